What follows belongs to an exercise in optimizing a design on an open flow for small area; a production flow would make more cautious choices. At most, simulation tests tie the RTL to the original design; equivalence was not proved. The runs stand in the order in which they began. Some may have run side by side, so a run need not build on the results above it, and the first need not be the original design. Not every run is shown, and edits may drop behaviour that the tests do not exercise. For runs 2 to 5, only the layout was checked, not whether the RTL still works. Power figures rest on the tool's default switching activity, not on a simulated workload.

## flow/config.mk

```make
export PLATFORM = sky130hd
export DESIGN_NAME = sound
export DESIGN_NICKNAME = sound
export VERILOG_FILES = /design/flow/design.v
export SDC_FILE = /design/flow/constraint.sdc
export NUM_CORES = 4
export LEC_CHECK = 0
export CAP_MARGIN = 20
export CORE_MARGIN = 2
export CORE_UTILIZATION = 40
export SLEW_MARGIN = 20
```

## flow/constraint.sdc

```tcl
create_clock -name core_clock -period 10.0 [get_ports {sys_CLK}]
set_input_delay 2.0000 -clock core_clock [delete_from_list [all_inputs] [get_ports {sys_CLK}]]
set_output_delay 2.0000 -clock core_clock [all_outputs]
set_load 0.01 [all_outputs]
```

## flow/design.v

```verilog
`timescale 1ns / 1ps
module sound(sys_CLK, rst, button, replay, key, high, low, audio, light);
  input         sys_CLK;
  input         rst;
  input  [2:0]  button;
  input         replay;
  input  [6:0]  key;
  input         high, low;
  output        audio;
  output [10:0] light;
  assign light = {replay, button, key};
  reg  [13:0] m;         
  reg  [13:0] count;     
  reg         audiof;
  reg  [4:0]  j;         
  reg  [4:0]  jd;        
  reg  [6:0]  len;       
  reg  [5:0]  track_c;   
  reg  [4:0]  last;      
  reg  [254:0] ring;     
  reg  [5:0]  p;         
  reg         clr;       
  reg         pend;      
  reg  [4:0]  rd;        
  assign audio = (|button || |key) ? audiof : 1'b1;
  wire tick4 = (m == 14'd8191);
  wire tick6 = ~m[0];
  function [4:0] song1;
    input [6:0] l;
    begin
      case (l)
        7'd0: song1 = 5'd10;
        7'd1: song1 = 5'd9;
        7'd2: song1 = 5'd10;
        7'd3: song1 = 5'd11;
        7'd4: song1 = 5'd11;
        7'd5: song1 = 5'd11;
        7'd6: song1 = 5'd0;
        7'd7: song1 = 5'd10;
        7'd8: song1 = 5'd10;
        7'd9: song1 = 5'd10;
        7'd10: song1 = 5'd11;
        7'd11: song1 = 5'd13;
        7'd12: song1 = 5'd13;
        7'd13: song1 = 5'd0;
        7'd14: song1 = 5'd11;
        7'd15: song1 = 5'd10;
        7'd16: song1 = 5'd9;
        7'd17: song1 = 5'd10;
        7'd18: song1 = 5'd11;
        7'd19: song1 = 5'd11;
        7'd20: song1 = 5'd11;
        7'd21: song1 = 5'd9;
        7'd22: song1 = 5'd0;
        7'd23: song1 = 5'd10;
        7'd24: song1 = 5'd10;
        7'd25: song1 = 5'd11;
        7'd26: song1 = 5'd10;
        7'd27: song1 = 5'd9;
        7'd28: song1 = 5'd0;
        7'd29: song1 = 5'd11;
        7'd30: song1 = 5'd11;
        7'd31: song1 = 5'd11;
        7'd32: song1 = 5'd11;
        7'd33: song1 = 5'd11;
        7'd34: song1 = 5'd11;
        7'd35: song1 = 5'd11;
        7'd36: song1 = 5'd11;
        7'd37: song1 = 5'd11;
        7'd38: song1 = 5'd11;
        7'd39: song1 = 5'd11;
        7'd40: song1 = 5'd11;
        7'd41: song1 = 5'd11;
        7'd42: song1 = 5'd11;
        7'd43: song1 = 5'd11;
        7'd44: song1 = 5'd11;
        7'd45: song1 = 5'd11;
        7'd46: song1 = 5'd11;
        7'd47: song1 = 5'd11;
        7'd48: song1 = 5'd11;
        7'd49: song1 = 5'd11;
        7'd50: song1 = 5'd11;
        7'd51: song1 = 5'd11;
        7'd52: song1 = 5'd11;
        7'd53: song1 = 5'd11;
        7'd54: song1 = 5'd11;
        7'd55: song1 = 5'd11;
        7'd56: song1 = 5'd11;
        7'd57: song1 = 5'd11;
        7'd58: song1 = 5'd11;
        7'd59: song1 = 5'd11;
        7'd60: song1 = 5'd11;
        7'd61: song1 = 5'd11;
        7'd62: song1 = 5'd11;
        7'd63: song1 = 5'd11;
        7'd64: song1 = 5'd11;
        7'd65: song1 = 5'd11;
        7'd66: song1 = 5'd11;
        7'd67: song1 = 5'd11;
        7'd68: song1 = 5'd11;
        7'd69: song1 = 5'd11;
        7'd70: song1 = 5'd11;
        7'd71: song1 = 5'd11;
        7'd72: song1 = 5'd11;
        7'd73: song1 = 5'd11;
        7'd74: song1 = 5'd11;
        7'd75: song1 = 5'd11;
        7'd76: song1 = 5'd11;
        7'd77: song1 = 5'd11;
        7'd78: song1 = 5'd11;
        7'd79: song1 = 5'd11;
        7'd80: song1 = 5'd11;
        7'd81: song1 = 5'd11;
        7'd82: song1 = 5'd11;
        7'd83: song1 = 5'd11;
        7'd84: song1 = 5'd11;
        7'd85: song1 = 5'd11;
        7'd86: song1 = 5'd11;
        7'd87: song1 = 5'd11;
        7'd88: song1 = 5'd11;
        7'd89: song1 = 5'd11;
        7'd90: song1 = 5'd11;
        7'd91: song1 = 5'd11;
        7'd92: song1 = 5'd11;
        7'd93: song1 = 5'd11;
        7'd94: song1 = 5'd11;
        7'd95: song1 = 5'd11;
        7'd96: song1 = 5'd11;
        7'd97: song1 = 5'd11;
        7'd98: song1 = 5'd11;
        7'd99: song1 = 5'd11;
        7'd100: song1 = 5'd11;
        7'd101: song1 = 5'd11;
        7'd102: song1 = 5'd11;
        7'd103: song1 = 5'd11;
        7'd104: song1 = 5'd11;
        7'd105: song1 = 5'd11;
        7'd106: song1 = 5'd11;
        7'd107: song1 = 5'd11;
        7'd108: song1 = 5'd11;
        7'd109: song1 = 5'd11;
        7'd110: song1 = 5'd11;
        7'd111: song1 = 5'd11;
        7'd112: song1 = 5'd11;
        7'd113: song1 = 5'd11;
        7'd114: song1 = 5'd11;
        7'd115: song1 = 5'd11;
        7'd116: song1 = 5'd11;
        7'd117: song1 = 5'd11;
        7'd118: song1 = 5'd11;
        7'd119: song1 = 5'd11;
        7'd120: song1 = 5'd11;
        7'd121: song1 = 5'd11;
        7'd122: song1 = 5'd11;
        7'd123: song1 = 5'd11;
        7'd124: song1 = 5'd11;
        7'd125: song1 = 5'd11;
        7'd126: song1 = 5'd11;
        7'd127: song1 = 5'd11;
        default: song1 = 5'd0;
      endcase
    end
  endfunction
  function [4:0] song2;
    input [6:0] l;
    begin
      case (l)
        7'd0: song2 = 5'd3;
        7'd1: song2 = 5'd3;
        7'd2: song2 = 5'd3;
        7'd3: song2 = 5'd5;
        7'd4: song2 = 5'd5;
        7'd5: song2 = 5'd5;
        7'd6: song2 = 5'd6;
        7'd7: song2 = 5'd9;
        7'd8: song2 = 5'd9;
        7'd9: song2 = 5'd9;
        7'd10: song2 = 5'd6;
        7'd11: song2 = 5'd6;
        7'd12: song2 = 5'd6;
        7'd13: song2 = 5'd6;
        7'd14: song2 = 5'd13;
        7'd15: song2 = 5'd13;
        7'd16: song2 = 5'd13;
        7'd17: song2 = 5'd17;
        7'd18: song2 = 5'd17;
        7'd19: song2 = 5'd17;
        7'd20: song2 = 5'd17;
        7'd21: song2 = 5'd17;
        7'd22: song2 = 5'd10;
        7'd23: song2 = 5'd10;
        7'd24: song2 = 5'd10;
        7'd25: song2 = 5'd10;
        7'd26: song2 = 5'd10;
        7'd27: song2 = 5'd10;
        7'd28: song2 = 5'd10;
        7'd29: song2 = 5'd10;
        7'd30: song2 = 5'd10;
        7'd31: song2 = 5'd10;
        7'd32: song2 = 5'd10;
        7'd33: song2 = 5'd11;
        7'd34: song2 = 5'd7;
        7'd35: song2 = 5'd7;
        7'd36: song2 = 5'd6;
        7'd37: song2 = 5'd6;
        7'd38: song2 = 5'd5;
        7'd39: song2 = 5'd5;
        7'd40: song2 = 5'd5;
        7'd41: song2 = 5'd6;
        7'd42: song2 = 5'd9;
        7'd43: song2 = 5'd9;
        7'd44: song2 = 5'd10;
        7'd45: song2 = 5'd10;
        7'd46: song2 = 5'd3;
        7'd47: song2 = 5'd3;
        7'd48: song2 = 5'd9;
        7'd49: song2 = 5'd9;
        7'd50: song2 = 5'd9;
        7'd51: song2 = 5'd5;
        7'd52: song2 = 5'd5;
        7'd53: song2 = 5'd9;
        7'd54: song2 = 5'd5;
        7'd55: song2 = 5'd5;
        7'd56: song2 = 5'd5;
        7'd57: song2 = 5'd5;
        7'd58: song2 = 5'd5;
        7'd59: song2 = 5'd5;
        7'd60: song2 = 5'd5;
        7'd61: song2 = 5'd5;
        7'd62: song2 = 5'd5;
        7'd63: song2 = 5'd3;
        7'd64: song2 = 5'd3;
        7'd65: song2 = 5'd3;
        7'd66: song2 = 5'd3;
        7'd67: song2 = 5'd3;
        7'd68: song2 = 5'd3;
        7'd69: song2 = 5'd3;
        7'd70: song2 = 5'd3;
        7'd71: song2 = 5'd3;
        7'd72: song2 = 5'd3;
        7'd73: song2 = 5'd3;
        7'd74: song2 = 5'd3;
        7'd75: song2 = 5'd3;
        7'd76: song2 = 5'd3;
        7'd77: song2 = 5'd3;
        7'd78: song2 = 5'd3;
        7'd79: song2 = 5'd3;
        7'd80: song2 = 5'd3;
        7'd81: song2 = 5'd3;
        7'd82: song2 = 5'd3;
        7'd83: song2 = 5'd3;
        7'd84: song2 = 5'd3;
        7'd85: song2 = 5'd3;
        7'd86: song2 = 5'd3;
        7'd87: song2 = 5'd3;
        7'd88: song2 = 5'd3;
        7'd89: song2 = 5'd3;
        7'd90: song2 = 5'd3;
        7'd91: song2 = 5'd3;
        7'd92: song2 = 5'd3;
        7'd93: song2 = 5'd3;
        7'd94: song2 = 5'd3;
        7'd95: song2 = 5'd3;
        7'd96: song2 = 5'd3;
        7'd97: song2 = 5'd3;
        7'd98: song2 = 5'd3;
        7'd99: song2 = 5'd3;
        7'd100: song2 = 5'd3;
        7'd101: song2 = 5'd3;
        7'd102: song2 = 5'd3;
        7'd103: song2 = 5'd3;
        7'd104: song2 = 5'd3;
        7'd105: song2 = 5'd3;
        7'd106: song2 = 5'd3;
        7'd107: song2 = 5'd3;
        7'd108: song2 = 5'd3;
        7'd109: song2 = 5'd3;
        7'd110: song2 = 5'd3;
        7'd111: song2 = 5'd3;
        7'd112: song2 = 5'd3;
        7'd113: song2 = 5'd3;
        7'd114: song2 = 5'd3;
        7'd115: song2 = 5'd3;
        7'd116: song2 = 5'd3;
        7'd117: song2 = 5'd3;
        7'd118: song2 = 5'd3;
        7'd119: song2 = 5'd3;
        7'd120: song2 = 5'd3;
        7'd121: song2 = 5'd3;
        7'd122: song2 = 5'd3;
        7'd123: song2 = 5'd3;
        7'd124: song2 = 5'd3;
        7'd125: song2 = 5'd3;
        7'd126: song2 = 5'd3;
        7'd127: song2 = 5'd3;
        default: song2 = 5'd0;
      endcase
    end
  endfunction
  function [4:0] song3;
    input [6:0] l;
    begin
      case (l)
        7'd0: song3 = 5'd9;
        7'd1: song3 = 5'd9;
        7'd2: song3 = 5'd7;
        7'd3: song3 = 5'd7;
        7'd4: song3 = 5'd7;
        7'd5: song3 = 5'd7;
        7'd6: song3 = 5'd5;
        7'd7: song3 = 5'd5;
        7'd8: song3 = 5'd3;
        7'd9: song3 = 5'd3;
        7'd10: song3 = 5'd3;
        7'd11: song3 = 5'd3;
        7'd12: song3 = 5'd3;
        7'd13: song3 = 5'd3;
        7'd14: song3 = 5'd7;
        7'd15: song3 = 5'd7;
        7'd16: song3 = 5'd7;
        7'd17: song3 = 5'd7;
        7'd18: song3 = 5'd6;
        7'd19: song3 = 5'd6;
        7'd20: song3 = 5'd6;
        7'd21: song3 = 5'd6;
        7'd22: song3 = 5'd9;
        7'd23: song3 = 5'd9;
        7'd24: song3 = 5'd9;
        7'd25: song3 = 5'd7;
        7'd26: song3 = 5'd7;
        7'd27: song3 = 5'd9;
        7'd28: song3 = 5'd9;
        7'd29: song3 = 5'd7;
        7'd30: song3 = 5'd7;
        7'd31: song3 = 5'd10;
        7'd32: song3 = 5'd10;
        7'd33: song3 = 5'd11;
        7'd34: song3 = 5'd11;
        7'd35: song3 = 5'd11;
        7'd36: song3 = 5'd11;
        7'd37: song3 = 5'd11;
        7'd38: song3 = 5'd11;
        7'd39: song3 = 5'd11;
        7'd40: song3 = 5'd11;
        7'd41: song3 = 5'd11;
        7'd42: song3 = 5'd11;
        7'd43: song3 = 5'd0;
        7'd44: song3 = 5'd6;
        7'd45: song3 = 5'd9;
        7'd46: song3 = 5'd6;
        7'd47: song3 = 5'd9;
        7'd48: song3 = 5'd9;
        7'd49: song3 = 5'd9;
        7'd50: song3 = 5'd9;
        7'd51: song3 = 5'd9;
        7'd52: song3 = 5'd11;
        7'd53: song3 = 5'd10;
        7'd54: song3 = 5'd10;
        7'd55: song3 = 5'd10;
        7'd56: song3 = 5'd10;
        7'd57: song3 = 5'd0;
        7'd58: song3 = 5'd5;
        7'd59: song3 = 5'd7;
        7'd60: song3 = 5'd5;
        7'd61: song3 = 5'd7;
        7'd62: song3 = 5'd7;
        7'd63: song3 = 5'd7;
        7'd64: song3 = 5'd7;
        7'd65: song3 = 5'd10;
        7'd66: song3 = 5'd10;
        7'd67: song3 = 5'd9;
        7'd68: song3 = 5'd9;
        7'd69: song3 = 5'd9;
        7'd70: song3 = 5'd9;
        7'd71: song3 = 5'd9;
        7'd72: song3 = 5'd9;
        7'd73: song3 = 5'd0;
        7'd74: song3 = 5'd11;
        7'd75: song3 = 5'd11;
        7'd76: song3 = 5'd10;
        7'd77: song3 = 5'd9;
        7'd78: song3 = 5'd9;
        7'd79: song3 = 5'd9;
        7'd80: song3 = 5'd9;
        7'd81: song3 = 5'd10;
        7'd82: song3 = 5'd10;
        7'd83: song3 = 5'd9;
        7'd84: song3 = 5'd9;
        7'd85: song3 = 5'd9;
        7'd86: song3 = 5'd6;
        7'd87: song3 = 5'd6;
        7'd88: song3 = 5'd5;
        7'd89: song3 = 5'd5;
        7'd90: song3 = 5'd5;
        7'd91: song3 = 5'd5;
        7'd92: song3 = 5'd5;
        7'd93: song3 = 5'd9;
        7'd94: song3 = 5'd7;
        7'd95: song3 = 5'd6;
        7'd96: song3 = 5'd5;
        7'd97: song3 = 5'd5;
        7'd98: song3 = 5'd5;
        7'd99: song3 = 5'd5;
        7'd100: song3 = 5'd9;
        7'd101: song3 = 5'd9;
        7'd102: song3 = 5'd9;
        7'd103: song3 = 5'd9;
        7'd104: song3 = 5'd9;
        7'd105: song3 = 5'd9;
        7'd106: song3 = 5'd9;
        7'd107: song3 = 5'd9;
        7'd108: song3 = 5'd9;
        7'd109: song3 = 5'd9;
        7'd110: song3 = 5'd9;
        7'd111: song3 = 5'd9;
        7'd112: song3 = 5'd9;
        7'd113: song3 = 5'd9;
        7'd114: song3 = 5'd9;
        7'd115: song3 = 5'd9;
        7'd116: song3 = 5'd9;
        7'd117: song3 = 5'd9;
        7'd118: song3 = 5'd9;
        7'd119: song3 = 5'd9;
        7'd120: song3 = 5'd9;
        7'd121: song3 = 5'd9;
        7'd122: song3 = 5'd9;
        7'd123: song3 = 5'd9;
        7'd124: song3 = 5'd9;
        7'd125: song3 = 5'd9;
        7'd126: song3 = 5'd9;
        7'd127: song3 = 5'd9;
        default: song3 = 5'd0;
      endcase
    end
  endfunction
  function [13:0] tone;
    input [4:0] c;
    begin
      case (c)
        5'd1: tone = 14'd4916;
        5'd2: tone = 14'd6168;
        5'd3: tone = 14'd7281;
        5'd4: tone = 14'd7791;
        5'd5: tone = 14'd8730;
        5'd6: tone = 14'd9565;
        5'd7: tone = 14'd10310;
        5'd9: tone = 14'd10647;
        5'd10: tone = 14'd11272;
        5'd11: tone = 14'd11831;
        5'd12: tone = 14'd12087;
        5'd13: tone = 14'd12556;
        5'd14: tone = 14'd12974;
        5'd15: tone = 14'd13346;
        5'd17: tone = 14'd13516;
        5'd18: tone = 14'd13829;
        5'd19: tone = 14'd14108;
        5'd20: tone = 14'd11535;
        5'd21: tone = 14'd14470;
        5'd22: tone = 14'd14678;
        5'd23: tone = 14'd14864;
        default: tone = 14'd0;
      endcase
    end
  endfunction
  reg [2:0] kk;
  always @* begin
    case (key)
      7'b0000001: kk = 3'd1;
      7'b0000010: kk = 3'd2;
      7'b0000100: kk = 3'd3;
      7'b0001000: kk = 3'd4;
      7'b0010000: kk = 3'd5;
      7'b0100000: kk = 3'd6;
      7'b1000000: kk = 3'd7;
      default:    kk = 3'd0;
    endcase
  end
  wire [4:0] kbd = (kk == 3'd0) ? 5'd0 : {high, ~high & ~low, kk};
  wire [6:0] len1 = len + 7'd1;
  wire       s1 = (button == 3'b001);
  wire       s2 = (button == 3'b010);
  wire       s3 = (button == 3'b100);
  wire       kb = ~s1 & ~s2 & ~s3 & ~replay;
  wire       rwrap = (len > 7'd50);
  wire [4:0] rnote = (len == 7'd50) ? 5'd0 : rd;
  reg [6:0] len_n;
  reg [4:0] j_n;
  always @* begin
    if (s1) begin
      len_n = (len > 7'd28) ? 7'd0 : len1;
      j_n = song1(len);
    end else if (s2) begin
      len_n = (len > 7'd62) ? 7'd0 : len1;
      j_n = song2(len);
    end else if (s3) begin
      len_n = (len > 7'd99) ? 7'd0 : len1;
      j_n = song3(len);
    end else if (replay) begin
      len_n = rwrap ? 7'd0 : len1;
      j_n = rnote;
    end else begin
      len_n = len;
      j_n = kbd;
    end
  end
  wire full = (track_c > 6'd50);
  wire wr = kb & ~full & ((track_c == 6'd0) | (last != j_n));
  always @(posedge sys_CLK) begin
    if (rst) begin
      m <= 14'd0;
      count <= 14'd0;
      audiof <= 1'b0;
      j <= 5'd0;
      jd <= 5'd0;
      len <= 7'd0;
      track_c <= 6'd0;
      pend <= 1'b0;
    end else begin
      m <= m + 14'd1;
      if (tick6) begin
        if (count == 14'd16383 && jd != 5'd0) begin
          count <= tone(jd);
          audiof <= ~audiof;
        end else
          count <= count + 14'd1;
      end
      if (tick4) begin
        j <= j_n;
        jd <= j;
        len <= len_n;
        if (kb & full)
          track_c <= 6'd0;
        else if (wr)
          track_c <= track_c + 6'd1;
      end
      if (tick4 & wr)
        pend <= 1'b1;
      else if (p == track_c)
        pend <= 1'b0;
    end
  end
  always @(posedge sys_CLK)
    if (tick4 & wr)
      last <= j_n;
  wire [5:0] pn = (p == 6'd51) ? 6'd1 : p + 6'd1;
  wire [4:0] rin = clr ? 5'd0 : (pend && p == track_c) ? j : ring[254:250];
  always @(posedge sys_CLK) begin
    ring <= {ring[249:0], rin};
    if (rst) begin
      p <= 6'd1;
      clr <= 1'b1;
    end else begin
      p <= pn;
      if (p == 6'd51)
        clr <= 1'b0;
    end
    if (rwrap ? (p == 6'd51) : (p == len1[5:0]))
      rd <= ring[249:245];
  end
endmodule
```

## flow/run.sh

```bash
#!/bin/bash
# synth_recipe.tcl (not shown) runs the flow's synth.tcl, then flattens the netlist and writes it again
# the make line also repeats each setting of config.mk as NAME=value (left out here)
make -C /OpenROAD-flow-scripts/flow DESIGN_CONFIG=/design/flow/config.mk WORK_HOME=/design/flow/orfs CLKGATE_MAP_FILE= SYNTH_SCRIPT=/design/flow/synth_recipe.tcl finish
```

==> impl_summary.txt, run 1 <==
----------------------------------------------------
[Floorplanning]
  Total Die Area ... 30000 um^2
  Num ports ... 27
  Die outline width ... between 150 and 200 um
  Std-Cell Core Area ... around 28000 um^2
  Initial Utilization ... 0.409
  Total number of placement rows ... around 60
  Overall die height ... 173 um

[Worst setup path]
  Data required time of the critical path ... ~10000 ps
  Start of the worst register-to-register path ... m[0]
  Worst Setup Start Kind ... primary input
  Kind of critical path ... primary input to flip-flop
  Number of cell instances on the worst register-to-register path ... 11
  Buffering stage count on the worst path with inverters included ... 2
  Crit path capture type ... flip-flop
  Data arrival time of the critical path ... approximately 6400 ps
  Largest stage delay, worst path ... 810 ps
  Largest fanout of any net on the critical path ... 18
  CP Cell Sequence ... clkdlybuf4s50_1 -> or3b_2 -> o211ai_1 -> nand2_1 -> nand2_1 -> a2bb2oi_2 -> ha_1 -> inv_1 -> nor2_1 -> a21oi_1 -> a211o_1 -> a311o_1
  Crit-path most repeated cell ... sky130_fd_sc_hd__nand2_1
  Top Family by Delay on Critical Path ... compound AO/OA/AOI/OAI gates
  Number of logic stages on the critical path including buffering ... 12
  Worst path slowest cell ... sky130_fd_sc_hd__clkdlybuf4s50_1
  Worst setup path start ... button[0]

[GRT]
  Wire length of the first global-routing pass ... around 36000 um
  Overflow left after global routing ... 0
  Number of global-route vias before repair ... 7128
  Pin count of the biggest net entering global routing ... 39
  Overall fraction of global-route tracks in use ... 0.146
  Number of antenna violations at the first check in global routing ... 0

[Min path]
  Hold Crit Depth ... 0
  Min-delay worst type ... flip-flop to flip-flop
  Startpoint of the most critical hold path ... ring[169]

[Power and ir drop]
  PwrDens ... roughly 220 nW/um^2
  Pleak ... roughly 0.0051 uW
  Worst vdd rail ir drop ... around 0.11 mV

[Layout]
  Commonest cells after routing, fill and taps aside ... 342 x sky130_fd_sc_hd__dfxtp_1, 89 x sky130_fd_sc_hd__nor2_1, 63 x sky130_fd_sc_hd__nand2_1
  Post-route cell area ... about 13000 um^2
  Most common cell after layout, fill and taps aside ... sky130_fd_sc_hd__dfxtp_1
  Fraction of final layout cells with drive strength greater than 1 ... 0.0804
  # diodes ... 0
  Nets@finish ... between 1k and 1.5k
  Area added between synthesis and finish ... 15.3%
  End-of-flow core utilization ... 0.471

[STA]
  Endpoints failing setup ... 0
  Minimum period implied by the final worst setup slack ... between 6000 and 7000 ps
  Number of hold violations in the final report ... 0
  Max Transition Viols Final ... 0
  Max Clock Skew ... about 11 ps
  Setup tns final ... 0 ps
  WHS ... roughly 320 ps
  Max-Slew Margin vs Limit ... 0.278
  Unrepaired setup endpoints after global routing ... false
  Achievable clock frequency ... around 170 MHz
  Measured slew at the worst slew-check pin ... between 1000 and 1500 ps
  Post-route fraction of the period consumed by the critical path ... 0.601

[Status]
  Status ... finished clean

[Clocking]
  Setup fix buffers added after clock tree synthesis ... 0
  Clock-pin slew on the worst setup and hold paths ... around 60 ps
  Hold_buf cts ... 0
  Number of buffers added by the clock tree synthesis step ... 35
  Skew-Pair Late Insertion Delay ... ~520 ps
  # clock sinks ... 352
  Number of H-tree levels ... 2
  Gates resized, CTS repair ... 0
  Library cell used as clock root buffer ... sky130_fd_sc_hd__clkbuf_16
  Bufs on Longest Clock Path ... 3
  CTS tree ... done

[Place]
  Final weighted congestion of routability-driven global placement ... around 0.9
  Quantity of I/O buffers inserted on ports ... 26
  Half-perimeter wire length after detailed placement ... roughly 14000 um
  Placed standard-cell area ... approximately 12000 um^2

[Logic synthesis]
  Number of enable-type register cells in the synthesized netlist ... 10
  Seq/Total Area, Yosys ... 0.624
  Flop and latch count out of synthesis ... ~350
  Number of different library cells in the post-synthesis netlist ... between 70 and 80
  Synth Net Count ... about 1.1k
  Gate count after technology mapping ... 1060
  Share of synthesized registers carrying an async set or reset ... 0
  Leading register cell type out of synthesis ... sky130_fd_sc_hd__dfxtp_1
  Synthesized area ... approximately 11000 um^2
  Synthesis warning total ... 1
  Post-synthesis average cell area ... roughly 11 um^2

[Route]
  DRC Markers ... 0
  Via-to-Cell Ratio ... between 5 and 6
  Overall via count from detail_route ... around 7.7k
  Detailed router's first-iteration violation count ... ~820
  Average wire per cell in the routed design ... 15.1 um
  Iteration count of the initial detailed-routing pass ... 5
  Routed Antenna Nets ... 0
  Final wirelength ... ~22000 um

[Job]
  Reported max-cap violation count ... 0

----------------------------------------------------
per-stage QoR:
stage	total power (uW)	instances	setup WS (ps)
after global placement	1520	1410	3720
after global routing	2950	1473	3720
after detailed placement	1520	1410	3600
final	2840	1473	3990
after floorplan	1500	1060	4810
after CTS	2880	1473	4120
cells by family after synthesis:
| logic type | share of synthesized area |
|---|---|
| AO/OA/AOI/OAI | 0.139 |
| XOR/XNOR | 0.0291 |
| adder cells (fa/ha/maj) | 0.0262 |
| buffers and inverters | 0.0349 |
| flip-flops | 0.624 |
| multiplexers | 0.0185 |
| AND/OR/NAND/NOR | 0.128 |
state kept, by name, summed over array words and instances (netlist names), named ones only:
register and cells:
len 7, pend 1, rd 5, m 14, ring 255, clr 1
p 6, count 14, jd 5, j 5, track_c 6, last 5
audiof 1
area by class of cell:
cell class / count / area (um^2)
Clock buffer: 44 / 961
Sequential cell: 352 / 7150
Clock inverter: 19 / 265
Tap cell: 378 / 473
Multi-Input combinational cell: 614 / 3930
Inverter: 35 / 131
Fill cell: 2571 / 14800
Timing Repair Buffer: 31 / 298
synth_stat cells, types with 8 or more instances:
cell type	instances	area (um^2)
sky130_fd_sc_hd__and3_1	11	68.8
sky130_fd_sc_hd__dfxtp_1	342	6850
sky130_fd_sc_hd__buf_4	11	82.6
sky130_fd_sc_hd__nor2_1	89	334
sky130_fd_sc_hd__o22ai_1	8	50.1
sky130_fd_sc_hd__edfxtp_1	10	300
sky130_fd_sc_hd__nand3_1	35	175
sky130_fd_sc_hd__a21oi_1	51	255
sky130_fd_sc_hd__nand2_1	63	236
sky130_fd_sc_hd__o211ai_1	15	113
sky130_fd_sc_hd__a31oi_1	9	56.3
sky130_fd_sc_hd__a211oi_1	12	90.1
sky130_fd_sc_hd__mux2i_1	20	200
sky130_fd_sc_hd__clkbuf_1	39	146
sky130_fd_sc_hd__inv_1	32	120
sky130_fd_sc_hd__xnor2_1	14	123
sky130_fd_sc_hd__nor3_1	14	70.1
sky130_fd_sc_hd__o21ai_0	52	260
sky130_fd_sc_hd__and2_1	8	50.1
sky130_fd_sc_hd__nand4_1	9	56.3
sky130_fd_sc_hd__nand2b_1	8	50.1
sky130_fd_sc_hd__ha_1	24	300
sky130_fd_sc_hd__nor4_1	10	62.6
sky130_fd_sc_hd__xor2_1	24	210
sky130_fd_sc_hd__or2_2	11	68.8
routing by layer:
layer	wire, um	share of wire	GRT usage
met1	10800	0.49	0.203
met2	9570	0.43	0.220
met3	1330	0.060	0.0352
met4	516	0.023	0.0537
met5	0	0	0
final timing paths:
kind | to | slack [ps]
setup / recovery | flip-flop | 3990
hold / removal | ring[174] | 320
setup reg to reg | flip-flop | 5320
hold reg to reg | ring[174] | 320
power breakdown:
group	internal, uW	total (uW)	switching [uW]
registers	1420	1420	8.36
clock network	803	1350	544
logic	29.8	69.3	39.5
worst reg2reg max path: stages (launching register included):
cell and delay [ps]:
sky130_fd_sc_hd__dfxtp_1 780, sky130_fd_sc_hd__ha_1 350, sky130_fd_sc_hd__nand3_1 140, sky130_fd_sc_hd__or4_1 780, sky130_fd_sc_hd__nor3_1 380, sky130_fd_sc_hd__nor4_1 120, sky130_fd_sc_hd__o21ai_2 350, sky130_fd_sc_hd__clkinv_1 690
sky130_fd_sc_hd__nor2_1 270, sky130_fd_sc_hd__a21oi_1 90, sky130_fd_sc_hd__a211o_1 310, sky130_fd_sc_hd__a311o_1 310
==> run 2: changes to the inputs <==
==> flow/design.v (replaced) <==
`timescale 1ns / 1ps
module sound(sys_CLK, rst, button, replay, key, high, low, audio, light);
  input         sys_CLK;
  input         rst;
  input  [2:0]  button;
  input         replay;
  input  [6:0]  key;
  input         high, low;
  output        audio;
  output [10:0] light;
  assign light = {replay, button, key};
  reg         t;         
  reg  [13:0] m;         
  reg  [13:0] count;     
  reg         audiof;
  reg  [4:0]  j;         
  reg  [4:0]  jd;        
  reg         f;         
  reg  [6:0]  len;       
  reg  [5:0]  track_c;   
  reg  [4:0]  last;      
  reg  [254:0] ring;     
  reg  [5:0]  p;         
  reg         clr;       
  assign audio = (|button || |key) ? audiof : 1'b1;
  wire tick4 = (m == 14'd4032);
  wire tick6 = ~t;
  wire [13:0] m_n = {m[12:0], m[13] ^ m[0] ^ m[1] ^ m[11] ^ (m[12:0] == 13'd0)};
  wire [13:0] count_n = {count[12:0], count[13] ^ count[0] ^ count[1] ^ count[11] ^ (count[12:0] == 13'd0)};
  localparam [639:0] SONG1_T = 640'h5ad6b5ad6b5ad6b5ad6b5ad6b5ad6b5ad6b5ad6b5ad6b5ad6b5ad6b5ad6b5ad6b5ad6b5ad6b5ad6b5ad6b5ad6b5ad6b5ad6b5ad6b5ad6b5ad6b5ad6b5ad604a96a5012b5ad4952c0d6ad4a5016b5a92a;
  function [4:0] song1;
    input [6:0] a;
    song1 = SONG1_T[a * 5 +: 5];
  endfunction
  localparam [639:0] SONG2_T = 640'h18c6318c6318c6318c6318c6318c6318c6318c6318c6318c6318c6318c6318c6318c6318c6318c63194a5294a5295252a52918d4a4a4c5294c639d6a5294a5294a52a318c62d6b4c631929498a528c63;
  function [4:0] song2;
    input [6:0] a;
    song2 = SONG2_T[a * 5 +: 5];
  endfunction
  localparam [639:0] SONG3_T = 640'h4a5294a5294a5294a5294a5294a5294a529294a531d25294a5319294a9494a52a5ac094a5294a94739ce53940a5294b4a5294992602d6b5ad6b5ad6a51ce949ce94a4c6318e739c6318c63294e739d29;
  function [4:0] song3;
    input [6:0] a;
    song3 = SONG3_T[a * 5 +: 5];
  endfunction
  localparam [447:0] TONE_T = 448'h939d8bf16ecb7ac0739afbdf4000a5e9ebfdf9ef788b5bd9e1d50000fa24d7fe1a9d6ab1eba7bd948000;
  function [13:0] tone;
    input [4:0] a;
    tone = TONE_T[a * 14 +: 14];
  endfunction
  reg [2:0] kk;
  always @* begin
    case (key)
      7'b0000001: kk = 3'd1;
      7'b0000010: kk = 3'd2;
      7'b0000100: kk = 3'd3;
      7'b0001000: kk = 3'd4;
      7'b0010000: kk = 3'd5;
      7'b0100000: kk = 3'd6;
      7'b1000000: kk = 3'd7;
      default:    kk = 3'd0;
    endcase
  end
  wire [4:0] kbd = (kk == 3'd0) ? 5'd0 : {high, ~high & ~low, kk};
  wire [6:0] len1 = len + 7'd1;
  wire       s1 = (button == 3'b001);
  wire       s2 = (button == 3'b010);
  wire       s3 = (button == 3'b100);
  wire       rp = ~s1 & ~s2 & ~s3 & replay;
  wire       kb = ~s1 & ~s2 & ~s3 & ~replay;
  reg [6:0] len_n;
  reg [4:0] j_n;
  always @* begin
    if (s1) begin
      len_n = (len > 7'd28) ? 7'd0 : len1;
      j_n = song1(len);
    end else if (s2) begin
      len_n = (len > 7'd62) ? 7'd0 : len1;
      j_n = song2(len);
    end else if (s3) begin
      len_n = (len > 7'd99) ? 7'd0 : len1;
      j_n = song3(len);
    end else if (replay) begin
      len_n = (len > 7'd50) ? 7'd0 : len1;
      j_n = 5'd0;
    end else begin
      len_n = len;
      j_n = kbd;
    end
  end
  wire full = (track_c > 6'd50);
  wire wr = kb & ~full & ((track_c == 6'd0) | (last != j_n));
  wire [4:0] ring_out = ring[254:250];
  wire fetch = f & (p == len1[5:0]);
  always @(posedge sys_CLK) begin
    if (rst) begin
      t <= 1'b0;
      m <= 14'd0;
      count <= 14'd0;
      audiof <= 1'b0;
      j <= 5'd0;
      jd <= 5'd0;
      f <= 1'b0;
      len <= 7'd0;
      track_c <= 6'd0;
    end else begin
      t <= ~t;
      m <= m_n;
      if (tick6) begin
        if (count == 14'd8192 && jd != 5'd0) begin
          count <= tone(jd);
          audiof <= ~audiof;
        end else
          count <= count_n;
      end
      if (tick4) begin
        j <= j_n;
        jd <= j;
        f <= rp & (len_n != 7'd51);
        len <= len_n;
        if (kb & full)
          track_c <= 6'd0;
        else if (wr)
          track_c <= track_c + 6'd1;
      end else if (fetch) begin
        j <= ring_out;
        f <= 1'b0;
      end
    end
  end
  always @(posedge sys_CLK)
    if (tick4 & wr)
      last <= j_n;
  wire [5:0] pn = (p == 6'd51) ? 6'd1 : p + 6'd1;
  wire [4:0] rin = clr ? 5'd0 : (p == track_c) ? last : ring_out;
  always @(posedge sys_CLK) begin
    ring <= {ring[249:0], rin};
    if (rst) begin
      p <= 6'd1;
      clr <= 1'b1;
    end else begin
      p <= pn;
      if (p == 6'd51)
        clr <= 1'b0;
    end
  end
endmodule
--- a/flow/config.mk
+++ b/flow/config.mk
@@ -6,6 +6,9 @@
 export NUM_CORES = 4
 export LEC_CHECK = 0
+export ABC_AREA = 1
 export CAP_MARGIN = 20
 export CORE_MARGIN = 2
-export CORE_UTILIZATION = 40
+export CORE_UTILIZATION = 60
+export CTS_BUF_LIST = sky130_fd_sc_hd__clkbuf_2 sky130_fd_sc_hd__clkbuf_4
+export CTS_CLUSTER_SIZE = 30
 export SLEW_MARGIN = 20
==> run 2 against run 1 <==
Net effect: synthesized cell count is 4.4% higher; setup slack better by 460 ps; count of clock-buffer cells in the layout is 61 higher; combinational power up 13%; register-to-register slack better by 1200 ps; die area shrank 38%; clock power is 27% lower; first-iteration DRC count down 16%; power is 17% lower; non-clock buffer count is 3 lower; global-route usage grew 9.8 points; highest routed layer unchanged; via count decreased by 1.1%.
==> impl_summary.txt, run 2 <==
----------------------------------------------------
[Status]
  Status ... finished clean

[Logic synthesis]
  Cell taking the most area after synthesis ... sky130_fd_sc_hd__dfxtp_1
  Synthesized area ... 10500 um^2 (-8.1%)
  Number of different library cells in the post-synthesis netlist ... 57 (-25%)
  Synth Net Count ... 1145 (+4.2%)
  Leading register cell type out of synthesis ... sky130_fd_sc_hd__dfxtp_1
  Gate count after technology mapping ... 1107 (+4.4%)
  Synthesis warning total ... 1 (unchanged)
  Share of synthesized registers carrying an async set or reset ... 0 (unchanged)
  Post-synthesis average cell area ... 9.50 um^2 (-12%)
  Share of Yosys cell area claimed by the top area cell type ... 0.601 (+0.00350)
  Seq/Total Area, Yosys ... 0.616 (-0.00845)
  Count leader, synth ... sky130_fd_sc_hd__dfxtp_1
  Cell types with the largest area share after synthesis ... sky130_fd_sc_hd__dfxtp_1 60%, sky130_fd_sc_hd__nand2_1 6.3%, sky130_fd_sc_hd__nand3_1 4.0%
  Flop and latch count out of synthesis ... 321 (-8.8%)
  Number of enable-type register cells in the synthesized netlist ... 5 (-5)
  Commonest cells in the synthesized netlist ... 316 x sky130_fd_sc_hd__dfxtp_1, 176 x sky130_fd_sc_hd__nand2_1, 98 x sky130_fd_sc_hd__inv_1, 84 x sky130_fd_sc_hd__nand3_1, 77 x sky130_fd_sc_hd__nor2_1

[Layout]
  Commonest cells after routing, fill and taps aside ... 316 x sky130_fd_sc_hd__dfxtp_1, 176 x sky130_fd_sc_hd__nand2_1, 105 x sky130_fd_sc_hd__clkbuf_4
  Area added between synthesis and finish ... 11.6%
  Most common cell after layout, fill and taps aside ... sky130_fd_sc_hd__dfxtp_1
  Flip-flop count of the largest register, all copies and words added ... 255 (unchanged)
  Fraction of final layout cells with drive strength greater than 1 ... 0.141 (+0.0610)
  Finished Layout Cells ... 1450 (-1.6%)
  Largest regs ... ring (255), count (14), m (14)
  Nets@finish ... 1210 (+9.2%)
  Largest Register ... ring

[GRT]
  Routing usage on met1 ... 0.328 (+0.124)
  Met3 usage in global routing ... 0.0552 (+0.0200)
  Global-route layer with the greatest usage ... met2
  Number of antenna violations at the first check in global routing ... 1 (+1)
  Number of global-route vias before repair ... 7285 (+2.2%)
  Overflow left after global routing ... 0 (unchanged)
  Overall fraction of global-route tracks in use ... 0.244 (+0.0983)
  Wire length of the first global-routing pass ... 35700 um (-1.8%)
  Pin count of the biggest net entering global routing ... 42 (+7.7%)
  Global-route met2 utilization ... 0.370 (+0.151)

[STA]
  Measured slew at the worst slew-check pin ... 857 ps (-217 ps)
  Achievable clock frequency ... 180 MHz (+8.3%)
  Number of hold violations in the final report ... 0 (unchanged)
  Max-Slew Margin vs Limit ... 0.428 (+0.150)
  Minimum period implied by the final worst setup slack ... 5550 ps (-462 ps)
  Unrepaired setup endpoints after global routing ... false
  Setup tns final ... 0 ps (unchanged)
  Post-route fraction of the period consumed by the critical path ... 0.555 (-0.0462)
  Endpoints failing setup ... 0 (unchanged)
  Max Transition Viols Final ... 0 (unchanged)
  Max Clock Skew ... 56.6 ps (+45.1 ps)

[Power and ir drop]
  Worst vdd rail ir drop ... 0.219 mV (+110%)
  Portion of total power attributed to the clock network ... 0.418 (-0.056)
  Pleak ... 0.00510 uW (+0.85%)
  Power dissipated by switching net loads ... 550 uW (-6.9%)
  Switching share of power ... 0.233 (+0.0244)
  Share of power burned in combinational logic ... 0.033 (+0.009)
  PwrDens ... 201 nW/um^2 (-6.4%)
  Final Power ... 2370 uW (-17%)
  Share of power burned in registers ... 0.549 (+0.047)
  Cell internal power dissipation ... 1820 uW (-19%)

[Worst setup path]
  Kind of critical path ... primary input to primary output
  Largest stage delay, worst path ... 540 ps (-270 ps)
  Crit path capture type ... primary output
  Worst Setup Start Kind ... primary input
  Crit-path most repeated cell ... sky130_fd_sc_hd__clkdlybuf4s50_1
  Top Family by Delay on Critical Path ... buffers and inverters
  Number of cell instances on the worst register-to-register path ... 16 (+5)
  CP Cell Sequence ... clkdlybuf4s50_1 -> nor3_4 -> a41o_1 -> clkdlybuf4s50_1
  Largest fanout of any net on the critical path ... 5 (-13)
  Worst path slowest cell ... sky130_fd_sc_hd__clkdlybuf4s50_1
  R2R Setup Slk ... 6500 ps (+1180 ps)
  Destination of the worst register-to-register timing path ... last[2]
  Start of the worst register-to-register path ... len[3]
  Data required time of the critical path ... 8000 ps (-2400 ps)
  Data arrival time of the critical path ... 3550 ps (-2860 ps)
  Buffering stage count on the worst path with inverters included ... 2 (unchanged)
  Worst setup path start ... key[6]

[Clocking]
  Setup fix buffers added after clock tree synthesis ... 0 (unchanged)
  Number of buffers added by the clock tree synthesis step ... 76 (+120%)
  Clock-pin slew on the worst setup and hold paths ... 70 ps (about the same)
  Hold_buf cts ... 0 (unchanged)
  Library cell used as clock root buffer ... sky130_fd_sc_hd__clkbuf_4
  Number of H-tree levels ... 3 (+1)
  Skew-Pair Late Insertion Delay ... 690 ps (+170 ps)
  # clock sinks ... 321 (-8.8%)
  Bufs on Longest Clock Path ... 3 (unchanged)
  CTS tree ... done
  Gates resized, CTS repair ... 0 (unchanged)

[Min path]
  Min-delay worst type ... flip-flop to flip-flop
  Hold worst-path end ... ring[234]
  Hold Crit Depth ... 0 (unchanged)
  Startpoint of the most critical hold path ... ring[229]

[Place]
  Final weighted congestion of routability-driven global placement ... 0.984 (+10%)
  Quantity of I/O buffers inserted on ports ... 26 (unchanged)
  Half-perimeter wire length after detailed placement ... 14200 um (-0.12%)
  Number of placed instances, taps included ... 1319 (-6.5%)

[Floorplanning]
  Std-Cell Core Area ... 17200 um^2 (-38%)
  Die outline width ... 136 um (-21%)
  Overall die height ... 136 um (-21%)
  Num ports ... 27 (unchanged)
  Initial Utilization ... 0.610 (+0.201)
  Total Die Area ... 18600 um^2 (-38%)
  Total number of placement rows ... 48 (-21%)

[Route]
  Iteration count of the initial detailed-routing pass ... 5 (unchanged)
  Final wirelength ... 21800 um (-2.2%)
  Overall via count from detail_route ... 7571 (-1.1%)
  Average wire per cell in the routed design ... 15.0 um (-0.61%)
  Detailed router's first-iteration violation count ... 688 (-16%)
  DRC Markers ... 0 (unchanged)
  Routed Antenna Nets ... 0 (unchanged)
  Via-to-Cell Ratio ... 5.22 (+0.42%)

[Job]
  Reported max-cap violation count ... 0 (unchanged)

----------------------------------------------------
==> run 2: cell type report <==
cell class | instances | area (um^2)
Clock buffer | 105 | 788
Fill cell | 1356 | 5490
Tap cell | 225 | 282
Inverter | 115 | 433
Antenna cell | 1 | 2.50
Clock inverter | 25 | 131
Sequential cell | 321 | 6480
Timing Repair Buffer | 28 | 275
Multi-Input combinational cell | 630 | 3360
==> run 2: metrics by stage <==
step	setup slack [ps]	utilization	hold slack [ps]	area, um^2
final	4450	0.681	274	11700
after global routing	4340	0.681	293	11700
after CTS	4450	0.681	291	11700
after detailed placement	4450	0.628	312	10800
after global placement	4460	0.628	310	10800
after floorplan	5510	-	310	10500
==> run 2: cells by family after synthesis <==
family	share of synthesized area
AND/OR/NAND/NOR	0.175
buffers and inverters	0.0653
AO/OA/AOI/OAI	0.103
adder cells (fa/ha/maj)	0.0274
XOR/XNOR	0.0142
flip-flops	0.616
==> run 2: worst max path at each step <==
stage                     slack, ps     to  cells after the start
after floorplan                5510  audio                      4
after global placement         4460  audio                      4
after detailed placement       4450  audio                      6
after CTS                      4450  audio                      4
after global routing           4340  audio                      6
final                          4450  audio                      4
==> run 2: power by group through the flow <==
stage	clock network (uW)	registers, uW	logic, uW
after floorplan	0	1320	57.4
after global placement	0	1330	75.7
after detailed placement	0	1330	78.1
after CTS	1020	1300	78.4
after global routing	1080	1300	88.2
final	988	1300	78.6
==> run 2: routing by layer <==
metal	vias up	part of all wire
met4	0	0.026
met3	46	0.057
met1	3459	0.47
met2	266	0.44
met5	-	0
li1	3800	-
==> run 3: changes to the inputs <==
--- a/flow/config.mk
+++ b/flow/config.mk
@@ -9,6 +9,5 @@
 export CAP_MARGIN = 20
 export CORE_MARGIN = 2
-export CORE_UTILIZATION = 60
-export CTS_BUF_LIST = sky130_fd_sc_hd__clkbuf_2 sky130_fd_sc_hd__clkbuf_4
-export CTS_CLUSTER_SIZE = 30
+export CORE_UTILIZATION = 40
+export CTS_BUF_LIST = sky130_fd_sc_hd__clkbuf_4
 export SLEW_MARGIN = 20
==> run 3 against run 2 <==
Net effect: cell count up 8.0%; clock power rose by 4%; critical endpoint unchanged; sequential share of layout area shrank 0.98 points; non-clock buffer count rose by 1; still clean; highest routed layer unchanged; critical path depth did not move; clock skew shrank 30 ps.
==> impl_summary.txt, run 3 <==
----------------------------------------------------
[Status]
  Status ... finished clean

[Worst setup path]
  Worst path slowest cell ... sky130_fd_sc_hd__clkdlybuf4s50_1
  Largest fanout of any net on the critical path ... 5 (unchanged)
  Kind of critical path ... primary input to primary output
  Largest stage delay, worst path ... 540 ps (about the same)
  Top Family by Delay on Critical Path ... buffers and inverters
  Worst Setup Start Kind ... primary input
  CP Cell Sequence ... clkdlybuf4s50_1 -> nor3_4 -> a41o_1 -> clkdlybuf4s50_1
  Crit path capture type ... primary output
  Buffering stage count on the worst path with inverters included ... 2 (unchanged)
  Start of the worst register-to-register path ... len[0]
  Data arrival time of the critical path ... 3570 ps (+20 ps)
  Data required time of the critical path ... 8000 ps (about the same)
  Crit-path most repeated cell ... sky130_fd_sc_hd__clkdlybuf4s50_1
  Worst setup path start ... key[6]

[Clocking]
  CTS tree ... done
  Setup fix buffers added after clock tree synthesis ... 0 (unchanged)
  Hold_buf cts ... 0 (unchanged)
  # clock sinks ... 321 (unchanged)
  Library cell used as clock root buffer ... sky130_fd_sc_hd__clkbuf_4
  Gates resized, CTS repair ... 0 (unchanged)
  Number of H-tree levels ... 3 (unchanged)
  Skew-Pair Late Insertion Delay ... 650 ps (-40 ps)
  Number of buffers added by the clock tree synthesis step ... 77 (+1.3%)
  Clock-pin slew on the worst setup and hold paths ... 70 ps (about the same)
  Bufs on Longest Clock Path ... 3 (unchanged)

[Route]
  Iteration count of the initial detailed-routing pass ... 5 (unchanged)
  Via-to-Cell Ratio ... 4.80 (-8.1%)
  Detailed router's first-iteration violation count ... 549 (-20%)
  Final wirelength ... 21400 um (-1.8%)
  Routed Antenna Nets ... 0 (unchanged)
  Average wire per cell in the routed design ... 13.6 um (-9.1%)
  Overall via count from detail_route ... 7514 (-0.75%)
  DRC Markers ... 0 (unchanged)

[GRT]
  Pin count of the biggest net entering global routing ... 42 (unchanged)
  Number of antenna violations at the first check in global routing ... 1 (unchanged)
  Number of global-route vias before repair ... 7362 (+1.1%)
  Overflow left after global routing ... 0 (unchanged)
  Wire length of the first global-routing pass ... 36000 um (+0.99%)
  Overall fraction of global-route tracks in use ... 0.157 (-0.0869)

[Min path]
  Min-delay worst type ... flip-flop to flip-flop
  Startpoint of the most critical hold path ... ring[246]

[STA]
  Max-Slew Margin vs Limit ... 0.457 (+0.0291)
  WHS ... 302 ps (+28.1 ps)
  Final worst-path setup slack ... 4430 ps (-22.1 ps)
  Setup tns final ... 0 ps (unchanged)
  Minimum period implied by the final worst setup slack ... 5570 ps (+22.1 ps)
  Endpoints failing setup ... 0 (unchanged)
  Max Clock Skew ... 26.6 ps (-30.1 ps)
  Post-route fraction of the period consumed by the critical path ... 0.557 (+0.00221)
  Measured slew at the worst slew-check pin ... 814 ps (-43.6 ps)
  Max Transition Viols Final ... 0 (unchanged)
  Unrepaired setup endpoints after global routing ... false
  Number of hold violations in the final report ... 0 (unchanged)
  Achievable clock frequency ... 180 MHz (-0.40%)

[Floorplanning]
  Std-Cell Core Area ... 25900 um^2 (+50%)
  Num ports ... 27 (unchanged)
  Die outline width ... 166 um (+22%)
  Overall die height ... 166 um (+22%)
  Total number of placement rows ... 59 (+23%)
  Initial Utilization ... 0.406 (-0.204)
  Total Die Area ... 27600 um^2 (+48%)

[Layout]
  End-of-flow core utilization ... 0.461 (-0.220)
  Nets@finish ... 1212 (+0.17%)
  Fraction of final layout cells with drive strength greater than 1 ... 0.149 (+0.00744)
  Flip-flop count of the largest register, all copies and words added ... 255 (unchanged)
  Finished Layout Cells ... 1566 (+8.0%)
  Commonest cells after routing, fill and taps aside ... 316 x sky130_fd_sc_hd__dfxtp_1, 176 x sky130_fd_sc_hd__nand2_1, 115 x sky130_fd_sc_hd__clkbuf_4
  Largest regs ... ring (255), count (14), m (14)
  Most common cell after layout, fill and taps aside ... sky130_fd_sc_hd__dfxtp_1
  Largest Register ... ring
  Area added between synthesis and finish ... 13.7%

[Logic synthesis]
  Count leader, synth ... sky130_fd_sc_hd__dfxtp_1
  Synthesized area ... 10500 um^2 (unchanged)
  Commonest cells in the synthesized netlist ... 316 x sky130_fd_sc_hd__dfxtp_1, 176 x sky130_fd_sc_hd__nand2_1, 98 x sky130_fd_sc_hd__inv_1, 84 x sky130_fd_sc_hd__nand3_1, 77 x sky130_fd_sc_hd__nor2_1
  Cell types with the largest area share after synthesis ... sky130_fd_sc_hd__dfxtp_1 60%, sky130_fd_sc_hd__nand2_1 6.3%, sky130_fd_sc_hd__nand3_1 4.0%
  Leading register cell type out of synthesis ... sky130_fd_sc_hd__dfxtp_1
  Flop and latch count out of synthesis ... 321 (unchanged)
  Share of synthesized registers carrying an async set or reset ... 0 (unchanged)
  Number of enable-type register cells in the synthesized netlist ... 5 (unchanged)
  Synthesis warning total ... 1 (unchanged)
  Seq/Total Area, Yosys ... 0.616 (unchanged)
  Synth Net Count ... 1145 (unchanged)
  Post-synthesis average cell area ... 9.50 um^2 (unchanged)
  Number of different library cells in the post-synthesis netlist ... 57 (unchanged)
  Cell taking the most area after synthesis ... sky130_fd_sc_hd__dfxtp_1
  Gate count after technology mapping ... 1107 (unchanged)
  Share of Yosys cell area claimed by the top area cell type ... 0.601 (unchanged)

[Power and ir drop]
  PwrDens ... 201 nW/um^2 (-0.11%)
  Pleak ... 0.00516 uW (+1.1%)
  Worst vdd rail ir drop ... 0.106 mV (-52%)

[Job]
  Reported max-cap violation count ... 0 (unchanged)

[Place]
  Minimum setup slack after placement ... 4430 ps (-24.5 ps)
  Final weighted congestion of routability-driven global placement ... 0.898 (-8.7%)
  Quantity of I/O buffers inserted on ports ... 26 (unchanged)
  Half-perimeter wire length after detailed placement ... 13900 um (-2.2%)
  Number of placed instances, taps included ... 1430 (+8.4%)

----------------------------------------------------
==> run 3: changes by cell type in the layout (fill, tap and decap cells not counted), sizes merged <==
cell | before | now
clkinv | 22 | 19
inv | 115 | 114
clkinvlp | 3 | 1
buf | 2 | 3
bufinv | 0 | 1
clkbuf | 105 | 115
==> run 3: routing by layer <==
metal,vias up,global-route usage,part of all wire,routed length (um)
li1,3801,-,-,-
met1,3436,0.211,0.48,10300
met2,229,0.235,0.43,9270
met3,48,0.0458,0.059,1270
met4,0,0.0711,0.027,567
met5,-,0,0,0
==> run 3: cells by family after synthesis <==
group / count (synthesis) / synth area share
flip-flops: 321 / 0.616
adder cells (fa/ha/maj): 23 / 0.0274
XOR/XNOR: 17 / 0.0142
AND/OR/NAND/NOR: 403 / 0.175
buffers and inverters: 156 / 0.0653
AO/OA/AOI/OAI: 187 / 0.103
==> run 3: power by group <==
part | total [uW] | switching (uW) | internal (uW)
combinational | 76.6 | 44.6 | 32.0
sequential | 1300 | 8.72 | 1290
clock | 1030 | 476 | 555
total | 2410 | 529 | 1880
==> run 3: final timing paths <==
path | end | slack [ps] | cells past startpoint
min reg2reg | ring[251] | 300 | 0
max | audio | 4430 | 4
min | ring[251] | 300 | 0
max reg2reg | last[3] | 6500 | 20
==> run 3: through the flow <==
stage | instance area (um^2) | power [uW]
2_1_floorplan | 10500 | 1380
3_3_place_gp | 11000 | 1400
3_5_place_dp | 11000 | 1400
4_1_cts | 12000 | 2460
5_1_grt | 12000 | 2540
6_report | 12000 | 2410
==> run 3: area by class of cell <==
class,count,area (um^2)
Clock inverter,20,123
Tap cell,335,419
Sequential cell,321,6480
Antenna cell,1,2.50
Inverter,115,433
Clock buffer,115,863
Timing Repair Buffer,29,283
Fill cell,2451,14000
Multi-Input combinational cell,630,3360
==> run 4: changes to the inputs <==
==> flow/flow/run.sh (new file) <==
#!/bin/bash
# Own layout flow: the standard layout (standard.sh) with two changes:
#  - synthesis maps the logic with an area-oriented ABC script (abc_area.script
#    here) in place of ORFS's; everything else in synthesis is the standard flow's own
#    (synth_recipe.tcl), so the registers are the standard synthesis's;
#  - clock tree synthesis uses larger sink clusters and no dummy loads.
# Each step's full output goes to a log file in this folder.
set -euo pipefail
W=$(pwd)
rm -rf "$W/scripts_area"
cp -r "$FLOW_HOME/scripts" "$W/scripts_area"
cp "$W/flow/abc_area.script" "$W/scripts_area/abc_area.script"
bash "$W/standard.sh" ABC_AREA=1 SCRIPTS_DIR="$W/scripts_area" synth > "$W/synth.log" 2>&1
export CTS_ARGS="$(cat "$W/flow/cts_args")"
bash "$W/standard.sh" "CTS_ARGS=$CTS_ARGS" > "$W/layout.log" 2>&1
==> flow/flow/abc_area.script (new file) <==
strash
dc2
dch -f
map -a
mfs2
strash
dch -f
map -a
==> flow/flow/cts_args (new file) <==
-sink_clustering_enable -repair_clock_nets -dont_use_dummy_load -sink_clustering_size 18 -sink_clustering_max_diameter 60 -buf_list sky130_fd_sc_hd__clkbuf_8
==> flow/standard.sh (new file) <==
#!/bin/bash
# synth_recipe.tcl (not shown) runs the flow's synth.tcl, then flattens the netlist and writes it again
# the make line also repeats each setting of config.mk as NAME=value (left out here)
make -C /OpenROAD-flow-scripts/flow DESIGN_CONFIG=/design/flow/config.mk WORK_HOME=/design/flow/orfs CLKGATE_MAP_FILE= SYNTH_SCRIPT=/design/flow/synth_recipe.tcl "${@:-finish}"
--- a/flow/config.mk
+++ b/flow/config.mk
@@ -10,4 +10,3 @@
 export CORE_MARGIN = 2
 export CORE_UTILIZATION = 40
-export CTS_BUF_LIST = sky130_fd_sc_hd__clkbuf_4
 export SLEW_MARGIN = 20
removed: flow/run.sh
==> run 4 against run 3 <==
Net effect: still clean; cell count is 15% lower; wire length is 13% lower; die area decreased by 7.0%; critical endpoint unchanged; largest power group unchanged.
==> impl_summary.txt, run 4 <==
----------------------------------------------------
[Worst setup path]
  Start of the worst register-to-register path ... len[0]
  Largest stage delay, worst path ... 560 ps (+20 ps)
  Worst Setup Start Kind ... primary input
  Worst setup path start ... key[0]
  Crit-path most repeated cell ... sky130_fd_sc_hd__clkdlybuf4s50_1
  Kind of critical path ... primary input to primary output
  Data arrival time of the critical path ... 3790 ps (+220 ps)
  Data required time of the critical path ... 8000 ps (about the same)
  Worst path slowest cell ... sky130_fd_sc_hd__clkdlybuf4s50_1
  CP Cell Sequence ... clkdlybuf4s50_1 -> nor4_1 -> nand3_1 -> o21ai_0 -> clkdlybuf4s50_1
  Largest fanout of any net on the critical path ... 5 (unchanged)
  Crit path capture type ... primary output

[Min path]
  Min-delay worst type ... flip-flop to flip-flop
  Startpoint of the most critical hold path ... ring[218]

[Layout]
  End-of-flow core utilization ... 0.443 (-0.0180)
  Largest Register ... ring
  Fraction of final layout cells with drive strength greater than 1 ... 0.0319 (-0.117)
  Area added between synthesis and finish ... 9.51%
  Commonest cells after routing, fill and taps aside ... 316 x sky130_fd_sc_hd__dfxtp_1, 123 x sky130_fd_sc_hd__nor2_1, 107 x sky130_fd_sc_hd__clkinv_1
  Flip-flop count of the largest register, all copies and words added ... 255 (unchanged)
  # diodes ... 0 (-1)
  Most common cell after layout, fill and taps aside ... sky130_fd_sc_hd__dfxtp_1
  Nets@finish ... 1042 (-14%)
  Largest regs ... ring (255), count (14), m (14)

[Floorplanning]
  Num ports ... 27 (unchanged)
  Die outline width ... 160 um (-3.6%)
  Initial Utilization ... 0.405 (-0.00104)
  Overall die height ... 160 um (-3.6%)
  Std-Cell Core Area ... 24100 um^2 (-7.0%)
  Total number of placement rows ... 57 (-3.4%)
  Total Die Area ... 25700 um^2 (-7.0%)

[Power and ir drop]
  Portion of total power attributed to the clock network ... 0.295 (-0.133)
  Switching share of power ... 0.211 (-0.00925)
  Final Power ... 1940 uW (-19%)
  Cell internal power dissipation ... 1530 uW (-18%)
  Pleak ... 0.00398 uW (-23%)
  Share of power burned in combinational logic ... 0.037 (+0.005)
  Worst vdd rail ir drop ... 0.116 mV (+10%)
  PwrDens ... 182 nW/um^2 (-9.6%)
  Power dissipated by switching net loads ... 409 uW (-23%)
  Share of power burned in registers ... 0.667 (+0.127)

[Place]
  Final weighted congestion of routability-driven global placement ... 0.930 (+3.5%)
  Minimum setup slack after placement ... 4190 ps (-243 ps)
  Half-perimeter wire length after detailed placement ... 12500 um (-10%)
  Quantity of I/O buffers inserted on ports ... 26 (unchanged)

[Route]
  Via-to-Cell Ratio ... 4.96 (+3.4%)
  Routed Antenna Nets ... 0 (unchanged)
  Overall via count from detail_route ... 6577 (-12%)
  Detailed router's first-iteration violation count ... 466 (-15%)
  Final wirelength ... 18600 um (-13%)
  DRC Markers ... 0 (unchanged)
  Iteration count of the initial detailed-routing pass ... 5 (unchanged)
  Average wire per cell in the routed design ... 14.0 um (+2.6%)

[Logic synthesis]
  Synth Net Count ... 999 (-13%)
  Flop and latch count out of synthesis ... 321 (unchanged)
  Synthesized area ... 9760 um^2 (-7.2%)
  Gate count after technology mapping ... 961 (-13%)
  Share of Yosys cell area claimed by the top area cell type ... 0.648 (+0.0467)
  Count leader, synth ... sky130_fd_sc_hd__dfxtp_1
  Seq/Total Area, Yosys ... 0.663 (+0.0478)
  Cell types with the largest area share after synthesis ... sky130_fd_sc_hd__dfxtp_1 65%, sky130_fd_sc_hd__nor2_1 4.7%, sky130_fd_sc_hd__o21ai_0 4.3%
  Post-synthesis average cell area ... 10.2 um^2 (+6.9%)
  Number of different library cells in the post-synthesis netlist ... 37 (-35%)
  Synthesis warning total ... 1 (unchanged)
  Number of enable-type register cells in the synthesized netlist ... 5 (unchanged)
  Commonest cells in the synthesized netlist ... 316 x sky130_fd_sc_hd__dfxtp_1, 123 x sky130_fd_sc_hd__nor2_1, 107 x sky130_fd_sc_hd__clkinv_1, 83 x sky130_fd_sc_hd__o21ai_0, 71 x sky130_fd_sc_hd__nand2_1
  Leading register cell type out of synthesis ... sky130_fd_sc_hd__dfxtp_1
  Share of synthesized registers carrying an async set or reset ... 0 (unchanged)
  Cell taking the most area after synthesis ... sky130_fd_sc_hd__dfxtp_1

[STA]
  Achievable clock frequency ... 173 MHz (-3.8%)
  Minimum period implied by the final worst setup slack ... 5790 ps (+218 ps)
  Post-route fraction of the period consumed by the critical path ... 0.579 (+0.0218)
  Final worst-path setup slack ... 4210 ps (-218 ps)
  Unrepaired setup endpoints after global routing ... false
  Number of hold violations in the final report ... 0 (unchanged)
  Measured slew at the worst slew-check pin ... 896 ps (+82.4 ps)
  Max Clock Skew ... 80.4 ps (+53.9 ps)
  Setup tns final ... 0 ps (unchanged)
  Endpoints failing setup ... 0 (unchanged)
  Max-Slew Margin vs Limit ... 0.397 (-0.0597)
  Max Transition Viols Final ... 0 (unchanged)

[Clocking]
  Number of H-tree levels ... 1 (-2)
  Library cell used as clock root buffer ... sky130_fd_sc_hd__clkbuf_8
  Gates resized, CTS repair ... 0 (unchanged)
  Clock-pin slew on the worst setup and hold paths ... 100 ps (+30 ps)
  # clock sinks ... 321 (unchanged)
  Hold_buf cts ... 0 (unchanged)
  Setup fix buffers added after clock tree synthesis ... 0 (unchanged)
  Skew-Pair Late Insertion Delay ... 560 ps (-90 ps)
  Number of buffers added by the clock tree synthesis step ... 24 (-69%)
  Bufs on Longest Clock Path ... 3 (unchanged)
  CTS tree ... done

[GRT]
  Number of antenna violations at the first check in global routing ... 0 (-1)
  Wire length of the first global-routing pass ... 31700 um (-12%)
  Pin count of the biggest net entering global routing ... 27 (-36%)
  Number of global-route vias before repair ... 6384 (-13%)
  Overall fraction of global-route tracks in use ... 0.147 (-0.0101)
  Overflow left after global routing ... 0 (unchanged)

[Status]
  Status ... finished clean

[Job]
  Reported max-cap violation count ... 0 (unchanged)

----------------------------------------------------
## run 4: final timing paths
kind                 to  slack (ps)  cells after the start
max               audio        4210                      5
min           ring[223]         280                      0
max reg2reg  track_c[5]        5600                     20
min reg2reg   ring[223]         280                      0
## run 4: power groups by stage
stage	combinational, uW	sequential, uW	clock [uW]
2_1_floorplan	51.0	1330	0
3_3_place_gp	71.6	1330	0
3_5_place_dp	72.1	1330	0
4_1_cts	72.5	1300	605
5_1_grt	82.2	1300	656
6_report	72.2	1300	574
## run 4: cells by family after synthesis
family	share of synthesized area
xor gates and xnor gates	0.0126
buffers and inverters	0.0496
adders and majority gates	0.0295
DFF	0.663
AOI/OAI and AO/OA	0.128
and+or+nand+nor	0.117
## run 4: worst max-delay path, delay by kind of cell
| kind | cells | cell delay, ps |
|---|---|---|
| buffers and inverters | 2 | 1040 |
| and+or+nand+nor | 2 | 570 |
| AOI/OAI and AO/OA | 1 | 170 |
## run 4: per-layer routing
layer / wire (um) / up-vias / track usage / share of wire
li1: - / 3296 / - / -
met2: 7680 / 229 / 0.225 / 0.41
met3: 1150 / 61 / 0.0288 / 0.062
met4: 693 / 0 / 0.0606 / 0.037
met1: 9030 / 2991 / 0.205 / 0.49
met5: 0 / - / 0 / 0
## run 4: layout make-up
type / instances / area [um^2]
Multi-Input combinational cell: 522 / 2800
Inverter: 107 / 402
Timing Repair Buffer: 28 / 275
Sequential cell: 321 / 6480
Clock buffer: 24 / 330
Fill cell: 2346 / 13400
Tap cell: 324 / 405
## run 4: stage by stage
step | cells | area [um^2] | hold WS, ps
2_1_floorplan | 961 | 9760 | 310
5_1_grt | 1326 | 10700 | 283
3_5_place_dp | 1302 | 10400 | 312
3_3_place_gp | 1302 | 10400 | 310
6_report | 1326 | 10700 | 285
4_1_cts | 1326 | 10700 | 283
==> run 5: changes to the inputs <==
==> flow/flow/cts_args (replaced) <==
-sink_clustering_enable -repair_clock_nets -dont_use_dummy_load -sink_clustering_size 32 -sink_clustering_max_diameter 80 -buf_list sky130_fd_sc_hd__clkbuf_16
==> run 5 against run 4 <==
Net effect: sequential power is essentially flat; first-iteration DRC count decreased by 13%; flip-flop and latch count stayed put; final area increased by 0.42%; still clean; clock skew fell by 23 ps; largest power group unchanged; critical endpoint unchanged.
==> impl_summary.txt, run 5 <==
----------------------------------------------------
[GRT]
  Met3 usage in global routing ... 0.0249 (-0.00390)
  Number of antenna violations at the first check in global routing ... 0 (unchanged)
  Overflow left after global routing ... 0 (unchanged)
  Pin count of the biggest net entering global routing ... 33 (+22%)
  Global-route layer with the greatest usage ... met2
  Number of global-route vias before repair ... 6288 (-1.5%)
  Global-route met2 utilization ... 0.227 (+0.00256)
  Wire length of the first global-routing pass ... 31300 um (-1.3%)
  Overall fraction of global-route tracks in use ... 0.145 (-0.00199)
  Routing usage on met1 ... 0.203 (-0.00244)

[Route]
  DRC Markers ... 0 (unchanged)
  Overall via count from detail_route ... 6589 (+0.18%)
  Detailed router's first-iteration violation count ... 404 (-13%)
  Routed Antenna Nets ... 0 (unchanged)
  Via-to-Cell Ratio ... 5.00 (+0.87%)
  Iteration count of the initial detailed-routing pass ... 5 (unchanged)
  Average wire per cell in the routed design ... 14.0 um (+0.34%)
  Final wirelength ... 18500 um (-0.34%)

[Floorplanning]
  Std-Cell Core Area ... 24100 um^2 (unchanged)
  Die outline width ... 160 um (unchanged)
  Num ports ... 27 (unchanged)
  Initial Utilization ... 0.405 (unchanged)
  Overall die height ... 160 um (unchanged)
  Total number of placement rows ... 57 (unchanged)
  Total Die Area ... 25700 um^2 (unchanged)

[Layout]
  # diodes ... 0 (unchanged)
  Largest regs ... ring (255), count (14), m (14)
  Number of fill cells in the layout ... 2335 (-0.47%)
  Flip-flop count of the largest register, all copies and words added ... 255 (unchanged)
  Most common cell after layout, fill and taps aside ... sky130_fd_sc_hd__dfxtp_1
  Area added between synthesis and finish ... 9.97%
  Commonest cells after routing, fill and taps aside ... 316 x sky130_fd_sc_hd__dfxtp_1, 123 x sky130_fd_sc_hd__nor2_1, 107 x sky130_fd_sc_hd__clkinv_1
  Largest Register ... ring
  Fraction of final layout cells with drive strength greater than 1 ... 0.0232 (-0.00877)
  Nets@finish ... 1033 (-0.86%)

[Clocking]
  Number of buffers added by the clock tree synthesis step ... 15 (-38%)
  Gates resized, CTS repair ... 0 (unchanged)
  Hold_buf cts ... 0 (unchanged)
  Bufs on Longest Clock Path ... 3 (unchanged)
  # clock sinks ... 321 (unchanged)
  Library cell used as clock root buffer ... sky130_fd_sc_hd__clkbuf_16
  Clock-pin slew on the worst setup and hold paths ... 110 ps (about the same)
  Skew-Pair Late Insertion Delay ... 490 ps (-70 ps)
  Number of H-tree levels ... 1 (unchanged)
  Setup fix buffers added after clock tree synthesis ... 0 (unchanged)
  CTS tree ... done

[Logic synthesis]
  Xor and xnor fraction of the mapped netlist area ... 0.0126 (unchanged)
  Fraction of synthesized area in multiplexers ... 0 (unchanged)
  Commonest cells in the synthesized netlist ... 316 x sky130_fd_sc_hd__dfxtp_1, 123 x sky130_fd_sc_hd__nor2_1, 107 x sky130_fd_sc_hd__clkinv_1, 83 x sky130_fd_sc_hd__o21ai_0, 71 x sky130_fd_sc_hd__nand2_1
  Seq/Total Area, Yosys ... 0.663 (unchanged)
  Count leader, synth ... sky130_fd_sc_hd__dfxtp_1
  Simple-gate area share of the yosys netlist ... 0.117 (unchanged)
  Gate count after technology mapping ... 961 (unchanged)
  Leading register cell type out of synthesis ... sky130_fd_sc_hd__dfxtp_1
  Compound-gate portion of the synthesized area ... 0.128 (unchanged)
  Share of synthesized registers carrying an async set or reset ... 0 (unchanged)
  Number of enable-type register cells in the synthesized netlist ... 5 (unchanged)
  Number of different library cells in the post-synthesis netlist ... 37 (unchanged)
  Share of Yosys cell area claimed by the top area cell type ... 0.648 (unchanged)
  Cell types with the largest area share after synthesis ... sky130_fd_sc_hd__dfxtp_1 65%, sky130_fd_sc_hd__nor2_1 4.7%, sky130_fd_sc_hd__o21ai_0 4.3%
  Synthesis warning total ... 1 (unchanged)
  Synthesized area ... 9760 um^2 (unchanged)
  Adder and majority gate portion of the synthesized area ... 0.0295 (unchanged)
  Dominant combinational cell family by area after synthesis ... compound AO/OA/AOI/OAI gates
  Post-synthesis average cell area ... 10.2 um^2 (unchanged)
  Flop and latch count out of synthesis ... 321 (unchanged)
  Synth Net Count ... 999 (unchanged)
  Cell taking the most area after synthesis ... sky130_fd_sc_hd__dfxtp_1

[STA]
  Achievable clock frequency ... 173 MHz (unchanged)
  Max-Slew Margin vs Limit ... 0.404 (+0.00733)
  Endpoints failing setup ... 0 (unchanged)
  Number of hold violations in the final report ... 0 (unchanged)
  Final worst-path setup slack ... 4210 ps (+0.0300 ps)
  Max Transition Viols Final ... 0 (unchanged)
  Post-route fraction of the period consumed by the critical path ... 0.579 (about the same)
  Setup tns final ... 0 ps (unchanged)
  Max Clock Skew ... 57.5 ps (-23.0 ps)
  Measured slew at the worst slew-check pin ... 885 ps (-10.9 ps)
  Minimum period implied by the final worst setup slack ... 5790 ps (-0.0300 ps)
  Unrepaired setup endpoints after global routing ... false

[Worst setup path]
  Number of cell instances on the worst register-to-register path ... 20 (unchanged)
  Crit path capture type ... primary output
  Data required time of the critical path ... 8000 ps (about the same)
  Kind of critical path ... primary input to primary output
  Data arrival time of the critical path ... 3790 ps (about the same)
  Largest fanout of any net on the critical path ... 5 (unchanged)
  Worst Setup Start Kind ... primary input
  CP Cell Sequence ... clkdlybuf4s50_1 -> nor4_1 -> nand3_1 -> o21ai_0 -> clkdlybuf4s50_1
  Worst path slowest cell ... sky130_fd_sc_hd__clkdlybuf4s50_1
  Largest stage delay, worst path ... 560 ps (about the same)
  Crit-path most repeated cell ... sky130_fd_sc_hd__clkdlybuf4s50_1

[Place]
  Half-perimeter wire length after detailed placement ... 12500 um (unchanged)
  Minimum setup slack after placement ... 4190 ps (unchanged)
  Final weighted congestion of routability-driven global placement ... 0.930 (unchanged)
  Quantity of I/O buffers inserted on ports ... 26 (unchanged)

[Min path]
  Hold Crit Depth ... 0 (unchanged)
  Min-delay worst type ... flip-flop to flip-flop

[Job]
  Reported max-cap violation count ... 0 (unchanged)

[Power and ir drop]
  Pleak ... 0.00400 uW (+0.31%)
  Portion of total power attributed to the clock network ... 0.314 (+0.019)
  Power dissipated by switching net loads ... 406 uW (-0.92%)
  Share of power burned in registers ... 0.650 (-0.017)
  Switching share of power ... 0.203 (-0.00741)
  PwrDens ... 186 nW/um^2 (+2.3%)
  Worst vdd rail ir drop ... 0.141 mV (+21%)
  Share of power burned in combinational logic ... 0.036 (about the same)
  Cell internal power dissipation ... 1590 uW (+3.7%)

[Status]
  Status ... finished clean

----------------------------------------------------
run 5: cell types whose count changed in the layout (fill, tap and decap cells not counted):
cell	before	now
sky130_fd_sc_hd__clkbuf_16	0	15
sky130_fd_sc_hd__clkbuf_8	24	0
run 5: cells by family (layout without fill, tap and decap cells):
kind of cell	after synthesis	count (layout)
AND/OR/NAND/NOR	270	270
AO/OA/AOI/OAI	215	215
flip-flops	321	321
buffers and inverters	118	150
XOR/XNOR	14	14
adder cells (fa/ha/maj)	23	23
run 5: cell type report:
cell class | count | area, um^2 | share of cell area
clock buffers | 15 | 375 | 0.0350
repair buffers | 28 | 275 | 0.0256
well taps | 324 | 405 | 0.0378
flip-flops and latches | 321 | 6480 | 0.603
multi-input cells | 522 | 2800 | 0.261
inverters | 107 | 402 | 0.0374
run 5: worst max-delay path: cells and delay by family:
kind	cells	cell delay, ps
and+or+nand+nor	2	570
AOI/OAI and AO/OA	1	170
buffers and inverters	2	1040
run 5: worst paths after layout:
path	startpoint	endpoint	slack [ps]
worst max-delay path	key[0]	audio	4210
worst min-delay path	ring[9]	ring[14]	330
worst max register to register	len[0]	track_c[5]	5570
worst min register to register	ring[9]	ring[14]	330
run 5: metal layers:
layer  part of all wire  wire length (um)
met5                  0                 0
met4              0.034               630
met3              0.055              1010
met2               0.42              7820
met1               0.49              9040
run 5: stage by stage:
stage               std cells  area (um^2)  total power, uW  utilization  hold WS (ps)
finish                   1317        10700             2000        0.445           327
global route             1317        10700             2080        0.445           321
CTS                      1317        10700             2030        0.445           325
detailed placement       1302        10400             1400        0.430           312
global placement         1302        10400             1400        0.430           310
floorplan                 961         9760             1380            -           310
run 5: power by group through the flow:
stage	clock network, uW	logic (uW)	registers (uW)
final	626	72.2	1300
after global placement	0	71.6	1330
after detailed placement	0	72.1	1330
after CTS	655	72.5	1300
after floorplan	0	51.0	1330
after global routing	698	82.1	1300
==> run 6: changes to the inputs <==
--- a/flow/design.v
+++ b/flow/design.v
@@ -10,7 +10,6 @@
   output [10:0] light;
   assign light = {replay, button, key};
-  reg         t;         
   reg  [13:0] m;         
-  reg  [13:0] count;     
+  reg  [14:0] w;         
   reg         audiof;
   reg  [4:0]  j;         
@@ -24,42 +23,42 @@
   reg         clr;       
   assign audio = (|button || |key) ? audiof : 1'b1;
-  wire tick4 = (m == 14'd4032);
-  wire tick6 = ~t;
+  wire tick4 = (m == 14'd0);
   wire [13:0] m_n = {m[12:0], m[13] ^ m[0] ^ m[1] ^ m[11] ^ (m[12:0] == 13'd0)};
-  wire [13:0] count_n = {count[12:0], count[13] ^ count[0] ^ count[1] ^ count[11] ^ (count[12:0] == 13'd0)};
-  localparam [639:0] SONG1_T = 640'h5ad6b5ad6b5ad6b5ad6b5ad6b5ad6b5ad6b5ad6b5ad6b5ad6b5ad6b5ad6b5ad6b5ad6b5ad6b5ad6b5ad6b5ad6b5ad6b5ad6b5ad6b5ad6b5ad6b5ad6b5ad604a96a5012b5ad4952c0d6ad4a5016b5a92a;
+  wire [14:0] w_n = {w[13:0], w[14] ^ w[13] ^ (w[13:0] == 14'd0)};
+  localparam [639:0] SONG1_T = 640'h842108421084210842108421084210842108421084210842108421084210842108421084210842108421084210842108421084210842108421084210842010c23180410846218405284631802108c43;
   function [4:0] song1;
     input [6:0] a;
     song1 = SONG1_T[a * 5 +: 5];
   endfunction
-  localparam [639:0] SONG2_T = 640'h18c6318c6318c6318c6318c6318c6318c6318c6318c6318c6318c6318c6318c6318c6318c6318c63194a5294a5295252a52918d4a4a4c5294c639d6a5294a5294a52a318c62d6b4c631929498a528c63;
+  localparam [639:0] SONG2_T = 640'h8c6318c6318c6318c6318c6318c6318c6318c6318c6318c6318c6318c6318c6318c6318c6318c6318d6b5ad6b5ad455a88428c46310af5ad6f7a502318c6318c6318d4a52945296f7bdc4215eb5ac631;
   function [4:0] song2;
     input [6:0] a;
     song2 = SONG2_T[a * 5 +: 5];
   endfunction
-  localparam [639:0] SONG3_T = 640'h4a5294a5294a5294a5294a5294a5294a529294a531d25294a5319294a9494a52a5ac094a5294a94739ce53940a5294b4a5294992602d6b5ad6b5ad6a51ce949ce94a4c6318e739c6318c63294e739d29;
+  localparam [639:0] SONG3_T = 640'h10842108421084210842108421084210842ad6b5bd055ad6b5bdc4210c6210843084021084210c74a5295a540318c611084215c570042108421084231d2821528210af7bde94a52318c631ad694a5042;
   function [4:0] song3;
     input [6:0] a;
     song3 = SONG3_T[a * 5 +: 5];
   endfunction
-  localparam [447:0] TONE_T = 448'h939d8bf16ecb7ac0739afbdf4000a5e9ebfdf9ef788b5bd9e1d50000fa24d7fe1a9d6ab1eba7bd948000;
-  function [13:0] tone;
+  localparam [479:0] TONE_T = 480'h210c40129ba5ef10a6a623ae5e00000cdb299b9af1617bd2f8d2ac0a00004296850bbd2bb68226e742fe690000;
+  function [14:0] tone;
     input [4:0] a;
-    tone = TONE_T[a * 14 +: 14];
+    tone = TONE_T[a * 15 +: 15];
   endfunction
   reg [2:0] kk;
   always @* begin
     case (key)
-      7'b0000001: kk = 3'd1;
-      7'b0000010: kk = 3'd2;
-      7'b0000100: kk = 3'd3;
-      7'b0001000: kk = 3'd4;
+      7'b0000001: kk = 3'd2;
+      7'b0000010: kk = 3'd3;
+      7'b0000100: kk = 3'd1;
+      7'b0001000: kk = 3'd6;
       7'b0010000: kk = 3'd5;
-      7'b0100000: kk = 3'd6;
-      7'b1000000: kk = 3'd7;
+      7'b0100000: kk = 3'd7;
+      7'b1000000: kk = 3'd4;
       default:    kk = 3'd0;
     endcase
   end
-  wire [4:0] kbd = (kk == 3'd0) ? 5'd0 : {high, ~high & ~low, kk};
+  wire [1:0] oc = high ? 2'd1 : low ? 2'd2 : 2'd0;
+  wire [4:0] kbd = (kk == 3'd0) ? 5'd0 : {oc, kk};
   wire [6:0] len1 = len + 7'd1;
   wire       s1 = (button == 3'b001);
@@ -94,7 +93,6 @@
   always @(posedge sys_CLK) begin
     if (rst) begin
-      t <= 1'b0;
-      m <= 14'd0;
-      count <= 14'd0;
+      m <= 14'd16130;
+      w <= 15'd2;
       audiof <= 1'b0;
       j <= 5'd0;
@@ -104,13 +102,10 @@
       track_c <= 6'd0;
     end else begin
-      t <= ~t;
       m <= m_n;
-      if (tick6) begin
-        if (count == 14'd8192 && jd != 5'd0) begin
-          count <= tone(jd);
-          audiof <= ~audiof;
-        end else
-          count <= count_n;
-      end
+      if (w == 15'd0 && jd != 5'd0) begin
+        w <= tone(jd);
+        audiof <= ~audiof;
+      end else
+        w <= w_n;
       if (tick4) begin
         j <= j_n;
--- a/flow/flow/run.sh
+++ b/flow/flow/run.sh
@@ -4,5 +4,7 @@
 #    here) in place of ORFS's; everything else in synthesis is the standard flow's own
 #    (synth_recipe.tcl), so the registers are the standard synthesis's;
-#  - clock tree synthesis uses larger sink clusters and no dummy loads.
+#  - clock tree synthesis uses larger sink clusters and no dummy loads
+#    (cts_args here);
+#  - the input and output ports are buffered with sky130_fd_sc_hd__buf_1.
 # Each step's full output goes to a log file in this folder.
 set -euo pipefail
@@ -13,3 +15,4 @@
 bash "$W/standard.sh" ABC_AREA=1 SCRIPTS_DIR="$W/scripts_area" synth > "$W/synth.log" 2>&1
 export CTS_ARGS="$(cat "$W/flow/cts_args")"
-bash "$W/standard.sh" "CTS_ARGS=$CTS_ARGS" > "$W/layout.log" 2>&1
+bash "$W/standard.sh" "CTS_ARGS=$CTS_ARGS" \
+  "BUFFER_PORTS_ARGS=-buffer_cell sky130_fd_sc_hd__buf_1" > "$W/layout.log" 2>&1
==> flow/flow/abc_area.script (replaced) <==
strash
&get -n
&deepsyn -T 60
&put
dch -f
map -a
mfs2
strash
dch -f
map -a
==> flow/flow/cts_args (replaced) <==
-sink_clustering_enable -repair_clock_nets -dont_use_dummy_load -sink_clustering_size 20 -sink_clustering_max_diameter 60 -buf_list sky130_fd_sc_hd__clkbuf_8
==> run 6 against run 5 <==
Net effect: register-to-register slack gained 520 ps; clock power shrank 16%; count of clock-buffer cells in the layout grew 5; sequential share of layout area grew 5.6 points; non-clock buffer count shrank 1; power shrank 7.3%; critical path depth is the same; flip-flop and latch count is the same; critical path type unchanged.
==> impl_summary.txt, run 6 <==
----------------------------------------------------
[Place]
  Half-perimeter wire length after detailed placement ... 11500 um (-7.7%)
  Quantity of I/O buffers inserted on ports ... 26 (unchanged)
  Final weighted congestion of routability-driven global placement ... 0.911 (-2.1%)
  Number of placed instances, taps included ... 1144 (-12%)

[Floorplanning]
  Total Die Area ... 24100 um^2 (-5.9%)
  Die outline width ... 155 um (-3.0%)
  Initial Utilization ... 0.406 (+0.00119)
  Overall die height ... 155 um (-3.0%)
  Std-Cell Core Area ... 22600 um^2 (-6.4%)
  Total number of placement rows ... 55 (-3.5%)
  Num ports ... 27 (unchanged)

[Route]
  Average wire per cell in the routed design ... 14.2 um (+1.1%)
  Overall via count from detail_route ... 5631 (-15%)
  Detailed router's first-iteration violation count ... 334 (-17%)
  Final wirelength ... 16500 um (-11%)
  Iteration count of the initial detailed-routing pass ... 5 (unchanged)
  Via-to-Cell Ratio ... 4.84 (-3.3%)
  Routed Antenna Nets ... 0 (unchanged)
  DRC Markers ... 0 (unchanged)

[Power and ir drop]
  Cell internal power dissipation ... 1480 uW (-7.0%)
  Portion of total power attributed to the clock network ... 0.283 (-0.031)
  Worst vdd rail ir drop ... 0.116 mV (-18%)
  Switching share of power ... 0.200 (-0.00278)
  Share of power burned in registers ... 0.697 (+0.047)
  PwrDens ... 188 nW/um^2 (+1.3%)
  Power dissipated by switching net loads ... 371 uW (-8.6%)
  Share of power burned in combinational logic ... 0.020 (-0.016)
  Pleak ... 0.00367 uW (-8.2%)

[STA]
  Achievable clock frequency ... 197 MHz (+14%)
  WHS ... 329 ps (+2.29 ps)
  Max Clock Skew ... 47.6 ps (-9.84 ps)
  Setup tns final ... 0 ps (unchanged)
  Max-Slew Margin vs Limit ... 0.569 (+0.165)
  Minimum period implied by the final worst setup slack ... 5090 ps (-699 ps)
  Unrepaired setup endpoints after global routing ... false
  Number of hold violations in the final report ... 0 (unchanged)
  Max Transition Viols Final ... 0 (unchanged)
  Post-route fraction of the period consumed by the critical path ... 0.509 (-0.0699)
  Endpoints failing setup ... 0 (unchanged)
  Measured slew at the worst slew-check pin ... 644 ps (-242 ps)

[Layout]
  # diodes ... 0 (unchanged)
  Fraction of final layout cells with drive strength greater than 1 ... 0.0307 (+0.00755)
  Area added between synthesis and finish ... 7.14%
  Nets@finish ... 917 (-11%)
  Number of fill cells in the layout ... 2162 (-7.4%)
  Finished Layout Cells ... 1164 (-12%)
  Most common cell after layout, fill and taps aside ... sky130_fd_sc_hd__dfxtp_1
  Flip-flop count of the largest register, all copies and words added ... 255 (unchanged)
  Commonest cells after routing, fill and taps aside ... 316 x sky130_fd_sc_hd__dfxtp_1, 103 x sky130_fd_sc_hd__clkinv_1, 84 x sky130_fd_sc_hd__nor2_1
  Largest regs ... ring (255), w (15), m (14)
  Largest Register ... ring

[Logic synthesis]
  Share of Yosys cell area claimed by the top area cell type ... 0.690 (+0.0420)
  Gate count after technology mapping ... 843 (-12%)
  Synthesized area ... 9170 um^2 (-6.1%)
  Share of synthesized registers carrying an async set or reset ... 0 (unchanged)
  Cell types with the largest area share after synthesis ... sky130_fd_sc_hd__dfxtp_1 69%, sky130_fd_sc_hd__clkinv_1 4.2%, sky130_fd_sc_hd__nor2_1 3.4%
  Commonest cells in the synthesized netlist ... 316 x sky130_fd_sc_hd__dfxtp_1, 103 x sky130_fd_sc_hd__clkinv_1, 84 x sky130_fd_sc_hd__nor2_1, 76 x sky130_fd_sc_hd__nand2_1, 47 x sky130_fd_sc_hd__o21ai_0
  Count leader, synth ... sky130_fd_sc_hd__dfxtp_1
  Post-synthesis average cell area ... 10.9 um^2 (+7.1%)
  Seq/Total Area, Yosys ... 0.706 (+0.0430)
  Flop and latch count out of synthesis ... 321 (unchanged)
  Synthesis warning total ... 1 (unchanged)
  Synth Net Count ... 879 (-12%)
  Number of different library cells in the post-synthesis netlist ... 36 (-2.7%)
  Number of enable-type register cells in the synthesized netlist ... 5 (unchanged)
  Leading register cell type out of synthesis ... sky130_fd_sc_hd__dfxtp_1
  Cell taking the most area after synthesis ... sky130_fd_sc_hd__dfxtp_1

[GRT]
  Wire length of the first global-routing pass ... 27100 um (-13%)
  Overall fraction of global-route tracks in use ... 0.138 (-0.00687)
  Pin count of the biggest net entering global routing ... 30 (-9.1%)
  Overflow left after global routing ... 0 (unchanged)
  Number of antenna violations at the first check in global routing ... 1 (+1)
  Number of global-route vias before repair ... 5312 (-16%)

[Worst setup path]
  Destination of the worst register-to-register timing path ... last[3]
  Data arrival time of the critical path ... 3090 ps (-700 ps)
  Largest stage delay, worst path ... 340 ps (-220 ps)
  Start of the worst register-to-register path ... len[0]
  Worst path slowest cell ... sky130_fd_sc_hd__nor3_1
  Crit-path most repeated cell ... sky130_fd_sc_hd__buf_1
  CP Cell Sequence ... buf_1 -> nor3_1 -> nand3_1 -> o21ai_0 -> buf_1
  Largest fanout of any net on the critical path ... 3 (-2)
  Number of cell instances on the worst register-to-register path ... 13 (-35%)
  Kind of critical path ... primary input to primary output
  Crit path capture type ... primary output
  Worst Setup Start Kind ... primary input
  R2R Setup Slk ... 6090 ps (+520 ps)
  Data required time of the critical path ... 8000 ps (about the same)

[Clocking]
  Number of buffers added by the clock tree synthesis step ... 20 (+5)
  Hold_buf cts ... 0 (unchanged)
  Clock-pin slew on the worst setup and hold paths ... 110 ps (about the same)
  CTS tree ... done
  Setup fix buffers added after clock tree synthesis ... 0 (unchanged)
  Skew-Pair Late Insertion Delay ... 520 ps (+30 ps)
  # clock sinks ... 321 (unchanged)
  Number of H-tree levels ... 1 (unchanged)
  Bufs on Longest Clock Path ... 3 (unchanged)
  Library cell used as clock root buffer ... sky130_fd_sc_hd__clkbuf_8
  Gates resized, CTS repair ... 0 (unchanged)

[Status]
  Status ... finished clean

[Min path]
  Hold Crit Depth ... 0 (unchanged)
  Min-delay worst type ... flip-flop to flip-flop
  Hold worst-path end ... ring[165]
  Startpoint of the most critical hold path ... ring[160]

[Job]
  Reported max-cap violation count ... 0 (unchanged)

----------------------------------------------------
==> run 6: layout make-up <==
cell class / instances / area, um^2 / share of cell area
repair buffers: 27 / 105 / 0.0107
flip-flops and latches: 321 / 6480 / 0.659
inverters: 103 / 387 / 0.0394
clock buffers: 20 / 275 / 0.0280
multi-input cells: 408 / 2220 / 0.226
well taps: 285 / 357 / 0.0363
==> run 6: cells by family (layout without fill, tap and decap cells) <==
logic type,after synthesis,count (layout),synth area share
buffers and inverters,114,150,0.0512
adder cells (fa/ha/maj),21,21,0.0287
flip-flops,321,321,0.706
XOR/XNOR,9,9,0.00860
AND/OR/NAND/NOR,223,223,0.103
AO/OA/AOI/OAI,155,155,0.102
==> run 6: metal layers <==
| metal | routed length (um) | GRT usage |
|---|---|---|
| met4 | 627 | 0.0629 |
| met3 | 888 | 0.0228 |
| met5 | 0 | 0 |
| met2 | 6970 | 0.205 |
| met1 | 8050 | 0.199 |
==> run 6: critical path: cells and delay by family <==
kind	cells	cell delay, ps
buffers and inverters	2	350
AO/OA/AOI/OAI	1	280
AND/OR/NAND/NOR	2	460
==> run 6: metrics by stage <==
step / power [uW] / util / setup slack (ps) / instance area [um^2]
6_report: 1850 / 0.435 / 4910 / 9820
3_5_place_dp: 1360 / 0.423 / 4800 / 9550
2_1_floorplan: 1350 / - / 5360 / 9170
3_3_place_gp: 1360 / 0.423 / 4880 / 9550
4_1_cts: 1880 / 0.435 / 4880 / 9820
5_1_grt: 1930 / 0.435 / 4770 / 9820
==> run 6: power by group through the flow <==
stage               Combinational [uW]  Clock (uW)  Sequential (uW)
CTS                               37.5         551             1290
global route                      41.8         597             1290
detailed placement                37.3           0             1320
global placement                  36.8           0             1320
floorplan                         26.4           0             1320
finish                            37.2         523             1290
==> run 6: worst max-delay path by stage <==
stage | cells past startpoint | from | end | slack, ps
5_1_grt | 20 | button[1] | track_c[3] | 4770
4_1_cts | 5 | key[0] | audio | 4880
2_1_floorplan | 3 | key[0] | audio | 5360
6_report | 5 | key[0] | audio | 4910
3_3_place_gp | 5 | key[0] | audio | 4880
3_5_place_dp | 20 | button[1] | track_c[3] | 4800
==> run 7: changes to the inputs <==
==> flow/flow/cts_args (replaced) <==
-sink_clustering_enable -repair_clock_nets -dont_use_dummy_load -sink_clustering_size 18 -sink_clustering_max_diameter 60 -buf_list sky130_fd_sc_hd__clkbuf_8
==> run 7 against run 6 <==
Net effect: still clean; non-clock buffer count unchanged; core utilization increased by 0.12 points; power is 1.1% higher; setup slack lost 11 ps; sequential share of layout area fell by 0.18 points; critical path depth stayed put; combinational power is essentially flat; via count up 0.75%; clock power rose by 4.0%; die area stayed put.
==> impl_summary.txt, run 7 <==
----------------------------------------------------
[Logic synthesis]
  Post-synthesis average cell area ... 10.9 um^2 (unchanged)
  Leading register cell type out of synthesis ... sky130_fd_sc_hd__dfxtp_1
  Seq/Total Area, Yosys ... 0.706 (unchanged)
  Count leader, synth ... sky130_fd_sc_hd__dfxtp_1
  Dominant combinational cell family by area after synthesis ... simple AND/OR/NAND/NOR gates
  Cell taking the most area after synthesis ... sky130_fd_sc_hd__dfxtp_1
  Share of synthesized registers carrying an async set or reset ... 0 (unchanged)
  Synth Net Count ... 879 (unchanged)
  Synthesized area ... 9170 um^2 (unchanged)
  Adder and majority gate portion of the synthesized area ... 0.0287 (unchanged)
  Compound-gate portion of the synthesized area ... 0.102 (unchanged)
  Gate count after technology mapping ... 843 (unchanged)
  Fraction of synthesized area in multiplexers ... 0 (unchanged)
  Commonest cells in the synthesized netlist ... 316 x sky130_fd_sc_hd__dfxtp_1, 103 x sky130_fd_sc_hd__clkinv_1, 84 x sky130_fd_sc_hd__nor2_1, 76 x sky130_fd_sc_hd__nand2_1, 47 x sky130_fd_sc_hd__o21ai_0
  Number of different library cells in the post-synthesis netlist ... 36 (unchanged)
  Flop and latch count out of synthesis ... 321 (unchanged)
  Cell types with the largest area share after synthesis ... sky130_fd_sc_hd__dfxtp_1 69%, sky130_fd_sc_hd__clkinv_1 4.2%, sky130_fd_sc_hd__nor2_1 3.4%
  Simple-gate area share of the yosys netlist ... 0.103 (unchanged)
  Synthesis warning total ... 1 (unchanged)
  Number of enable-type register cells in the synthesized netlist ... 5 (unchanged)
  Share of Yosys cell area claimed by the top area cell type ... 0.690 (unchanged)
  Xor and xnor fraction of the mapped netlist area ... 0.00860 (unchanged)

[GRT]
  Number of antenna violations at the first check in global routing ... 1 (unchanged)
  Number of global-route vias before repair ... 5331 (+0.36%)
  Overall fraction of global-route tracks in use ... 0.139 (+0.000828)
  Overflow left after global routing ... 0 (unchanged)
  Pin count of the biggest net entering global routing ... 30 (unchanged)
  Wire length of the first global-routing pass ... 27300 um (+0.61%)

[Worst setup path]
  Number of logic stages on the critical path including buffering ... 5 (unchanged)
  Kind of critical path ... primary input to primary output
  Worst Setup Start Kind ... primary input
  Top Family by Delay on Critical Path ... simple AND/OR/NAND/NOR gates
  Largest fanout of any net on the critical path ... 3 (unchanged)
  CP Cell Sequence ... buf_1 -> nor3_1 -> nand3_1 -> o21ai_0 -> buf_1
  Data required time of the critical path ... 8000 ps (about the same)
  Data arrival time of the critical path ... 3100 ps (about the same)
  Buffering stage count on the worst path with inverters included ... 2 (unchanged)
  Number of cell instances on the worst register-to-register path ... 12 (-1)
  Worst path slowest cell ... sky130_fd_sc_hd__nor3_1
  Largest stage delay, worst path ... 340 ps (about the same)
  Crit-path most repeated cell ... sky130_fd_sc_hd__buf_1
  Crit path capture type ... primary output

[STA]
  Max Transition Viols Final ... 0 (unchanged)
  Unrepaired setup endpoints after global routing ... false
  Achievable clock frequency ... 196 MHz (-0.21%)
  Endpoints failing setup ... 0 (unchanged)
  Max Clock Skew ... 40.6 ps (-7.04 ps)
  Number of hold violations in the final report ... 0 (unchanged)
  Measured slew at the worst slew-check pin ... 637 ps (-6.76 ps)
  Max-Slew Margin vs Limit ... 0.574 (+0.00452)
  Minimum period implied by the final worst setup slack ... 5100 ps (+11.0 ps)
  Setup tns final ... 0 ps (unchanged)
  Post-route fraction of the period consumed by the critical path ... 0.510 (+0.00110)

[Clocking]
  Number of buffers added by the clock tree synthesis step ... 22 (+10%)
  Number of H-tree levels ... 1 (unchanged)
  Hold_buf cts ... 0 (unchanged)
  Clock-pin slew on the worst setup and hold paths ... 90 ps (-20 ps)
  # clock sinks ... 321 (unchanged)
  Library cell used as clock root buffer ... sky130_fd_sc_hd__clkbuf_8
  Gates resized, CTS repair ... 0 (unchanged)
  Skew-Pair Late Insertion Delay ... 530 ps (about the same)
  Bufs on Longest Clock Path ... 3 (unchanged)
  Setup fix buffers added after clock tree synthesis ... 0 (unchanged)
  CTS tree ... done

[Route]
  DRC Markers ... 0 (unchanged)
  Detailed router's first-iteration violation count ... 326 (-2.4%)
  Average wire per cell in the routed design ... 14.3 um (+0.47%)
  Overall via count from detail_route ... 5673 (+0.75%)
  Iteration count of the initial detailed-routing pass ... 5 (unchanged)
  Via-to-Cell Ratio ... 4.87 (+0.57%)
  Final wirelength ... 16600 um (+0.64%)
  Routed Antenna Nets ... 0 (unchanged)

[Layout]
  Nets@finish ... 919 (+0.22%)
  Most common cell after layout, fill and taps aside ... sky130_fd_sc_hd__dfxtp_1
  Number of fill cells in the layout ... 2165 (+0.14%)
  Flip-flop count of the largest register, all copies and words added ... 255 (unchanged)
  Largest regs ... ring (255), w (15), m (14)
  # diodes ... 0 (unchanged)
  Fraction of final layout cells with drive strength greater than 1 ... 0.0329 (+0.00220)
  Commonest cells after routing, fill and taps aside ... 316 x sky130_fd_sc_hd__dfxtp_1, 103 x sky130_fd_sc_hd__clkinv_1, 84 x sky130_fd_sc_hd__nor2_1
  End-of-flow core utilization ... 0.436 (+0.00122)
  Area added between synthesis and finish ... 7.44%
  Largest Register ... ring
  Finished Layout Cells ... 1166 (+0.17%)

[Power and ir drop]
  Final Power ... 1870 uW (+1.1%)
  Cell internal power dissipation ... 1500 uW (+1.1%)
  PwrDens ... 190 nW/um^2 (+0.85%)
  Worst vdd rail ir drop ... 0.127 mV (+9.3%)
  Pleak ... 0.00368 uW (+0.39%)
  Switching share of power ... 0.200 (about the same)
  Share of power burned in combinational logic ... 0.020 (about the same)
  Share of power burned in registers ... 0.689 (-0.008)
  Power dissipated by switching net loads ... 375 uW (+1.2%)
  Portion of total power attributed to the clock network ... 0.291 (+0.008)

[Place]
  Number of placed instances, taps included ... 1144 (unchanged)
  Quantity of I/O buffers inserted on ports ... 26 (unchanged)
  Half-perimeter wire length after detailed placement ... 11500 um (unchanged)
  Final weighted congestion of routability-driven global placement ... 0.911 (unchanged)

[Status]
  Status ... finished clean

[Floorplanning]
  Num ports ... 27 (unchanged)
  Total number of placement rows ... 55 (unchanged)
  Overall die height ... 155 um (unchanged)
  Std-Cell Core Area ... 22600 um^2 (unchanged)
  Total Die Area ... 24100 um^2 (unchanged)
  Die outline width ... 155 um (unchanged)
  Initial Utilization ... 0.406 (unchanged)

[Job]
  Reported max-cap violation count ... 0 (unchanged)

[Min path]
  Min-delay worst type ... flip-flop to flip-flop
  Hold Crit Depth ... 0 (unchanged)

----------------------------------------------------
-- run 7: cell counts after synthesis --
Identical to the previous run, type by type.
-- run 7: final cells by class --
type / count / area [um^2] / share of cell area
Tap cell: 285 / 357 / 0.0362
Timing Repair Buffer: 27 / 105 / 0.0107
Sequential cell: 321 / 6480 / 0.658
Inverter: 103 / 387 / 0.0393
Clock buffer: 22 / 303 / 0.0307
Multi-Input combinational cell: 408 / 2220 / 0.226
-- run 7: stage by stage --
step	area (um^2)	hold WS, ps	worst slack, ps
floorplan	9170	310	5360
global placement	9550	310	4880
detailed placement	9550	312	4800
CTS	9850	326	4880
global route	9850	320	4790
finish	9850	316	4900
-- run 7: cell families after synthesis --
group,after synthesis
AND/OR/NAND/NOR,223
AO/OA/AOI/OAI,155
XOR/XNOR,9
flip-flops,321
buffers and inverters,114
adder cells (fa/ha/maj),21
-- run 7: path summary, 6_finish.rpt --
path         slack (ps)        end  startpoint
max                4900      audio      key[0]
min                 320  ring[143]   ring[138]
max reg2reg        6070    last[3]      len[3]
min reg2reg         320  ring[143]   ring[138]
-- run 7: per-layer routing --
layer / track usage / up-vias / part of all wire
li1: - / 2863 / -
met4: 0.0651 / 0 / 0.042
met1: 0.200 / 2587 / 0.49
met5: 0 / - / 0
met3: 0.0240 / 59 / 0.051
met2: 0.204 / 164 / 0.41
-- run 7: power groups by stage --
stage                     Sequential (uW)  Combinational (uW)  Clock [uW]
after floorplan                      1320                26.4           0
final                                1290                37.2         544
after global routing                 1290                41.8         623
after detailed placement             1320                37.3           0
after CTS                            1290                37.5         574
after global placement               1320                36.8           0
==> run 8: changes to the inputs <==
--- a/flow/design.v
+++ b/flow/design.v
@@ -87,5 +87,6 @@
     end
   end
-  wire full = (track_c > 6'd50);
+  wire full = &{track_c[5:4], track_c[1:0]};   
+  wire pwrap = &{p[5:4], p[1:0]};               
   wire wr = kb & ~full & ((track_c == 6'd0) | (last != j_n));
   wire [4:0] ring_out = ring[254:250];
@@ -111,5 +112,5 @@
         j <= j_n;
         jd <= j;
-        f <= rp & (len_n != 7'd51);
+        f <= rp;
         len <= len_n;
         if (kb & full)
@@ -126,5 +127,5 @@
     if (tick4 & wr)
       last <= j_n;
-  wire [5:0] pn = (p == 6'd51) ? 6'd1 : p + 6'd1;
+  wire [5:0] pn = pwrap ? 6'd1 : p + 6'd1;
   wire [4:0] rin = clr ? 5'd0 : (p == track_c) ? last : ring_out;
   always @(posedge sys_CLK) begin
@@ -135,5 +136,5 @@
     end else begin
       p <= pn;
-      if (p == 6'd51)
+      if (pwrap)
         clr <= 1'b0;
     end
==> flow/flow/abc_area.script (replaced) <==
strash
&get -n
&deepsyn -T 180
&put
dch -f
map -a
mfs2
strash
dch -f
map -a
==> run 8 against run 7 <==
Net effect: still clean; critical path depth is 2 higher; via count is 3.1% lower; clock skew is 4.2 ps lower; die area is 0.31% lower; clock power hardly changed; count of clock-buffer cells in the layout stayed put; combinational power is 8.1% lower; register-to-register slack worse by 60 ps; power is 0.19% lower; highest routed layer unchanged.
==> impl_summary.txt, run 8 <==
----------------------------------------------------
[Layout]
  Flip-flop count of the largest register, all copies and words added ... 255 (unchanged)
  # diodes ... 0 (unchanged)
  Largest Register ... ring
  Number of fill cells in the layout ... 2138 (-1.2%)
  Nets@finish ... 905 (-1.5%)
  Multi-input gate area in the final layout ... 2150 um^2 (-3.2%)
  Finished Layout Cells ... 1152 (-1.2%)
  Sequential cell area ... 6480 um^2 (unchanged)
  Largest regs ... ring (255), w (15), m (14)
  Commonest cells after routing, fill and taps aside ... 316 x sky130_fd_sc_hd__dfxtp_1, 114 x sky130_fd_sc_hd__clkinv_1, 69 x sky130_fd_sc_hd__nand2_1
  Most common cell after layout, fill and taps aside ... sky130_fd_sc_hd__dfxtp_1
  Area added between synthesis and finish ... 7.54% (about the same)
  Fraction of final layout cells with drive strength greater than 1 ... 0.0334 (+0.000532)

[Floorplanning]
  Die outline width ... 155 um (-0.15%)
  Overall die height ... 155 um (-0.15%)
  Num ports ... 27 (unchanged)
  Initial Utilization ... 0.406 (about the same)
  Std-Cell Core Area ... 22500 um^2 (-0.30%)
  Total Die Area ... 24100 um^2 (-0.31%)
  Total number of placement rows ... 55 (unchanged)

[Logic synthesis]
  Flop and latch count out of synthesis ... 321 (unchanged)
  Leading register cell type out of synthesis ... sky130_fd_sc_hd__dfxtp_1
  Commonest cells in the synthesized netlist ... 316 x sky130_fd_sc_hd__dfxtp_1, 114 x sky130_fd_sc_hd__clkinv_1, 69 x sky130_fd_sc_hd__nand2_1, 68 x sky130_fd_sc_hd__nor2_1, 39 x sky130_fd_sc_hd__a21oi_1
  Synth Net Count ... 864 (-1.7%)
  Cell types with the largest area share after synthesis ... sky130_fd_sc_hd__dfxtp_1 69%, sky130_fd_sc_hd__clkinv_1 4.7%, sky130_fd_sc_hd__ha_1 2.9%
  Post-synthesis average cell area ... 11.0 um^2 (+1.5%)
  Synthesis warning total ... 1 (unchanged)
  Share of synthesized registers carrying an async set or reset ... 0 (unchanged)
  Count leader, synth ... sky130_fd_sc_hd__dfxtp_1
  Synthesized area ... 9140 um^2 (-0.31%)
  Cell taking the most area after synthesis ... sky130_fd_sc_hd__dfxtp_1
  Number of different library cells in the post-synthesis netlist ... 35 (-2.8%)
  Gate count after technology mapping ... 828 (-1.8%)
  Share of Yosys cell area claimed by the top area cell type ... 0.692 (+0.00217)
  Seq/Total Area, Yosys ... 0.709 (+0.00222)
  Number of enable-type register cells in the synthesized netlist ... 5 (unchanged)

[Min path]
  Min-delay worst type ... flip-flop to flip-flop

[Job]
  Reported max-cap violation count ... 0 (unchanged)

[Clocking]
  Gates resized, CTS repair ... 0 (unchanged)
  Bufs on Longest Clock Path ... 3 (unchanged)
  Library cell used as clock root buffer ... sky130_fd_sc_hd__clkbuf_8
  Skew-Pair Late Insertion Delay ... 520 ps (about the same)
  Number of H-tree levels ... 1 (unchanged)
  Clock-pin slew on the worst setup and hold paths ... 100 ps (about the same)
  # clock sinks ... 321 (unchanged)
  Hold_buf cts ... 0 (unchanged)
  Number of buffers added by the clock tree synthesis step ... 22 (unchanged)
  Setup fix buffers added after clock tree synthesis ... 0 (unchanged)
  CTS tree ... done

[Worst setup path]
  Worst path slowest cell ... sky130_fd_sc_hd__nor3_1
  Data required time of the critical path ... 8000 ps (about the same)
  Crit path capture type ... primary output
  Worst Setup Start Kind ... primary input
  R2R Setup Slk ... 6010 ps (-60 ps)
  Kind of critical path ... primary input to primary output
  Data arrival time of the critical path ... 3050 ps (-50 ps)
  Largest fanout of any net on the critical path ... 4 (+1)
  Largest stage delay, worst path ... 210 ps (-130 ps)
  CP Cell Sequence ... buf_1 -> nor2_1 -> nand2_1 -> nor3_1 -> nand2_1 -> o31ai_1 -> buf_1

[STA]
  Measured slew at the worst slew-check pin ... 806 ps (+169 ps)
  Setup tns final ... 0 ps (unchanged)
  Post-route fraction of the period consumed by the critical path ... 0.505 (-0.00508)
  Unrepaired setup endpoints after global routing ... false
  Minimum period implied by the final worst setup slack ... 5050 ps (-50.8 ps)
  Max Clock Skew ... 36.4 ps (-4.20 ps)
  Achievable clock frequency ... 198 MHz (+1.0%)
  Max-Slew Margin vs Limit ... 0.457 (-0.117)
  Endpoints failing setup ... 0 (unchanged)
  Max Transition Viols Final ... 0 (unchanged)
  Number of hold violations in the final report ... 0 (unchanged)

[Route]
  Iteration count of the initial detailed-routing pass ... 5 (unchanged)
  Routed Antenna Nets ... 0 (unchanged)
  Detailed router's first-iteration violation count ... 363 (+11%)
  Via-to-Cell Ratio ... 4.77 (-1.9%)
  Final wirelength ... 16000 um (-4.1%)
  Overall via count from detail_route ... 5496 (-3.1%)
  DRC Markers ... 0 (unchanged)
  Average wire per cell in the routed design ... 13.9 um (-2.9%)

[Place]
  Quantity of I/O buffers inserted on ports ... 26 (unchanged)
  Number of placed instances, taps included ... 1130 (-1.2%)
  Half-perimeter wire length after detailed placement ... 11000 um (-4.4%)
  Final weighted congestion of routability-driven global placement ... 0.933 (+2.4%)

[Power and ir drop]
  Pleak ... 0.00367 uW (-0.35%)
  Worst vdd rail ir drop ... 0.107 mV (-16%)
  Final Power ... 1870 uW (-0.19%)
  PwrDens ... 190 nW/um^2 (about the same)

[GRT]
  Overall fraction of global-route tracks in use ... 0.134 (-0.00512)
  Pin count of the biggest net entering global routing ... 30 (unchanged)
  Number of antenna violations at the first check in global routing ... 0 (-1)
  Number of global-route vias before repair ... 5262 (-1.3%)
  Wire length of the first global-routing pass ... 26500 um (-3.0%)
  Overflow left after global routing ... 0 (unchanged)

[Status]
  Status ... finished clean

----------------------------------------------------
==> run 8: cell types whose count changed in the layout (fill, tap and decap cells not counted), moves of 4 or more <==
cell,delta
sky130_fd_sc_hd__a21oi_1,-4
sky130_fd_sc_hd__nand2_1,-7
sky130_fd_sc_hd__nor3_1,+5
sky130_fd_sc_hd__o22ai_1,+6
sky130_fd_sc_hd__clkinv_1,+11
sky130_fd_sc_hd__nor2_1,-16
sky130_fd_sc_hd__nand3_1,-4
sky130_fd_sc_hd__o21ai_0,-11
sky130_fd_sc_hd__o221ai_1,+5
==> run 8: final cells by class <==
type / count / share of cell area
Sequential cell: 321 / 0.659
Multi-Input combinational cell: 382 / 0.219
Inverter: 114 / 0.0435
Tap cell: 285 / 0.0363
Clock buffer: 22 / 0.0308
Timing Repair Buffer: 28 / 0.0115
==> run 8: final timing paths <==
kind	from	end	depth (start not counted)
max	key[0]	audio	7
min	ring[54]	ring[59]	0
max reg2reg	len[2]	track_c[5]	18
min reg2reg	ring[54]	ring[59]	0
==> run 8: logic make-up (layout without fill, tap and decap cells) <==
logic type      Yosys count  count (layout)  share of synthesized area
flops                   321             321                      0.709
fa+ha+maj                21              21                     0.0288
simple gates            199             199                     0.0932
compound gates          152             152                      0.104
xor+xnor                 10              10                    0.00958
buf+inv                 125             164                     0.0559
==> run 8: per-layer routing <==
layer | vias up | track usage | share of wire
met2 | 145 | 0.202 | 0.42
met5 | - | 0 | 0
met1 | 2508 | 0.196 | 0.50
met3 | 33 | 0.0262 | 0.050
li1 | 2810 | - | -
met4 | 0 | 0.0401 | 0.022
==> run 8: worst max-delay path, delay by kind of cell <==
kind,cells,cell delay (ps)
and+or+nand+nor,4,550
AOI/OAI and AO/OA,1,210
buffers and inverters,2,280
==> run 8: per-stage QoR <==
step,utilization,worst slack (ps),hold slack (ps),instance area [um^2]
6_report,0.437,4950,319,9830
5_1_grt,0.437,4800,335,9830
4_1_cts,0.437,4950,319,9830
3_5_place_dp,0.423,4830,312,9530
3_3_place_gp,0.423,4990,310,9530
2_1_floorplan,-,5220,310,9140
==> run 8: report_power, final <==
group          internal, uW  switching, uW
combinational          12.1           22.2
clock                   198            345
sequential             1290           4.34
==> run 9: changes to the inputs <==
==> flow/flow/cts_args (replaced) <==
-sink_clustering_enable -repair_clock_nets -dont_use_dummy_load -sink_clustering_size 34 -sink_clustering_max_diameter 70 -buf_list sky130_fd_sc_hd__clkbuf_16
==> run 9 against run 8 <==
Net effect: still clean; critical path depth is 18 higher; cell count up 0.26%; combinational power is 2% higher; synthesized cell count is 1.4% higher; non-clock buffer count fell by 1; sequential power is essentially flat; final area up 0.76%; clock power up 9.9%; wire length is 0.98% lower; count of clock-buffer cells in the layout shrank 8.
==> impl_summary.txt, run 9 <==
----------------------------------------------------
[Logic synthesis]
  Share of synthesized registers carrying an async set or reset ... 0 (unchanged)
  Cell taking the most area after synthesis ... sky130_fd_sc_hd__dfxtp_1
  Count leader, synth ... sky130_fd_sc_hd__dfxtp_1
  Share of Yosys cell area claimed by the top area cell type ... 0.690 (-0.00264)
  Synth Net Count ... 876 (+1.4%)
  Number of different library cells in the post-synthesis netlist ... 33 (-5.7%)
  Number of enable-type register cells in the synthesized netlist ... 5 (unchanged)
  Commonest cells in the synthesized netlist ... 316 x sky130_fd_sc_hd__dfxtp_1, 118 x sky130_fd_sc_hd__clkinv_1, 72 x sky130_fd_sc_hd__nor2_1, 68 x sky130_fd_sc_hd__nand2_1, 46 x sky130_fd_sc_hd__a21oi_1
  Flop and latch count out of synthesis ... 321 (unchanged)
  Seq/Total Area, Yosys ... 0.706 (-0.00271)
  Leading register cell type out of synthesis ... sky130_fd_sc_hd__dfxtp_1
  Gate count after technology mapping ... 840 (+1.4%)
  Cell types with the largest area share after synthesis ... sky130_fd_sc_hd__dfxtp_1 69%, sky130_fd_sc_hd__clkinv_1 4.8%, sky130_fd_sc_hd__nor2_1 2.9%
  Synthesis warning total ... 1 (unchanged)
  Synthesized area ... 9170 um^2 (+0.38%)
  Post-synthesis average cell area ... 10.9 um^2 (-1.1%)

[STA]
  Max-Slew Margin vs Limit ... 0.472 (+0.0151)
  Setup tns final ... 0 ps (unchanged)
  Endpoints failing setup ... 0 (unchanged)
  WHS ... 286 ps (-33.5 ps)
  Measured slew at the worst slew-check pin ... 789 ps (-17.1 ps)
  Post-route fraction of the period consumed by the critical path ... 0.528 (+0.0235)
  Minimum period implied by the final worst setup slack ... 5280 ps (+235 ps)
  Max Transition Viols Final ... 0 (unchanged)
  Achievable clock frequency ... 189 MHz (-4.5%)
  Max Clock Skew ... 56.0 ps (+19.6 ps)
  Unrepaired setup endpoints after global routing ... false
  Number of hold violations in the final report ... 0 (unchanged)

[GRT]
  Number of global-route vias before repair ... 5267 (+0.095%)
  Number of antenna violations at the first check in global routing ... 0 (unchanged)
  Pin count of the biggest net entering global routing ... 35 (+17%)
  Overall fraction of global-route tracks in use ... 0.133 (-0.00104)
  Wire length of the first global-routing pass ... 26400 um (-0.15%)
  Overflow left after global routing ... 0 (unchanged)

[Power and ir drop]
  PwrDens ... 194 nW/um^2 (+2.3%)
  Worst vdd rail ir drop ... 0.156 mV (+46%)
  Pleak ... 0.00367 uW (about the same)

[Worst setup path]
  Data required time of the critical path ... 10400 ps (+2400 ps)
  Start of the worst register-to-register path ... len[3]
  Crit path capture type ... flip-flop
  Kind of critical path ... primary input to flip-flop
  Number of logic stages on the critical path including buffering ... 25 (+18)
  Worst Setup Start Kind ... primary input
  Data arrival time of the critical path ... 5690 ps (+2640 ps)
  Top Family by Delay on Critical Path ... simple AND/OR/NAND/NOR gates
  R2R Setup Slk ... 5820 ps (-190 ps)
  Worst setup path start ... button[1]
  Largest fanout of any net on the critical path ... 6 (+2)
  End of the critical path ... track_c[5]
  Buffering stage count on the worst path with inverters included ... 7 (+5)
  Number of cell instances on the worst register-to-register path ... 21 (+3)
  Largest stage delay, worst path ... 580 ps (+370 ps)
  Destination of the worst register-to-register timing path ... track_c[5]
  Worst path slowest cell ... sky130_fd_sc_hd__a2111oi_0

[Route]
  DR WL met2 ... 6610 um (-2.6%)
  Detailed router's first-iteration violation count ... 513 (+41%)
  Routed Antenna Nets ... 0 (unchanged)
  Met3 Wirelength ... 763 um (-5.0%)
  Uppermost metal layer occupied by signal nets ... met4
  Via-to-Cell Ratio ... 4.83 (+1.3%)
  Average wire per cell in the routed design ... 13.7 um (-1.2%)
  Iteration count of the initial detailed-routing pass ... 6 (+1)
  Final wirelength ... 15800 um (-0.98%)
  DRT met1 WL ... 8090 um (+0.63%)
  Overall via count from detail_route ... 5583 (+1.6%)
  DRC Markers ... 0 (unchanged)

[Place]
  Final weighted congestion of routability-driven global placement ... 0.931 (-0.18%)
  Half-perimeter wire length after detailed placement ... 10800 um (-1.5%)
  Quantity of I/O buffers inserted on ports ... 26 (unchanged)

[Clocking]
  Number of H-tree levels ... 1 (unchanged)
  CTS tree ... done
  Library cell used as clock root buffer ... sky130_fd_sc_hd__clkbuf_16
  Setup fix buffers added after clock tree synthesis ... 0 (unchanged)
  Hold_buf cts ... 0 (unchanged)
  Gates resized, CTS repair ... 0 (unchanged)
  Skew-Pair Late Insertion Delay ... 500 ps (-20 ps)
  Clock-pin slew on the worst setup and hold paths ... 120 ps (+20 ps)
  # clock sinks ... 321 (unchanged)
  Bufs on Longest Clock Path ... 3 (unchanged)
  Number of buffers added by the clock tree synthesis step ... 14 (-36%)

[Layout]
  # diodes ... 0 (unchanged)
  Fraction of final layout cells with drive strength greater than 1 ... 0.0218 (-0.0116)
  Area added between synthesis and finish ... 7.95%
  Nets@finish ... 908 (+0.33%)
  Largest regs ... ring (255), w (15), m (14)
  Most common cell after layout, fill and taps aside ... sky130_fd_sc_hd__dfxtp_1
  Largest Register ... ring
  Commonest cells after routing, fill and taps aside ... 316 x sky130_fd_sc_hd__dfxtp_1, 118 x sky130_fd_sc_hd__clkinv_1, 72 x sky130_fd_sc_hd__nor2_1
  Flip-flop count of the largest register, all copies and words added ... 255 (unchanged)

[Job]
  Reported max-cap violation count ... 0 (unchanged)

[Floorplanning]
  Num ports ... 27 (unchanged)
  Total number of placement rows ... 55 (unchanged)
  Overall die height ... 155 um (+0.19%)
  Die outline width ... 155 um (+0.19%)
  Std-Cell Core Area ... 22600 um^2 (+0.31%)
  Initial Utilization ... 0.406 (about the same)
  Total Die Area ... 24200 um^2 (+0.37%)

[Status]
  Status ... finished clean

[Min path]
  Min-delay worst type ... flip-flop to flip-flop

----------------------------------------------------
## run 9: cell types whose count changed in the layout (fill, tap and decap cells not counted), moves of 5 or more
cell,change
sky130_fd_sc_hd__a21oi_1,+7
sky130_fd_sc_hd__clkbuf_16,+14
sky130_fd_sc_hd__clkbuf_8,-22
sky130_fd_sc_hd__o22ai_1,-5
## run 9: layout make-up
class / instances / area (um^2)
multi-input cells: 390 / 2170
inverters: 118 / 443
flip-flops and latches: 321 / 6480
repair buffers: 27 / 105
fillers: 2125 / 12700
well taps: 285 / 357
clock buffers: 14 / 350
## run 9: cell families (layout without fill, tap and decap cells)
family                     after synthesis  after routing  share of synthesized area
buffers and inverters                  129            159                     0.0573
DFF                                    321            321                      0.706
AOI/OAI and AO/OA                      154            154                      0.102
adders and majority gates               21             21                     0.0286
xor gates and xnor gates                11             11                     0.0105
and+or+nand+nor                        204            204                     0.0952
## run 9: metrics by stage
stage / total power, uW / instances / setup slack [ps] / util / instance area, um^2
3_3_place_gp: 1360 / 1141 / 4490 / 0.423 / 9550
6_report: 1930 / 1155 / 4720 / 0.439 / 9900
4_1_cts: 1950 / 1155 / 4710 / 0.439 / 9900
3_5_place_dp: 1360 / 1141 / 4230 / 0.423 / 9550
5_1_grt: 2000 / 1155 / 4220 / 0.439 / 9900
2_1_floorplan: 1350 / 840 / 5170 / - / 9170
## run 9: metal layers
metal | vias up | track usage
met4 | 0 | 0.0415
met1 | 2574 | 0.196
met5 | - | 0
met3 | 30 | 0.0226
met2 | 145 | 0.199
li1 | 2834 | -
## run 9: worst register-to-register path, stage by stage (launching register included)
cell and delay [ps]:
sky130_fd_sc_hd__dfxtp_1 490, sky130_fd_sc_hd__clkinv_1 300, sky130_fd_sc_hd__nor2_1 520, sky130_fd_sc_hd__clkinv_1 190, sky130_fd_sc_hd__nor3_1 180, sky130_fd_sc_hd__clkinv_1 130
sky130_fd_sc_hd__nand2_1 100, sky130_fd_sc_hd__a221oi_1 70, sky130_fd_sc_hd__nand3_1 100, sky130_fd_sc_hd__o311ai_0 160, sky130_fd_sc_hd__nor2_1 160, sky130_fd_sc_hd__nand3_1 180
sky130_fd_sc_hd__xor2_1 200, sky130_fd_sc_hd__o2111ai_1 120, sky130_fd_sc_hd__o21ai_0 270, sky130_fd_sc_hd__clkinv_1 150, sky130_fd_sc_hd__nor2_1 200, sky130_fd_sc_hd__clkinv_1 160
sky130_fd_sc_hd__nand2_1 80, sky130_fd_sc_hd__nor2_1 60, sky130_fd_sc_hd__and3_2 170, sky130_fd_sc_hd__nor3_1 120
## run 9: how the worst min path moves through the flow
| stage | from | endpoint | cells past startpoint |
|---|---|---|---|
| 2_1_floorplan | ring[95] | ring[100] | 0 |
| 3_3_place_gp | ring[111] | ring[116] | 0 |
| 3_5_place_dp | ring[96] | ring[101] | 0 |
| 4_1_cts | ring[59] | ring[64] | 0 |
| 5_1_grt | ring[74] | ring[79] | 0 |
| 6_report | ring[59] | ring[64] | 0 |
## run 9: where the power goes
| part | internal (uW) | switching, uW |
|---|---|---|
| sequential | 1290 | 4.25 |
| combinational | 11.5 | 23.3 |
| clock | 254 | 345 |
| total | 1550 | 372 |
==> run 10: changes to the inputs <==
==> flow/flow/run.sh (replaced) <==
#!/bin/bash
# Own layout flow: the standard layout (standard.sh) with two changes:
#  - synthesis maps the logic with an area-oriented ABC script (abc_area.script
#    here) in place of ORFS's, and leaves adders to ABC (no half/full adder
#    cells); everything else in synthesis is the standard flow's own (synth_recipe.tcl),
#    so the registers are the standard synthesis's;
#  - clock tree synthesis uses larger sink clusters and no dummy loads
#    (cts_args here);
#  - the input and output ports are buffered with sky130_fd_sc_hd__buf_1.
# Each step's full output goes to a log file in this folder.
set -euo pipefail
W=$(pwd)
rm -rf "$W/scripts_area"
cp -r "$FLOW_HOME/scripts" "$W/scripts_area"
cp "$W/flow/abc_area.script" "$W/scripts_area/abc_area.script"
bash "$W/standard.sh" ABC_AREA=1 SCRIPTS_DIR="$W/scripts_area" ADDER_MAP_FILE= synth > "$W/synth.log" 2>&1
export CTS_ARGS="$(cat "$W/flow/cts_args")"
bash "$W/standard.sh" "CTS_ARGS=$CTS_ARGS" \
  "BUFFER_PORTS_ARGS=-buffer_cell sky130_fd_sc_hd__buf_1" > "$W/layout.log" 2>&1
==> flow/flow/abc_area.script (replaced) <==
strash
&get -n
&deepsyn -T 60
&put
dch -f
map -a
mfs2
strash
dch -f
map -a
==> flow/flow/cts_args (replaced) <==
-sink_clustering_enable -repair_clock_nets -dont_use_dummy_load -sink_clustering_size 18 -sink_clustering_max_diameter 60 -buf_list sky130_fd_sc_hd__clkbuf_8
==> run 10 against run 9 <==
Net effect: global-route usage down 0.24 points; clock skew down 2.1 ps; wire length shrank 3.2%; register-to-register slack lost 750 ps; power is 0.28% lower; count of clock-buffer cells in the layout grew 9.
==> impl_summary.txt, run 10 <==
----------------------------------------------------
[Logic synthesis]
  Gate count after technology mapping ... 801 (-4.6%)
  Leading register cell type out of synthesis ... sky130_fd_sc_hd__dfxtp_1
  Count leader, synth ... sky130_fd_sc_hd__dfxtp_1
  Post-synthesis average cell area ... 11.0 um^2 (+0.42%)
  Synth Net Count ... 816 (-6.8%)
  Number of enable-type register cells in the synthesized netlist ... 5 (unchanged)
  Seq/Total Area, Yosys ... 0.737 (+0.0313)
  Share of synthesized registers carrying an async set or reset ... 0 (unchanged)
  Cell taking the most area after synthesis ... sky130_fd_sc_hd__dfxtp_1
  Number of different library cells in the post-synthesis netlist ... 34 (+3.0%)
  Share of Yosys cell area claimed by the top area cell type ... 0.720 (+0.0305)
  Cell types with the largest area share after synthesis ... sky130_fd_sc_hd__dfxtp_1 72%, sky130_fd_sc_hd__nor2_1 4.4%, sky130_fd_sc_hd__clkinv_1 3.8%
  Synthesis warning total ... 1 (unchanged)
  Commonest cells in the synthesized netlist ... 316 x sky130_fd_sc_hd__dfxtp_1, 103 x sky130_fd_sc_hd__nor2_1, 88 x sky130_fd_sc_hd__clkinv_1, 61 x sky130_fd_sc_hd__nand2_1, 49 x sky130_fd_sc_hd__a21oi_1
  Synthesized area ... 8780 um^2 (-4.2%)
  Flop and latch count out of synthesis ... 321 (unchanged)

[Route]
  Average wire per cell in the routed design ... 13.7 um (-0.20%)
  Iteration count of the initial detailed-routing pass ... 5 (-1)
  DRC Markers ... 0 (unchanged)
  Overall via count from detail_route ... 5454 (-2.3%)
  Routed Antenna Nets ... 0 (unchanged)
  Detailed router's first-iteration violation count ... 282 (-45%)
  Via-to-Cell Ratio ... 4.87 (+0.74%)
  Final wirelength ... 15300 um (-3.2%)

[Clocking]
  CTS tree ... done
  Library cell used as clock root buffer ... sky130_fd_sc_hd__clkbuf_8
  Number of buffers added by the clock tree synthesis step ... 23 (+9)
  Hold_buf cts ... 0 (unchanged)
  Skew-Pair Late Insertion Delay ... 520 ps (+20 ps)
  Clock-pin slew on the worst setup and hold paths ... 100 ps (-20 ps)
  Bufs on Longest Clock Path ... 3 (unchanged)
  Gates resized, CTS repair ... 0 (unchanged)
  # clock sinks ... 321 (unchanged)
  Number of H-tree levels ... 1 (unchanged)
  Setup fix buffers added after clock tree synthesis ... 0 (unchanged)

[Worst setup path]
  Data required time of the critical path ... 8000 ps (-2400 ps)
  Start of the worst register-to-register path ... len[3]
  Crit-path most repeated cell ... sky130_fd_sc_hd__buf_1
  CP Cell Sequence ... buf_1 -> nor3_1 -> clkinv_1 -> o41ai_1 -> buf_1
  Data arrival time of the critical path ... 3070 ps (-2620 ps)
  Crit path capture type ... primary output
  Largest fanout of any net on the critical path ... 4 (-2)
  Number of cell instances on the worst register-to-register path ... 22 (+4.8%)
  Kind of critical path ... primary input to primary output
  Destination of the worst register-to-register timing path ... track_c[4]
  Worst Setup Start Kind ... primary input
  End of the critical path ... audio
  Worst path slowest cell ... sky130_fd_sc_hd__o41ai_1
  R2R Setup Slk ... 5070 ps (-750 ps)
  Worst setup path start ... key[0]
  Largest stage delay, worst path ... 290 ps (-290 ps)

[Layout]
  Flip-flop count of the largest register, all copies and words added ... 255 (unchanged)
  Fraction of final layout cells with drive strength greater than 1 ... 0.0357 (+0.0139)
  # diodes ... 0 (unchanged)
  Most common cell after layout, fill and taps aside ... sky130_fd_sc_hd__dfxtp_1
  Multi-input gate area in the final layout ... 1900 um^2 (-13%)
  Largest regs ... ring (255), w (15), m (14)
  Nets@finish ... 857 (-5.6%)
  End-of-flow core utilization ... 0.437 (-0.00192)
  Commonest cells after routing, fill and taps aside ... 316 x sky130_fd_sc_hd__dfxtp_1, 103 x sky130_fd_sc_hd__nor2_1, 88 x sky130_fd_sc_hd__clkinv_1
  Area added between synthesis and finish ... 7.85% (about the same)
  Largest Register ... ring
  Finished Layout Cells ... 1120 (-3.0%)
  Number of fill cells in the layout ... 2049 (-3.6%)
  Sequential cell area ... 6480 um^2 (unchanged)

[Floorplanning]
  Die outline width ... 152 um (-2.1%)
  Std-Cell Core Area ... 21700 um^2 (-3.9%)
  Initial Utilization ... 0.405 (-0.00139)
  Overall die height ... 152 um (-2.1%)
  Total Die Area ... 23200 um^2 (-4.1%)
  Total number of placement rows ... 54 (-1.8%)
  Num ports ... 27 (unchanged)

[GRT]
  Overall fraction of global-route tracks in use ... 0.131 (-0.00237)
  Number of global-route vias before repair ... 5043 (-4.3%)
  Wire length of the first global-routing pass ... 25200 um (-4.5%)
  Overflow left after global routing ... 0 (unchanged)
  Pin count of the biggest net entering global routing ... 29 (-17%)
  Number of antenna violations at the first check in global routing ... 0 (unchanged)

[Place]
  Number of placed instances, taps included ... 1097 (-3.9%)
  Minimum setup slack after placement ... 4810 ps (+575 ps)
  Half-perimeter wire length after detailed placement ... 10400 um (-4.5%)
  Final weighted congestion of routability-driven global placement ... 1.08 (+16%)
  Quantity of I/O buffers inserted on ports ... 26 (unchanged)

[STA]
  Achievable clock frequency ... 197 MHz (+4.3%)
  Max Transition Viols Final ... 0 (unchanged)
  Max-Slew Margin vs Limit ... 0.509 (+0.0362)
  Final worst-path setup slack ... 4930 ps (+217 ps)
  WHS ... 260 ps (-25.7 ps)
  Measured slew at the worst slew-check pin ... 732 ps (-57.0 ps)
  Post-route fraction of the period consumed by the critical path ... 0.507 (-0.0217)
  Max Clock Skew ... 53.9 ps (-2.10 ps)
  Minimum period implied by the final worst setup slack ... 5070 ps (-217 ps)
  Setup tns final ... 0 ps (unchanged)
  Unrepaired setup endpoints after global routing ... false
  Endpoints failing setup ... 0 (unchanged)
  Number of hold violations in the final report ... 0 (unchanged)

[Power and ir drop]
  Share of power burned in registers ... 0.677 (+0.006)
  Switching share of power ... 0.209 (+0.0157)
  PwrDens ... 203 nW/um^2 (+4.2%)
  Worst vdd rail ir drop ... 0.136 mV (-13%)
  Portion of total power attributed to the clock network ... 0.288 (-0.023)
  Share of power burned in combinational logic ... 0.035 (+0.017)
  Cell internal power dissipation ... 1520 uW (-2.2%)
  Pleak ... 0.00349 uW (-4.8%)
  Power dissipated by switching net loads ... 401 uW (+7.8%)

[Min path]
  Hold Crit Depth ... 0 (unchanged)
  Min-delay worst type ... flip-flop to flip-flop

[Job]
  Reported max-cap violation count ... 0 (unchanged)

[Status]
  Status ... finished clean

----------------------------------------------------
run 10: changes by cell type after synthesis, sizes merged, moves of 9 or more:
| cell | change |
|---|---|
| clkinv | -30 |
| ha | -21 |
| nand3 | -11 |
| nor2 | +31 |
| nor3 | +9 |
| o22ai | -13 |
run 10: through the flow:
step / power, uW / instance area [um^2]
after floorplan: 1370 / 8780
after CTS: 1950 / 9470
after global routing: 2010 / 9470
after global placement: 1400 / 9160
after detailed placement: 1400 / 9160
final: 1920 / 9470
run 10: kinds of logic (layout without fill, tap and decap cells):
family,after synthesis,count (layout),synth area share
xor+xnor,6,6,0.00598
flops,321,321,0.737
buf+inv,99,138,0.0470
compound gates,146,146,0.0993
simple gates,229,229,0.111
run 10: power groups by stage:
| stage | clock, uW | combinational [uW] | sequential, uW |
|---|---|---|---|
| after global placement | 0 | 66.8 | 1330 |
| after global routing | 633 | 75.2 | 1300 |
| after CTS | 585 | 66.7 | 1300 |
| final | 554 | 67.1 | 1300 |
| after detailed placement | 0 | 66.4 | 1330 |
| after floorplan | 0 | 47.9 | 1330 |
run 10: layer usage:
layer / wire, um / global-route usage / up-vias
met5: 0 / 0 / -
met4: 687 / 0.0623 / 0
met3: 1010 / 0.0319 / 57
met2: 6000 / 0.177 / 184
met1: 7600 / 0.194 / 2491
li1: - / - / 2722
run 10: critical path: cells and delay by family:
family / cells / cell delay [ps]
and+or+nand+nor: 1 / 270
buffers and inverters: 3 / 500
AOI/OAI and AO/OA: 1 / 290
run 10: area by class of cell:
class	count	area share
multi-input combinational	381	0.200
tap	280	0.0370
inverter	88	0.0349
clock buffer	23	0.0334
timing repair buffer	27	0.0111
sequential	321	0.684
run 10: how the worst min path moves through the flow:
| stage | to | startpoint |
|---|---|---|
| final | ring[148] | ring[143] |
| after global routing | ring[148] | ring[143] |
| after CTS | ring[148] | ring[143] |
| after detailed placement | ring[196] | ring[191] |
| after global placement | ring[253] | ring[248] |
| after floorplan | ring[100] | ring[95] |
==> run 11: changes to the inputs <==
--- a/flow/flow/run.sh
+++ b/flow/flow/run.sh
@@ -5,5 +5,6 @@
 #    cells); everything else in synthesis is the standard flow's own (synth_recipe.tcl),
 #    so the registers are the standard synthesis's;
-#  - clock tree synthesis uses larger sink clusters and no dummy loads
+#  - clock tree synthesis uses larger sink clusters, a smaller root buffer
+#    and no dummy loads
 #    (cts_args here);
 #  - the input and output ports are buffered with sky130_fd_sc_hd__buf_1.
==> flow/flow/abc_area.script (replaced) <==
strash
&get -n
&deepsyn -T 60
&put
dch -f
map -a
mfs2
strash
dch -f
map -a
mfs2
strash
dch -f
amap
==> flow/flow/cts_args (replaced) <==
-sink_clustering_enable -repair_clock_nets -dont_use_dummy_load -sink_clustering_size 18 -sink_clustering_max_diameter 60 -buf_list sky130_fd_sc_hd__clkbuf_8 -root_buf sky130_fd_sc_hd__clkbuf_4
==> run 11 against run 10 <==
Net effect: combinational power fell by 23%; power fell by 1.2%; area after synthesis fell by 0.54%; largest cell class unchanged.
==> impl_summary.txt, run 11 <==
----------------------------------------------------
[Layout]
  Multi-input gate area in the final layout ... 1870 um^2 (-1.5%)
  Commonest cells after routing, fill and taps aside ... 316 x sky130_fd_sc_hd__dfxtp_1, 118 x sky130_fd_sc_hd__nor2_1, 83 x sky130_fd_sc_hd__clkinv_1
  Largest Register ... ring
  Most common cell after layout, fill and taps aside ... sky130_fd_sc_hd__dfxtp_1
  Area added between synthesis and finish ... 7.86% (about the same)
  Sequential cell area ... 6480 um^2 (unchanged)
  Fraction of final layout cells with drive strength greater than 1 ... 0.0309 (-0.00481)
  Nets@finish ... 826 (-3.6%)
  Finished Layout Cells ... 1090 (-2.7%)
  Largest regs ... ring (255), w (15), m (14)
  Flip-flop count of the largest register, all copies and words added ... 255 (unchanged)
  Number of fill cells in the layout ... 2085 (+1.8%)

[Clocking]
  Hold_buf cts ... 0 (unchanged)
  CTS tree ... done
  Skew-Pair Late Insertion Delay ... 690 ps (+170 ps)
  Gates resized, CTS repair ... 0 (unchanged)
  Setup fix buffers added after clock tree synthesis ... 0 (unchanged)
  Clock-pin slew on the worst setup and hold paths ... 100 ps (about the same)
  # clock sinks ... 321 (unchanged)
  Number of buffers added by the clock tree synthesis step ... 24 (+4.3%)
  Bufs on Longest Clock Path ... 3 (unchanged)
  Library cell used as clock root buffer ... sky130_fd_sc_hd__clkbuf_4
  Number of H-tree levels ... 1 (unchanged)

[Route]
  Via-to-Cell Ratio ... 5.02 (+3.1%)
  Uppermost metal layer occupied by signal nets ... met4
  DRC Markers ... 0 (unchanged)
  Overall via count from detail_route ... 5470 (+0.29%)
  Routed Antenna Nets ... 0 (unchanged)
  DR WL met2 ... 6430 um (+7.1%)
  Final wirelength ... 15300 um (+0.25%)
  DRT met1 WL ... 7460 um (-1.9%)
  Detailed router's first-iteration violation count ... 419 (+49%)
  Met3 Wirelength ... 1060 um (+4.6%)
  Average wire per cell in the routed design ... 14.1 um (+3.0%)
  Iteration count of the initial detailed-routing pass ... 5 (unchanged)

[Place]
  Quantity of I/O buffers inserted on ports ... 26 (unchanged)
  Minimum setup slack after placement ... 4280 ps (-527 ps)
  Final weighted congestion of routability-driven global placement ... 0.953 (-11%)
  Half-perimeter wire length after detailed placement ... 10400 um (about the same)
  Number of placed instances, taps included ... 1065 (-2.9%)

[Logic synthesis]
  Count leader, synth ... sky130_fd_sc_hd__dfxtp_1
  Cell types with the largest area share after synthesis ... sky130_fd_sc_hd__dfxtp_1 72%, sky130_fd_sc_hd__nor2_1 5.1%, sky130_fd_sc_hd__clkinv_1 3.6%
  Share of synthesized registers carrying an async set or reset ... 0 (unchanged)
  Cell taking the most area after synthesis ... sky130_fd_sc_hd__dfxtp_1
  Commonest cells in the synthesized netlist ... 316 x sky130_fd_sc_hd__dfxtp_1, 118 x sky130_fd_sc_hd__nor2_1, 83 x sky130_fd_sc_hd__clkinv_1, 37 x sky130_fd_sc_hd__o22ai_1, 34 x sky130_fd_sc_hd__nand2_1
  Flop and latch count out of synthesis ... 321 (unchanged)
  Gate count after technology mapping ... 769 (-4.0%)
  Synthesized area ... 8740 um^2 (-0.54%)
  Leading register cell type out of synthesis ... sky130_fd_sc_hd__dfxtp_1
  Number of enable-type register cells in the synthesized netlist ... 5 (unchanged)
  Share of Yosys cell area claimed by the top area cell type ... 0.724 (+0.00392)
  Synthesis warning total ... 1 (unchanged)
  Number of different library cells in the post-synthesis netlist ... 41 (+21%)
  Synth Net Count ... 784 (-3.9%)
  Post-synthesis average cell area ... 11.4 um^2 (+3.6%)
  Seq/Total Area, Yosys ... 0.741 (+0.00401)

[GRT]
  Overflow left after global routing ... 0 (unchanged)
  Pin count of the biggest net entering global routing ... 35 (+21%)
  Wire length of the first global-routing pass ... 25300 um (+0.25%)
  Number of global-route vias before repair ... 5001 (-0.83%)
  Number of antenna violations at the first check in global routing ... 1 (+1)
  Overall fraction of global-route tracks in use ... 0.136 (+0.00577)

[Power and ir drop]
  Pleak ... 0.00343 uW (-1.8%)
  Worst vdd rail ir drop ... 0.104 mV (-24%)
  PwrDens ... 201 nW/um^2 (-0.63%)
  Final Power ... 1900 uW (-1.2%)

[Status]
  Status ... finished clean

[Min path]
  Min-delay worst type ... flip-flop to flip-flop
  Startpoint of the most critical hold path ... ring[241]

[Floorplanning]
  Total number of placement rows ... 54 (unchanged)
  Total Die Area ... 23000 um^2 (-0.52%)
  Die outline width ... 152 um (-0.26%)
  Std-Cell Core Area ... 21600 um^2 (-0.31%)
  Overall die height ... 152 um (-0.26%)
  Num ports ... 27 (unchanged)
  Initial Utilization ... 0.404 (-0.000933)

[Worst setup path]
  Largest fanout of any net on the critical path ... 6 (+2)
  Worst setup path start ... button[1]
  Data required time of the critical path ... 10610 ps (+2610 ps)
  Start of the worst register-to-register path ... len[2]
  Kind of critical path ... primary input to flip-flop
  Data arrival time of the critical path ... 5740 ps (+2670 ps)
  Crit path capture type ... flip-flop
  Worst Setup Start Kind ... primary input

[STA]
  Final worst-path setup slack ... 4870 ps (-65.7 ps)
  Number of hold violations in the final report ... 0 (unchanged)
  Unrepaired setup endpoints after global routing ... false
  Achievable clock frequency ... 195 MHz (-1.3%)
  Post-route fraction of the period consumed by the critical path ... 0.513 (+0.00657)
  WHS ... 303 ps (+42.9 ps)
  Minimum period implied by the final worst setup slack ... 5130 ps (+65.7 ps)
  Max-Slew Margin vs Limit ... 0.475 (-0.0333)
  Setup tns final ... 0 ps (unchanged)
  Measured slew at the worst slew-check pin ... 767 ps (+35.7 ps)
  Endpoints failing setup ... 0 (unchanged)
  Max Clock Skew ... 89.8 ps (+35.9 ps)
  Max Transition Viols Final ... 0 (unchanged)

[Job]
  Reported max-cap violation count ... 0 (unchanged)

----------------------------------------------------
## run 11: cell count changes in the layout (fill, tap and decap cells not counted), sizes merged, moves of 5 or more
cell | previous run | this run
a211oi | 3 | 11
a21oi | 49 | 12
a221oi | 2 | 8
a22oi | 9 | 2
clkinv | 88 | 83
nand2 | 61 | 34
nor2 | 103 | 118
o21ai | 43 | 23
o22a | 0 | 5
o22ai | 8 | 37
## run 11: critical path: stages
cell and delay, ps:
sky130_fd_sc_hd__buf_1 130, sky130_fd_sc_hd__nor2_1 170, sky130_fd_sc_hd__clkinv_1 100, sky130_fd_sc_hd__a221oi_1 680, sky130_fd_sc_hd__nand2_1 220, sky130_fd_sc_hd__clkinv_1 160
sky130_fd_sc_hd__o21ai_0 140, sky130_fd_sc_hd__a311o_1 340, sky130_fd_sc_hd__o21ai_0 80, sky130_fd_sc_hd__a2111oi_0 90, sky130_fd_sc_hd__a21oi_1 250, sky130_fd_sc_hd__o22ai_1 120
sky130_fd_sc_hd__o41ai_1 430, sky130_fd_sc_hd__nor2b_1 320, sky130_fd_sc_hd__nor3_1 120, sky130_fd_sc_hd__nand2_1 120, sky130_fd_sc_hd__nor2_1 60, sky130_fd_sc_hd__a211oi_1 200
## run 11: power breakdown
group	leakage, uW	switching [uW]	internal [uW]
registers	0.00260	5.28	1290
logic	0.000669	34.8	16.8
clock network	0.000165	352	199
total	0.00343	393	1510
## run 11: routing by layer
metal	vias up	track usage
met2	195	0.200
li1	2688	-
met5	-	0
met4	0	0.0509
met1	2546	0.201
met3	41	0.0246
## run 11: cell families after synthesis
family,after synthesis,share of synthesized area
AOI/OAI and AO/OA,136,0.106
and+or+nand+nor,218,0.107
buffers and inverters,94,0.0451
DFF,321,0.741
## run 11: final timing paths
check / endpoint / slack [ps] / cells after the start
max reg2reg: track_c[4] / 4890 / 22
max: track_c[4] / 4870 / 18
min reg2reg: ring[246] / 300 / 0
min: ring[246] / 300 / 0
## run 11: layout make-up
cell class / count / area share
Multi-Input combinational cell: 354 / 0.198
Tap cell: 280 / 0.0372
Timing Repair Buffer: 27 / 0.0112
Clock buffer: 24 / 0.0331
Sequential cell: 321 / 0.687
Inverter: 83 / 0.0331
Antenna cell: 1 / 0.000266
## run 11: per-stage QoR
step / cell area [um^2] / util
floorplan: 8740 / -
global placement: 9110 / 0.421
detailed placement: 9110 / 0.421
CTS: 9420 / 0.436
global route: 9420 / 0.436
finish: 9420 / 0.436

[separate check: timing with driven ports]
The results above use ideal ports. As a check the final layouts listed here were re-extracted and re-timed, cells and wires unchanged. Step 1 assumes that a clkbuf_16 drives the clock port and a buf_2 every other input. Step 2 moves the port delays by t, midway between the first and last clock arrival at a register: inputs arrive t later, outputs are due t later. That takes back most of the time a late clock gives input paths. Slacks: no drivers / after step 1 / after step 2; pairs: no drivers / after step 1.
| run | t, ns | setup slack, ns | worst register clock-pin slew, ns | worst slew at a driven data input, ns | pins driven straight from the clock port |
|---|---|---|---|---|---|
| run 1 | 0.555 | 3.991 / 4.006 / 3.450 | 0.07 / 0.07 | 0.04 | 1 |
| run 2 | 0.702 | 4.453 / 4.431 / 4.431 | 0.08 / 0.08 | 0.04 | 1 |
| run 3 | 0.674 | 4.431 / 4.407 / 4.407 | 0.07 / 0.07 | 0.04 | 1 |
| run 4 | 0.566 | 4.213 / 4.188 / 4.146 | 0.10 / 0.10 | 0.04 | 1 |
| run 5 | 0.507 | 4.213 / 4.188 / 4.137 | 0.11 / 0.11 | 0.04 | 1 |
| run 6 | 0.539 | 4.912 / 4.893 / 4.732 | 0.12 / 0.12 | 0.03 | 1 |
| run 7 | 0.546 | 4.901 / 4.882 / 4.716 | 0.11 / 0.11 | 0.03 | 1 |
| run 8 | 0.540 | 4.952 / 4.931 / 4.810 | 0.10 / 0.10 | 0.03 | 1 |
| run 9 | 0.516 | 4.717 / 4.741 / 4.225 | 0.12 / 0.12 | 0.03 | 1 |
| run 10 | 0.532 | 4.933 / 4.912 / 4.841 | 0.11 / 0.11 | 0.03 | 1 |
| run 11 | 0.682 | 4.868 / 4.886 / 4.204 | 0.10 / 0.10 | 0.03 | 1 |
After both steps every run listed still meets setup and hold. The setup slack of run 11, which loses most, moves by +0.018 ns with the drivers and by -0.664 ns with both steps.
